From an optimization exercise on the open Yosys and OpenROAD flow, aimed at small area; shortcuts taken in it are not production practice.
Function was checked by simulation only, so behaviour that the tests miss may differ from the original.
Runs are listed by start time; runs that overlapped did not see each other's results, and the first one shown may already differ from the original design.
Not every run is shown, and edits may drop behaviour that the tests do not exercise.
Power is estimated from default activity; no workload was simulated.

### flow/design.v
`timescale 1ns / 1ps
module pap_predictor (
    input  wire       clk,
    input  wire       reset,
    input  wire       branch_detected,
    input  wire       branch_taken,
    input  wire [5:0] pc,
    output wire       prediction,
    output wire [5:0] bht_out,
    output wire [1:0] pht_select
);
    reg [5:0] bht [0:63];
    reg [1:0] pht [0:255];
    integer i;
    reg [7:0] bh, bl;
    always @* begin
        for (i = 0; i < 8; i = i + 1) begin
            bh[i] = (pc[5:3] == i);
            bl[i] = (pc[2:0] == i);
        end
    end
    reg [5:0] bgrp [0:7];
    reg [5:0] row;
    integer h, l;
    always @* begin
        for (h = 0; h < 8; h = h + 1) begin
            bgrp[h] = 6'b0;
            for (l = 0; l < 8; l = l + 1)
                bgrp[h] = bgrp[h] | (bht[h*8+l] & {6{bl[l]}});
        end
        row = 6'b0;
        for (h = 0; h < 8; h = h + 1)
            row = row | (bgrp[h] & {6{bh[h]}});
    end
    wire [7:0] idx = {pc[1:0], row};
    reg [15:0] ph, pl;
    always @* begin
        for (i = 0; i < 16; i = i + 1) begin
            ph[i] = (idx[7:4] == i);
            pl[i] = (idx[3:0] == i);
        end
    end
    reg [1:0] pgrp [0:15];
    reg [1:0] ctr;
    always @* begin
        for (h = 0; h < 16; h = h + 1) begin
            pgrp[h] = 2'b0;
            for (l = 0; l < 16; l = l + 1)
                pgrp[h] = pgrp[h] | (pht[h*16+l] & {2{pl[l]}});
        end
        ctr = 2'b0;
        for (h = 0; h < 16; h = h + 1)
            ctr = ctr | (pgrp[h] & {2{ph[h]}});
    end
    assign bht_out    = row;
    assign pht_select = pc[1:0];
    assign prediction = ctr[1];
    wire [1:0] ctr_upd = branch_taken ? ((ctr == 2'b11) ? 2'b11 : ctr + 2'b01)
                                      : ((ctr == 2'b00) ? 2'b00 : ctr - 2'b01);
    wire [1:0] ctr_nxt = reset ? 2'b01 : ctr_upd;
    wire [5:0] row_nxt = reset ? 6'b000000 : {row[4:0], branch_taken};
    wire [7:0]  bwh = {8{reset}} | ({8{branch_detected}} & bh);
    wire [7:0]  bwl = {8{reset}} | bl;
    wire [15:0] pwh = {16{reset}} | ({16{branch_detected}} & ph);
    wire [15:0] pwl = {16{reset}} | pl;
    genvar r;
    generate
        for (r = 0; r < 64; r = r + 1) begin : g_bht
            always @(posedge clk)
                if (bwh[r/8] & bwl[r%8])
                    bht[r] <= row_nxt;
        end
        for (r = 0; r < 256; r = r + 1) begin : g_pht
            always @(posedge clk)
                if (pwh[r/16] & pwl[r%16])
                    pht[r] <= ctr_nxt;
        end
    endgenerate
endmodule
### flow/constraint.sdc
create_clock -name core_clock -period 12.0 [get_ports {clk}]
set_input_delay 2.4000 -clock core_clock [delete_from_list [all_inputs] [get_ports {clk}]]
set_output_delay 2.4000 -clock core_clock [all_outputs]
set_load 0.01 [all_outputs]
### flow/config.mk
export PLATFORM = sky130hd
export DESIGN_NAME = pap_predictor
export DESIGN_NICKNAME = pap_predictor
export VERILOG_FILES = /design/flow/design.v
export SDC_FILE = /design/flow/constraint.sdc
export NUM_CORES = 4
export LEC_CHECK = 0
export CAP_MARGIN = 20
export CORE_MARGIN = 2
export CORE_UTILIZATION = 40
export SLEW_MARGIN = 20
### flow/run.sh
#!/bin/bash
# synth_recipe.tcl (not shown) runs the flow's synth.tcl, then flattens the netlist and writes it again
# the make line also repeats each setting of config.mk as NAME=value (left out here)
make -C /OpenROAD-flow-scripts/flow DESIGN_CONFIG=/design/flow/config.mk WORK_HOME=/design/flow/orfs CLKGATE_MAP_FILE= SYNTH_SCRIPT=/design/flow/synth_recipe.tcl finish
==> impl_metrics.ini, run 1 <==
[setup_path]
path_common_cell = buf_4
crit_fanout = 30
rrSetupSlack_ns = 5.37
crit_path_top_delay_cell = and2_2
cp-start-kind = primary input
critPathTopFamily = buffers and inverters
path_cells = buf_4, buf_4, and2_2, a22oi_1, o32ai_1, a221o_1, nor4_4, inv_2, buf_4, mux2i_1, o32ai_1, a221o_1, or3_1, a2111oi_2, nand4_1, or2_2, clkdlybuf4s50_1
crit_type = primary input to output port
slowest_delay_ns = 0.74
critPathBufInv = 5
required_ns = 9.60
critPathCaptureType = output port
crit_arrival_ns = 8.78

[final_layout]
regArea_sq_mm = 0.0269
final_common_cell = edfxtp_1
drive_gt1_share_pct = 15.2
multi_input_area_sq_mm = 0.00935
insertedDiodeCount = 0
fill_cells = 7913
final_cell_mix = 896 x edfxtp_1, 355 x nor2_1, 145 x a22oi_1
instances_no_fill = 3823
syn_to_final_growth_pct = 14.1
final_nets = 2579
final_area_sq_mm = 0.0420

[min_path]
hold_path_class = flop to flop

[yosys]
synth_top_area_share_pct = 73.1
dominantRegCellSynth = edfxtp_1
yosys.area_share.simple_pct = 9.54
synthArstFlopShare_pct = 0
synth_edf_count = 896
synth_area_leaders = edfxtp_1 73%, nor2_1 3.8%, a22oi_1 3.0%, mux2i_1 1.4%, nand2_1 1.3%
yosys.area_share.adder_pct = 0
synth_area_per_cell_sq_um = 14.7
synth-seq-area-share_pct = 73.1
yosysWarnings = 5
synth_top_family_by_area = compound AO/OA/AOI/OAI gates
yosysTopAreaCell = edfxtp_1
synth_cell_types = 78
synth_compound_area_share_pct = 11.4
synth_seq_cells = 896
syn_nets = 2520
netlist_area_sq_mm = 0.0368
synthCells = 2510
synth_xor_area_share_pct = 0
synthMuxAreaShare_pct = 3.53

[flow_run]
maxCapViolCount = 0

[sta]
clock_skew_ns = 0.0337
finalSetupTns_ns = 0
slew_headroom_pct = 12.2
setup_viol = 0
fmax_ghz = 0.0895
rsz0062_at_grt = false
min_period_over_period_pct = 93.1
period_needed_ns = 11.18
final-hold-violation-count = 0
slew_viol_final = 0
fin_hold_ws_ns = 1.67
worst_pin_slew_ns = 1.31

[routing]
drcViolationCount = 0
post_drt_wl_per_cell_um = 32.5
viasPerCell = 6.54
drt_iter0_drc = 4391
first_pass_iters = 9
wl_um = 124000
ant_nets = 0
dr_total_vias = 24999

[floorplanning]
row_count = 111
initial_core_util_pct = 40.3
die_h_um = 307
die_w_um = 307
ioPinCount = 19
fp.coreArea_sq_mm = 0.0914
die_area_sq_mm = 0.0944

[global_routing]
overflow = 0
grt_pass1_vias = 23910
antenna_found_initial = 7
grt_max_degree = 144
grt_pass1_wl_um = 176000
grt_usage_pct = 25.9

[clock_tree]
hold_buffers = 0
clockBufferDepth = 3
clock_latency_ns = 0.67
htreeDepth = 3
tritoncts = done
cts_buffers = 88
cts_resized = 0
cts.clk_slew.worst_paths_ns = 0.07
root_buffer = clkbuf_16
cts_sinks = 896
postCtsSetupRepairBufs = 0

[placed_design]
gp_congestion = 0.990
place_area_sq_mm = 0.0391
post-place-cells = 3664
io_buffers = 18
hpwl_um = 78200

[power]
total_power_mw = 8.37
vdd_drop_max_uv = 130
p_per_area_mw_per_mm2 = 200
leakagePower_nw = 13.9

[outcome]
run_status = finished clean
==> routing by layer <==
layer	vias up	routed length (um)	GRT usage [%]
li1	10086	-	-
met1	12692	49200	37.4
met2	1922	53600	37.5
met5	-	81	0
met3	287	16900	6.50
met4	12	4590	9.89
==> logic make-up after synthesis <==
family	Yosys count
buffers and inverters	202
multiplexers	104
AND/OR/NAND/NOR	747
flip-flops	896
AO/OA/AOI/OAI	561
==> synth_stat cells (5+ instances only) <==
| library cell | count |
|---|---|
| edfxtp_1 | 896 |
| nor2_1 | 376 |
| a22oi_1 | 145 |
| nand2_1 | 126 |
| clkbuf_1 | 95 |
| a21oi_1 | 83 |
| buf_2 | 63 |
| nand3_1 | 54 |
| mux2i_1 | 52 |
| o22ai_1 | 47 |
| a221oi_1 | 42 |
| nand3b_1 | 36 |
| mux2_2 | 34 |
| a22o_1 | 33 |
| nor3_1 | 29 |
| o21ai_0 | 26 |
| a31oi_1 | 24 |
| buf_1 | 22 |
| and3_1 | 20 |
| a32oi_1 | 18 |
| mux4_2 | 17 |
| a32o_1 | 13 |
| nand4_1 | 13 |
| nor3b_1 | 13 |
| nor4_1 | 13 |
| o211ai_1 | 13 |
| o221ai_1 | 12 |
| o2bb2ai_1 | 12 |
| or3b_2 | 12 |
| a221o_1 | 11 |
| nor2b_1 | 11 |
| o32ai_1 | 9 |
| a211oi_1 | 8 |
| and2_1 | 8 |
| a211o_1 | 7 |
| o2111ai_1 | 7 |
| a222oi_1 | 6 |
| and3b_1 | 6 |
| buf_4 | 6 |
| or4_1 | 6 |
| a2111o_1 | 5 |
| a2111oi_0 | 5 |
| buf_6 | 5 |
| inv_1 | 5 |
==> report_power, final <==
part / leakage, nW / internal (mW) / switching, mW / total [mW]
Combinational: 4.05 / 0.368 / 1.06 / 1.43
Clock: 1.37 / 1.57 / 1.18 / 2.75
Sequential: 8.49 / 4.07 / 0.119 / 4.19
==> final cells by class <==
| type | count | share of cell area, % |
|---|---|---|
| Tap cell | 1186 | 3.54 |
| Timing Repair Buffer | 160 | 3.30 |
| Multi-Input combinational cell | 1412 | 22.3 |
| Clock buffer | 105 | 5.45 |
| Clock inverter | 53 | 1.23 |
| Sequential cell | 896 | 64.1 |
| Inverter | 11 | 0.101 |
==> flip-flops by register name, indices dropped and copies added (netlist names) <==
signal / count
pht: 512
bht: 384
==> worst reg2reg max path: stages, from the launching register on <==
cell and delay (ns):
edfxtp_1 0.37, and3b_1 0.17, o21ai_0 0.48, o2111ai_1 0.19
a221o_1 0.45, nor4_4 0.43, inv_2 0.36, buf_4 0.34
nor3_2 0.57, buf_4 0.32, a22oi_1 0.09, a21oi_1 0.26
o41ai_1 0.14, a211o_1 0.27, o221ai_1 0.12, o21ai_0 0.29
o2bb2ai_4 0.79, buf_12 0.51
==> final timing paths <==
kind / startpoint / end / depth (start not counted)
min reg2reg: pht[39][0] / pht[168][0] / 5
min: pht[39][0] / pht[168][0] / 5
max reg2reg: bht[22][1] / pht[239][1] / 17
max: pc[0] / prediction / 17
==> through the flow <==
step / utilization, % / setup WS, ns
final: 45.9 / 0.824
after global routing: 45.9 / 0.697
after CTS: 45.9 / 0.904
after detailed placement: 42.8 / 0.902
after global placement: 42.8 / 0.322
after floorplan: - / 0.991
==> run 2: changes to the inputs <==
==> flow/design.v (replaced) <==
`timescale 1ns / 1ps
module pap_oai22 (input wire a0, b0, a1, b1, output wire y);
    assign y = ~((a0 | b0) & (a1 | b1));
endmodule
module pap_o21a (input wire a0, a1, b, output wire y);
    assign y = (a0 | a1) & b;
endmodule
module pap_inv (input wire a, output wire y);
    assign y = ~a;
endmodule
module pap_nor2 (input wire a, b, output wire y);
    assign y = ~(a | b);
endmodule
module pap_nand2 (input wire a, b, output wire y);
    assign y = ~(a & b);
endmodule
module pap_nand3 (input wire a, b, c, output wire y);
    assign y = ~(a & b & c);
endmodule
module pap_nand4 (input wire a, b, c, d, output wire y);
    assign y = ~(a & b & c & d);
endmodule
module pap_and2 (input wire a, b, output wire y);
    assign y = a & b;
endmodule
module pap_and4 (input wire a, b, c, d, output wire y);
    assign y = a & b & c & d;
endmodule
module pap_xor2 (input wire a, b, output wire y);
    assign y = a ^ b;
endmodule
module pap_sel4 (
    input  wire [3:0] s_n,
    input  wire [3:0] d_n,
    output wire       y_n
);
    wire p0, p1;
    pap_oai22 u0 (.a0(s_n[0]), .b0(d_n[0]), .a1(s_n[1]), .b1(d_n[1]), .y(p0));
    pap_oai22 u1 (.a0(s_n[2]), .b0(d_n[2]), .a1(s_n[3]), .b1(d_n[3]), .y(p1));
    pap_nor2  u2 (.a(p0), .b(p1), .y(y_n));
endmodule
module pap_sel8n (
    input  wire [7:0] s_n,
    input  wire [7:0] d_n,
    output wire       y_n
);
    wire q0, q1;
    pap_sel4 u0 (.s_n(s_n[3:0]), .d_n(d_n[3:0]), .y_n(q0));
    pap_sel4 u1 (.s_n(s_n[7:4]), .d_n(d_n[7:4]), .y_n(q1));
    pap_and2 u2 (.a(q0), .b(q1), .y(y_n));
endmodule
module pap_sel8 (
    input  wire [7:0] s_n,
    input  wire [7:0] d_n,
    output wire       y
);
    wire q0, q1;
    pap_sel4  u0 (.s_n(s_n[3:0]), .d_n(d_n[3:0]), .y_n(q0));
    pap_sel4  u1 (.s_n(s_n[7:4]), .d_n(d_n[7:4]), .y_n(q1));
    pap_nand2 u2 (.a(q0), .b(q1), .y(y));
endmodule
module pap_sel16n (
    input  wire [15:0] s_n,
    input  wire [15:0] d_n,
    output wire        y_n
);
    wire [3:0] q;
    genvar i;
    generate
        for (i = 0; i < 4; i = i + 1) begin : g_q
            pap_sel4 u (.s_n(s_n[4*i +: 4]), .d_n(d_n[4*i +: 4]), .y_n(q[i]));
        end
    endgenerate
    pap_and4 u4 (.a(q[0]), .b(q[1]), .c(q[2]), .d(q[3]), .y(y_n));
endmodule
module pap_sel16 (
    input  wire [15:0] s_n,
    input  wire [15:0] d_n,
    output wire        y
);
    wire [3:0] q;
    genvar i;
    generate
        for (i = 0; i < 4; i = i + 1) begin : g_q
            pap_sel4 u (.s_n(s_n[4*i +: 4]), .d_n(d_n[4*i +: 4]), .y_n(q[i]));
        end
    endgenerate
    pap_nand4 u4 (.a(q[0]), .b(q[1]), .c(q[2]), .d(q[3]), .y(y));
endmodule
module pap_dec2 (input wire [1:0] a, input wire [1:0] a_n, output wire [3:0] y);
    pap_nor2 u0 (.a(a[1]),   .b(a[0]),   .y(y[0]));
    pap_nor2 u1 (.a(a[1]),   .b(a_n[0]), .y(y[1]));
    pap_nor2 u2 (.a(a_n[1]), .b(a[0]),   .y(y[2]));
    pap_nor2 u3 (.a(a_n[1]), .b(a_n[0]), .y(y[3]));
endmodule
module pap_dec3n (input wire [2:0] a, output wire [7:0] y_n);
    wire [2:0] a_n;
    pap_inv i0 (.a(a[0]), .y(a_n[0]));
    pap_inv i1 (.a(a[1]), .y(a_n[1]));
    pap_inv i2 (.a(a[2]), .y(a_n[2]));
    genvar i;
    generate
        for (i = 0; i < 8; i = i + 1) begin : g_y
            pap_nand3 u (.a(i & 1 ? a[0] : a_n[0]), .b(i & 2 ? a[1] : a_n[1]),
                         .c(i & 4 ? a[2] : a_n[2]), .y(y_n[i]));
        end
    endgenerate
endmodule
module pap_dec4n (input wire [3:0] a, output wire [15:0] y_n);
    wire [3:0] a_n, lo, hi;
    pap_inv i0 (.a(a[0]), .y(a_n[0]));
    pap_inv i1 (.a(a[1]), .y(a_n[1]));
    pap_inv i2 (.a(a[2]), .y(a_n[2]));
    pap_inv i3 (.a(a[3]), .y(a_n[3]));
    pap_dec2 u_lo (.a(a[1:0]), .a_n(a_n[1:0]), .y(lo));
    pap_dec2 u_hi (.a(a[3:2]), .a_n(a_n[3:2]), .y(hi));
    genvar i;
    generate
        for (i = 0; i < 16; i = i + 1) begin : g_y
            pap_nand2 u (.a(hi[i/4]), .b(lo[i%4]), .y(y_n[i]));
        end
    endgenerate
endmodule
module pap_wdech #(parameter N = 8) (
    input  wire         rst_n,
    input  wire         bd_n,
    input  wire [N-1:0] sel_n,
    output wire [N-1:0] y_n
);
    genvar i;
    generate
        for (i = 0; i < N; i = i + 1) begin : g_y
            pap_o21a u (.a0(bd_n), .a1(sel_n[i]), .b(rst_n), .y(y_n[i]));
        end
    endgenerate
endmodule
module pap_wdecl #(parameter N = 8) (
    input  wire         rst_n,
    input  wire [N-1:0] sel_n,
    output wire [N-1:0] y_n
);
    genvar i;
    generate
        for (i = 0; i < N; i = i + 1) begin : g_y
            pap_and2 u (.a(rst_n), .b(sel_n[i]), .y(y_n[i]));
        end
    endgenerate
endmodule
module pap_wline (input wire h_n, l_n, output wire wr, hold);
    pap_nor2 u0 (.a(h_n), .b(l_n), .y(wr));
    pap_inv  u1 (.a(wr), .y(hold));
endmodule
module pap_next (
    input  wire       reset,
    input  wire       taken,
    input  wire       p,
    input  wire [5:0] y_row,
    input  wire [1:0] ctr,
    output wire [5:0] row_d,
    output wire [1:0] ctr_d
);
    wire [1:0] ctr_upd = taken ? ((ctr == 2'b11) ? 2'b11 : ctr + 2'b01)
                               : ((ctr == 2'b00) ? 2'b00 : ctr - 2'b01);
    assign ctr_d = reset ? 2'b01 : ~(ctr_upd ^ {2{p}});
    assign row_d = reset ? 6'b000000 : {~y_row[4:0], ~(taken ^ p)};
endmodule
module pap_phase_next (input wire reset, p, output wire y);
    assign y = ~(reset | p);
endmodule
module pap_predictor (
    input  wire       clk,
    input  wire       reset,
    input  wire       branch_detected,
    input  wire       branch_taken,
    input  wire [5:0] pc,
    output wire       prediction,
    output wire [5:0] bht_out,
    output wire [1:0] pht_select
);
    reg       p;
    reg [5:0] bht_x [0:63];
    reg [1:0] pht_x [0:255];
    genvar g, k, b;
    wire rst_n, bd_n;
    pap_inv u_rstn (.a(reset), .y(rst_n));
    pap_inv u_bdn  (.a(branch_detected), .y(bd_n));
    wire [7:0] bh_n, bl_n;
    pap_dec3n u_bh (.a(pc[5:3]), .y_n(bh_n));
    pap_dec3n u_bl (.a(pc[2:0]), .y_n(bl_n));
    wire [5:0] y_row, row;
    generate
        for (b = 0; b < 6; b = b + 1) begin : g_bb
            wire [7:0] gv_n;
            for (g = 0; g < 8; g = g + 1) begin : g_g
                wire [7:0] d_n;
                for (k = 0; k < 8; k = k + 1) begin : g_k
                    assign d_n[k] = bht_x[g*8+k][b];
                end
                pap_sel8n u_in (.s_n(bl_n), .d_n(d_n), .y_n(gv_n[g]));
            end
            pap_sel8 u_out (.s_n(bh_n), .d_n(gv_n), .y(y_row[b]));
            pap_xor2 u_x (.a(y_row[b]), .b(p), .y(row[b]));
        end
    endgenerate
    wire [7:0] idx = {pc[1:0], row};
    wire [15:0] ph_n, pl_n;
    pap_dec4n u_ph (.a(idx[7:4]), .y_n(ph_n));
    pap_dec4n u_pl (.a(idx[3:0]), .y_n(pl_n));
    wire [1:0] y_ctr, ctr;
    generate
        for (b = 0; b < 2; b = b + 1) begin : g_pb
            wire [15:0] gv_n;
            for (g = 0; g < 16; g = g + 1) begin : g_g
                wire [15:0] d_n;
                for (k = 0; k < 16; k = k + 1) begin : g_k
                    assign d_n[k] = pht_x[g*16+k][b];
                end
                pap_sel16n u_in (.s_n(pl_n), .d_n(d_n), .y_n(gv_n[g]));
            end
            pap_sel16 u_out (.s_n(ph_n), .d_n(gv_n), .y(y_ctr[b]));
            pap_xor2 u_x (.a(y_ctr[b]), .b(p), .y(ctr[b]));
        end
    endgenerate
    assign bht_out    = row;
    assign pht_select = pc[1:0];
    assign prediction = ctr[1];
    wire [5:0] row_d;
    wire [1:0] ctr_d;
    pap_next u_next (.reset(reset), .taken(branch_taken), .p(p), .y_row(y_row),
                     .ctr(ctr), .row_d(row_d), .ctr_d(ctr_d));
    wire p_d;
    pap_phase_next u_pn (.reset(reset), .p(p), .y(p_d));
    always @(posedge clk) p <= p_d;
    wire [7:0]  bwh_n, bwl_n;
    wire [15:0] pwh_n, pwl_n;
    pap_wdech #(.N(8))  u_bwh (.rst_n(rst_n), .bd_n(bd_n), .sel_n(bh_n), .y_n(bwh_n));
    pap_wdecl #(.N(8))  u_bwl (.rst_n(rst_n), .sel_n(bl_n), .y_n(bwl_n));
    pap_wdech #(.N(16)) u_pwh (.rst_n(rst_n), .bd_n(bd_n), .sel_n(ph_n), .y_n(pwh_n));
    pap_wdecl #(.N(16)) u_pwl (.rst_n(rst_n), .sel_n(pl_n), .y_n(pwl_n));
    generate
        for (g = 0; g < 64; g = g + 1) begin : g_bht
            wire wr, hold;
            pap_wline u_l (.h_n(bwh_n[g/8]), .l_n(bwl_n[g%8]), .wr(wr), .hold(hold));
            for (b = 0; b < 6; b = b + 1) begin : g_b
                wire nx;
                pap_oai22 u_s (.a0(bht_x[g][b]), .b0(wr), .a1(hold), .b1(row_d[b]), .y(nx));
                always @(posedge clk) bht_x[g][b] <= nx;
            end
        end
        for (g = 0; g < 256; g = g + 1) begin : g_pht
            wire wr, hold;
            pap_wline u_l (.h_n(pwh_n[g/16]), .l_n(pwl_n[g%16]), .wr(wr), .hold(hold));
            for (b = 0; b < 2; b = b + 1) begin : g_b
                wire nx;
                pap_oai22 u_s (.a0(pht_x[g][b]), .b0(wr), .a1(hold), .b1(ctr_d[b]), .y(nx));
                always @(posedge clk) pht_x[g][b] <= nx;
            end
        end
    endgenerate
endmodule
--- a/flow/config.mk
+++ b/flow/config.mk
@@ -9,3 +9,4 @@
 export CORE_MARGIN = 2
 export CORE_UTILIZATION = 40
 export SLEW_MARGIN = 20
+export SYNTH_HIERARCHICAL = 1
==> run 2 against run 1 <==
Still clean. Critical path depth up 5. Utilization up 1.7 points. Worst hold slack worse by 1.2 ns. Clock power up 11%. Fmax about the same. Non-clock buffer count down 68. Largest cell class unchanged.
==> impl_metrics.ini, run 2 <==
[outcome]
run_status = finished clean

[final_layout]
drive_gt1_share_pct = 6.65
final_core_util_pct = 47.6
final_nets = 3602
top_regs = pht_x (512), bht_x (384), p (1)
fill_cells = 7483
final_cell_mix = 1384 x o22ai_1, 897 x dfxtp_1, 582 x nor2_1
syn_to_final_growth_pct = 17.7
final_common_cell = o22ai_1
largest_register_ffs = 512
insertedDiodeCount = 0
regMostFlops = pht_x

[setup_path]
required_ns = 9.60
critPathCaptureType = output port
crit_arrival_ns = 8.77
rrSetupSlack_ns = 5.68
crit_type = primary input to output port
crit_fanout = 32
cp-start-kind = primary input

[routing]
ant_nets = 0
wl_um = 101000
drcViolationCount = 0
viasPerCell = 6.00
first_pass_iters = 6
dr_total_vias = 28233
drt_iter0_drc = 2394
post_drt_wl_per_cell_um = 21.4

[global_routing]
overflow = 0
grt_max_degree = 207
grt_pass1_wl_um = 156000
antenna_found_initial = 2
grt_pass1_vias = 27019
grt_usage_pct = 24.1

[clock_tree]
cts_sinks = 897
root_buffer = clkbuf_16
cts_resized = 0
hold_buffers = 0
clockBufferDepth = 3
cts_buffers = 94
postCtsSetupRepairBufs = 0
cts.clk_slew.worst_paths_ns = 0.05
clock_latency_ns = 0.67
tritoncts = done
htreeDepth = 3

[floorplanning]
ioPinCount = 19
row_count = 102
die_h_um = 284
fp.coreArea_sq_mm = 0.0776
die_area_sq_mm = 0.0807
initial_core_util_pct = 40.4
die_w_um = 284

[placed_design]
hpwl_um = 63400
dp_slack_ns = 0.997
gp_congestion = 0.839
io_buffers = 18

[yosys]
dominantRegCellSynth = dfxtp_1
synthArstFlopShare_pct = 0
synth_most_common_cell = o22ai_1
syn_nets = 3417
synth_top_area_share_pct = 57.2
netlist_area_sq_mm = 0.0314
synth_cell_types = 18
synthTopCellsByCount = 1384 x o22ai_1, 897 x dfxtp_1, 588 x nor2_1
synth_area_leaders = dfxtp_1 57%, o22ai_1 28%, nor2_1 7.0%, inv_1 4.0%, and2_1 1.4%
synth-seq-area-share_pct = 57.2
synth_area_per_cell_sq_um = 9.21
yosysWarnings = 11
synth_seq_cells = 897
synthCells = 3407
synth_edf_count = 0
yosysTopAreaCell = dfxtp_1

[sta]
layout_setup_ws_ns = 0.826
min_period_over_period_pct = 93.1
slew_headroom_pct = 20.8
final-hold-violation-count = 0
setup_viol = 0
worst_pin_slew_ns = 1.19
period_needed_ns = 11.17
slew_viol_final = 0
rsz0062_at_grt = false
clock_skew_ns = 0.0603
finalSetupTns_ns = 0
fmax_ghz = 0.0895

[flow_run]
maxCapViolCount = 0

[power]
vdd_drop_max_uv = 216
leakagePower_nw = 13.8
p_per_area_mw_per_mm2 = 270

[min_path]
hold_path_class = flop to flop
run 2: cell count changes after synthesis, moves of 42 or more:
cell / delta
edfxtp_1: -896
nand2_1: -88
a221oi_1: -42
a22oi_1: -145
inv_1: +332
and2_1: +64
buf_2: -63
dfxtp_1: +897
clkbuf_1: -94
a21oi_1: -83
o22ai_1: +1337
nor2_1: +212
mux2i_1: -51
run 2: report_power, final:
group / total (mW) / switching (mW) / internal [mW] / leakage (nW)
Sequential: 4.64 / 0.590 / 4.05 / 7.57
Clock: 3.06 / 1.23 / 1.83 / 1.62
Combinational: 2.27 / 1.36 / 0.913 / 4.64
Total: 9.98 / 3.19 / 6.79 / 13.8
run 2: final timing paths:
path,startpoint,end,depth (start not counted)
worst max-delay path,pc[1],prediction,22
worst min-delay path,bht_x[11][1],bht_x[11][1],1
worst max register to register,bht_x[20][1],pht_x[4][1],22
worst min register to register,bht_x[11][1],bht_x[11][1],1
run 2: cell type report:
| type | instances | area, sq um | area share (%) |
|---|---|---|---|
| Timing Repair Buffer | 92 | 863 | 2.34 |
| Multi-Input combinational cell | 2170 | 12300 | 33.2 |
| Inverter | 337 | 1260 | 3.42 |
| Tap cell | 1040 | 1300 | 3.52 |
| Sequential cell | 897 | 18000 | 48.6 |
| Clock buffer | 139 | 2770 | 7.51 |
| Clock inverter | 32 | 527 | 1.43 |
run 2: stage by stage:
step                instances  hold WS (ns)  area (sq um)  power (mW)
finish                   4707         0.441         36900        9.98
global route             4707         0.449         36900        10.5
CTS                      4707         0.445         36900        9.98
detailed placement       4536         0.437         33600        6.92
global placement         4534         0.430         33600        6.89
floorplan                3407         0.422         31400        6.08
run 2: metal layers:
layer / global-route usage, % / routed length [um] / vias to the layer above
met5: 0 / 10 / -
met4: 9.37 / 3670 / 2
met3: 4.04 / 6550 / 204
met2: 38.3 / 45300 / 918
met1: 32.8 / 45300 / 13636
li1: - / - / 13473
run 2: logic make-up after synthesis:
logic type	Yosys count	synth area share, %
AO/OA/AOI/OAI	1408	28.2
flip-flops	897	57.2
AND/OR/NAND/NOR	749	10.1
buffers and inverters	340	4.09
XOR/XNOR	9	0.251
multiplexers	2	0.0797
adder cells (fa/ha/maj)	2	0.0678
run 2: modules after synthesis (local to each module, per instance), excerpt:
module	area, sq um	flops+latches
pap_nor2	3.75	0
pap_next	95.1	0
pap_predictor	18000	897
pap_xor2	8.76	0
pap_nand3	5.00	0
pap_nand4	6.26	0
pap_inv	3.75	0
pap_phase_next	3.75	0
pap_and4	8.76	0
pap_nand2	3.75	0
run 2: worst max-delay path, cell delays in order:
cell             delay, ns
clkdlybuf4s50_1       0.70
nand3_2               0.71
buf_4                 0.47
o22ai_1               0.14
nor2_1                0.08
and2_1                0.15
o22ai_1               0.22
nor2_1                0.10
nand2_1               0.21
xor2_1                0.36
inv_1                 0.10
nor2_1                0.22
nand2_1               0.56
buf_4                 0.39
o22ai_1               0.15
nor2_1                0.07
and4_1                0.21
o22ai_1               0.22
nor2_1                0.14
nand4_1               0.13
xor2_1                0.39
clkdlybuf4s50_1       0.63
==> run 3: changes to the inputs <==
--- a/flow/design.v
+++ b/flow/design.v
@@ -28,6 +28,9 @@
 endmodule
 module pap_xor2 (input wire a, b, output wire y);
     assign y = a ^ b;
+endmodule
+module pap_xnor2 (input wire a, b, output wire y);
+    assign y = ~(a ^ b);
 endmodule
 module pap_sel4 (
     input  wire [3:0] s_n,
@@ -38,26 +41,6 @@
     pap_oai22 u0 (.a0(s_n[0]), .b0(d_n[0]), .a1(s_n[1]), .b1(d_n[1]), .y(p0));
     pap_oai22 u1 (.a0(s_n[2]), .b0(d_n[2]), .a1(s_n[3]), .b1(d_n[3]), .y(p1));
     pap_nor2  u2 (.a(p0), .b(p1), .y(y_n));
-endmodule
-module pap_sel8n (
-    input  wire [7:0] s_n,
-    input  wire [7:0] d_n,
-    output wire       y_n
-);
-    wire q0, q1;
-    pap_sel4 u0 (.s_n(s_n[3:0]), .d_n(d_n[3:0]), .y_n(q0));
-    pap_sel4 u1 (.s_n(s_n[7:4]), .d_n(d_n[7:4]), .y_n(q1));
-    pap_and2 u2 (.a(q0), .b(q1), .y(y_n));
-endmodule
-module pap_sel8 (
-    input  wire [7:0] s_n,
-    input  wire [7:0] d_n,
-    output wire       y
-);
-    wire q0, q1;
-    pap_sel4  u0 (.s_n(s_n[3:0]), .d_n(d_n[3:0]), .y_n(q0));
-    pap_sel4  u1 (.s_n(s_n[7:4]), .d_n(d_n[7:4]), .y_n(q1));
-    pap_nand2 u2 (.a(q0), .b(q1), .y(y));
 endmodule
 module pap_sel16n (
     input  wire [15:0] s_n,
@@ -93,18 +76,14 @@
     pap_nor2 u2 (.a(a_n[1]), .b(a[0]),   .y(y[2]));
     pap_nor2 u3 (.a(a_n[1]), .b(a_n[0]), .y(y[3]));
 endmodule
-module pap_dec3n (input wire [2:0] a, output wire [7:0] y_n);
-    wire [2:0] a_n;
+module pap_dec2n (input wire [1:0] a, output wire [3:0] y_n);
+    wire [1:0] a_n;
     pap_inv i0 (.a(a[0]), .y(a_n[0]));
     pap_inv i1 (.a(a[1]), .y(a_n[1]));
-    pap_inv i2 (.a(a[2]), .y(a_n[2]));
-    genvar i;
-    generate
-        for (i = 0; i < 8; i = i + 1) begin : g_y
-            pap_nand3 u (.a(i & 1 ? a[0] : a_n[0]), .b(i & 2 ? a[1] : a_n[1]),
-                         .c(i & 4 ? a[2] : a_n[2]), .y(y_n[i]));
-        end
-    endgenerate
+    pap_nand2 u0 (.a(a_n[1]), .b(a_n[0]), .y(y_n[0]));
+    pap_nand2 u1 (.a(a_n[1]), .b(a[0]),   .y(y_n[1]));
+    pap_nand2 u2 (.a(a[1]),   .b(a_n[0]), .y(y_n[2]));
+    pap_nand2 u3 (.a(a[1]),   .b(a[0]),   .y(y_n[3]));
 endmodule
 module pap_dec4n (input wire [3:0] a, output wire [15:0] y_n);
     wire [3:0] a_n, lo, hi;
@@ -154,7 +133,7 @@
     input  wire       reset,
     input  wire       taken,
     input  wire       p,
-    input  wire [5:0] y_row,
+    input  wire [5:0] y_row_n,
     input  wire [1:0] ctr,
     output wire [5:0] row_d,
     output wire [1:0] ctr_d
@@ -162,7 +141,7 @@
     wire [1:0] ctr_upd = taken ? ((ctr == 2'b11) ? 2'b11 : ctr + 2'b01)
                                : ((ctr == 2'b00) ? 2'b00 : ctr - 2'b01);
     assign ctr_d = reset ? 2'b01 : ~(ctr_upd ^ {2{p}});
-    assign row_d = reset ? 6'b000000 : {~y_row[4:0], ~(taken ^ p)};
+    assign row_d = reset ? 6'b000000 : {y_row_n[4:0], ~(taken ^ p)};
 endmodule
 module pap_phase_next (input wire reset, p, output wire y);
     assign y = ~(reset | p);
@@ -184,22 +163,23 @@
     wire rst_n, bd_n;
     pap_inv u_rstn (.a(reset), .y(rst_n));
     pap_inv u_bdn  (.a(branch_detected), .y(bd_n));
-    wire [7:0] bh_n, bl_n;
-    pap_dec3n u_bh (.a(pc[5:3]), .y_n(bh_n));
-    pap_dec3n u_bl (.a(pc[2:0]), .y_n(bl_n));
-    wire [5:0] y_row, row;
+    wire [3:0]  bh_n;
+    wire [15:0] bl_n;
+    pap_dec2n u_bh (.a(pc[5:4]), .y_n(bh_n));
+    pap_dec4n u_bl (.a(pc[3:0]), .y_n(bl_n));
+    wire [5:0] y_row_n, row;
     generate
         for (b = 0; b < 6; b = b + 1) begin : g_bb
-            wire [7:0] gv_n;
-            for (g = 0; g < 8; g = g + 1) begin : g_g
-                wire [7:0] d_n;
-                for (k = 0; k < 8; k = k + 1) begin : g_k
-                    assign d_n[k] = bht_x[g*8+k][b];
+            wire [3:0] gv_n;
+            for (g = 0; g < 4; g = g + 1) begin : g_g
+                wire [15:0] d_n;
+                for (k = 0; k < 16; k = k + 1) begin : g_k
+                    assign d_n[k] = bht_x[g*16+k][b];
                 end
-                pap_sel8n u_in (.s_n(bl_n), .d_n(d_n), .y_n(gv_n[g]));
-            end
-            pap_sel8 u_out (.s_n(bh_n), .d_n(gv_n), .y(y_row[b]));
-            pap_xor2 u_x (.a(y_row[b]), .b(p), .y(row[b]));
+                pap_sel16n u_in (.s_n(bl_n), .d_n(d_n), .y_n(gv_n[g]));
+            end
+            pap_sel4 u_out (.s_n(bh_n), .d_n(gv_n), .y_n(y_row_n[b]));
+            pap_xnor2 u_x (.a(y_row_n[b]), .b(p), .y(row[b]));
         end
     endgenerate
     wire [7:0] idx = {pc[1:0], row};
@@ -226,21 +206,22 @@
     assign prediction = ctr[1];
     wire [5:0] row_d;
     wire [1:0] ctr_d;
-    pap_next u_next (.reset(reset), .taken(branch_taken), .p(p), .y_row(y_row),
+    pap_next u_next (.reset(reset), .taken(branch_taken), .p(p), .y_row_n(y_row_n),
                      .ctr(ctr), .row_d(row_d), .ctr_d(ctr_d));
     wire p_d;
     pap_phase_next u_pn (.reset(reset), .p(p), .y(p_d));
     always @(posedge clk) p <= p_d;
-    wire [7:0]  bwh_n, bwl_n;
+    wire [3:0]  bwh_n;
+    wire [15:0] bwl_n;
     wire [15:0] pwh_n, pwl_n;
-    pap_wdech #(.N(8))  u_bwh (.rst_n(rst_n), .bd_n(bd_n), .sel_n(bh_n), .y_n(bwh_n));
-    pap_wdecl #(.N(8))  u_bwl (.rst_n(rst_n), .sel_n(bl_n), .y_n(bwl_n));
+    pap_wdech #(.N(4))  u_bwh (.rst_n(rst_n), .bd_n(bd_n), .sel_n(bh_n), .y_n(bwh_n));
+    pap_wdecl #(.N(16)) u_bwl (.rst_n(rst_n), .sel_n(bl_n), .y_n(bwl_n));
     pap_wdech #(.N(16)) u_pwh (.rst_n(rst_n), .bd_n(bd_n), .sel_n(ph_n), .y_n(pwh_n));
     pap_wdecl #(.N(16)) u_pwl (.rst_n(rst_n), .sel_n(pl_n), .y_n(pwl_n));
     generate
         for (g = 0; g < 64; g = g + 1) begin : g_bht
             wire wr, hold;
-            pap_wline u_l (.h_n(bwh_n[g/8]), .l_n(bwl_n[g%8]), .wr(wr), .hold(hold));
+            pap_wline u_l (.h_n(bwh_n[g/16]), .l_n(bwl_n[g%16]), .wr(wr), .hold(hold));
             for (b = 0; b < 6; b = b + 1) begin : g_b
                 wire nx;
                 pap_oai22 u_s (.a0(bht_x[g][b]), .b0(wr), .a1(hold), .b1(row_d[b]), .y(nx));
--- a/flow/config.mk
+++ b/flow/config.mk
@@ -8,5 +8,8 @@
 export CAP_MARGIN = 20
 export CORE_MARGIN = 2
 export CORE_UTILIZATION = 40
+export CTS_BUF_LIST = sky130_fd_sc_hd__clkbuf_8
+export CTS_CLUSTER_DIAMETER = 50
+export CTS_CLUSTER_SIZE = 16
 export SLEW_MARGIN = 20
 export SYNTH_HIERARCHICAL = 1
==> run 3 against run 2 <==
Largest cell class unchanged. Global-route usage fell by 0.21 points. Non-clock buffer count fell by 17. Final cell count fell by 1.3%.
==> impl_metrics.ini, run 3 <==
[outcome]
run_status = finished clean

[yosys]
synth_top_area_share_pct = 57.5
yosysTopAreaCell = dfxtp_1
synth_cell_types = 17
synthTopCellsByCount = 1372 x o22ai_1, 897 x dfxtp_1, 585 x nor2_1
netlist_area_sq_mm = 0.0312
synthArstFlopShare_pct = 0
dominantRegCellSynth = dfxtp_1
synth_area_leaders = dfxtp_1 58%, o22ai_1 27%, nor2_1 7.0%, inv_1 4.1%, and4_1 1.6%
synthCells = 3374
syn_nets = 3384
yosysWarnings = 11
synth_area_per_cell_sq_um = 9.26
synth_seq_cells = 897
synth_edf_count = 0
synth-seq-area-share_pct = 57.5
synth_most_common_cell = o22ai_1

[setup_path]
crit_arrival_ns = 8.71
crit_fanout = 25
r2r.worst_path.cells = 21
critPathTopFamily = simple AND/OR/NAND/NOR gates
critPathBufInv = 4
crit_type = primary input to output port
path_cells = clkdlybuf4s50_1, nor2_1, nand2_1, o22ai_1, nor2_1, and4_1, o22ai_1, nor2_1, xnor2_1, inv_1, nor2_1, nand2_1, buf_4, o22ai_1, nor2_1, and4_1, o22ai_1, nor2_1, nand4_1, xor2_1, clkdlybuf4s50_1
r2r-start = bht_x[38][1]
required_ns = 9.60
reg2reg_to = pht_x[177][1]
path_common_cell = nor2_1
cp-start-kind = primary input
crit_path_top_delay_cell = nand2_1
critPathCaptureType = output port
slowest_delay_ns = 0.74
rrSetupSlack_ns = 5.68

[final_layout]
final_nets = 3546
final_core_util_pct = 45.7
final_cell_mix = 1372 x o22ai_1, 897 x dfxtp_1, 584 x nor2_1
drive_gt1_share_pct = 6.13
final_common_cell = o22ai_1
fill_cells = 7568
syn_to_final_growth_pct = 13.2
largest_register_ffs = 512
top_regs = pht_x (512), bht_x (384), p (1)
regMostFlops = pht_x
instances_no_fill = 4647

[sta]
rsz0062_at_grt = false
fmax_ghz = 0.0900
min_period_over_period_pct = 92.6
slew_viol_final = 0
clock_skew_ns = 0.0539
slew_headroom_pct = 26.7
fin_hold_ws_ns = 0.446
setup_viol = 0
final-hold-violation-count = 0
period_needed_ns = 11.11
finalSetupTns_ns = 0
worst_pin_slew_ns = 1.10

[min_path]
min_from = pht_x[135][0]
min_to = pht_x[135][0]
min_delay_path_depth = 1
hold_path_class = flop to flop

[clock_tree]
clockBufferDepth = 3
cts.clk_slew.worst_paths_ns = 0.08
postCtsSetupRepairBufs = 0
clock_latency_ns = 0.75
root_buffer = clkbuf_8
cts_resized = 0
tritoncts = done
cts_buffers = 87
cts_sinks = 897
htreeDepth = 3
hold_buffers = 0

[routing]
drt_iter0_drc = 2452
wl_um = 99900
viasPerCell = 5.98
dr_total_vias = 27781
post_drt_wl_per_cell_um = 21.5
ant_nets = 0
drcViolationCount = 0
first_pass_iters = 5

[floorplanning]
initial_core_util_pct = 40.4
die_w_um = 283
die_area_sq_mm = 0.0803
ioPinCount = 19
fp.coreArea_sq_mm = 0.0773
die_h_um = 283
row_count = 102

[placed_design]
hpwl_um = 63100
post-place-cells = 4487
io_buffers = 18
gp_congestion = 0.916

[global_routing]
grt_max_degree = 157
grt_pass1_vias = 25991
grt_pass1_wl_um = 153000
grt_usage_pct = 23.9
overflow = 0
antenna_found_initial = 2

[power]
p_per_area_mw_per_mm2 = 256
total_power_mw = 9.04
vdd_drop_max_uv = 165
leakagePower_nw = 13.1

[flow_run]
maxCapViolCount = 0
## run 3: cell count changes in the layout (fill, tap and decap cells not counted), sizes merged, moves of 4 or more
cell and delta:
xor2 -6, o22ai -12, nand2 +14, and4 +24, buf -17, o21a -4
clkbuf -46, and2 -40, clkinvlp +8, inv +28, xnor2 +6, nor2b +5
nand3 -16
## run 3: worst max-delay path by stage
| stage | start | endpoint | slack (ns) | cells after the start |
|---|---|---|---|---|
| floorplan | pc[2] | pht_x[0][0] | 1.70 | 23 |
| global placement | pc[3] | prediction | 1.14 | 21 |
| detailed placement | pc[3] | prediction | 1.12 | 21 |
| CTS | pc[3] | prediction | 1.11 | 21 |
| global route | pc[3] | prediction | 0.60 | 22 |
| finish | pc[0] | prediction | 0.89 | 21 |
## run 3: modules after synthesis, one instance, submodules excluded, excerpt
module          area (sq um)  cells
pap_o21a                7.51      1
pap_nor2                3.75      1
pap_and4                8.76      1
pap_and2                6.26      1
pap_phase_next          3.75      1
pap_predictor          18000    899
pap_xnor2               8.76      1
pap_next                 104     14
pap_inv                 3.75      1
pap_nand2               3.75      1
pap_xor2                8.76      1
pap_nand4               6.26      1
pap_oai22               6.26      1
## run 3: cell type report
type	instances	area, sq um	area share (%)
clock buffer	93	1280	3.62
sequential	897	18000	50.8
timing repair buffer	75	708	2.00
inverter	337	1260	3.58
antenna	2	5.00	0.0142
multi-input combinational	2138	12100	34.1
clock inverter	65	764	2.16
tap	1040	1300	3.68
## run 3: kinds of logic (layout without fill, tap and decap cells)
| logic type | count (synthesis) | in the layout | share of synthesized area (%) |
|---|---|---|---|
| compound gates | 1392 | 1392 | 28.0 |
| flops | 897 | 897 | 57.5 |
| simple gates | 733 | 733 | 10.0 |
| buf+inv | 339 | 570 | 4.10 |
| xor+xnor | 9 | 9 | 0.252 |
| fa+ha+maj | 2 | 2 | 0.0681 |
| mux | 2 | 2 | 0.0801 |
| other cells | 0 | 2 | 0 |
## run 3: worst reg2reg max path, stage by stage (launching register included)
cell and delay [ns]:
dfxtp_1 0.34, o22ai_1 0.10, nor2_1 0.38, and4_1 0.27, o22ai_1 0.11, nor2_1 0.43, xnor2_1 0.26, inv_1 0.10
nor2_1 0.24, nand2_1 0.58, buf_12 0.39, o22ai_1 0.13, nor2_1 0.07, and4_1 0.17, o22ai_1 0.21, nor2_1 0.15
nand4_1 0.11, xor2_1 0.39, maj3_2 0.31, mux2_8 0.65, buf_4 0.63, o22ai_1 0.18
## run 3: layer usage
| metal | GRT usage, % | vias to the layer above | part of all wire [%] |
|---|---|---|---|
| met5 | 0 | - | 0 |
| met4 | 11.0 | 0 | 4.5 |
| met3 | 3.29 | 210 | 6.2 |
| met2 | 37.1 | 998 | 44 |
| met1 | 33.1 | 13252 | 45 |
| li1 | - | 13321 | - |
## run 3: power by group
part	total (mW)	leakage, nW	internal [mW]	switching [mW]
clock network	2.17	1.04	0.977	1.19
logic	2.26	4.46	0.897	1.36
registers	4.62	7.57	4.04	0.576
## run 3: metrics by stage
step	setup WS, ns	instance area, sq um
5_1_grt	0.596	35300
3_5_place_dp	1.12	33300
4_1_cts	1.11	35300
3_3_place_gp	1.14	33300
2_1_floorplan	1.70	31200
6_report	0.886	35300
==> run 4: changes to the inputs <==
==> flow/flow/run.sh (new file) <==
#!/bin/bash
# Standard layout, with clock tree synthesis told not to add dummy loads
# and to cluster sinks under clkbuf_8 leaf buffers.
set -euo pipefail
export CTS_ARGS="-sink_clustering_enable -repair_clock_nets -dont_use_dummy_load -buf_list sky130_fd_sc_hd__clkbuf_8 -sink_clustering_size 20 -sink_clustering_max_diameter 50"
bash standard.sh > standard_flow.log 2>&1
==> flow/standard.sh (new file) <==
#!/bin/bash
# synth_recipe.tcl (not shown) runs the flow's synth.tcl, then flattens the netlist and writes it again
# the make line also repeats each setting of config.mk as NAME=value (left out here)
make -C /OpenROAD-flow-scripts/flow DESIGN_CONFIG=/design/flow/config.mk WORK_HOME=/design/flow/orfs CLKGATE_MAP_FILE= SYNTH_SCRIPT=/design/flow/synth_recipe.tcl "${@:-finish}"
--- a/flow/config.mk
+++ b/flow/config.mk
@@ -8,8 +8,5 @@
 export CAP_MARGIN = 20
 export CORE_MARGIN = 2
 export CORE_UTILIZATION = 40
-export CTS_BUF_LIST = sky130_fd_sc_hd__clkbuf_8
-export CTS_CLUSTER_DIAMETER = 50
-export CTS_CLUSTER_SIZE = 16
 export SLEW_MARGIN = 20
 export SYNTH_HIERARCHICAL = 1
removed: flow/run.sh
==> run 4 against run 3 <==
Global-route usage is 0.13 points lower. Wire length is 0.55% lower. Sequential power hardly changed. Final cell count is 1.5% lower. Critical path type unchanged. Fmax is 0.64% higher. Power is 6.3% lower. Worst hold slack worse by 0.0044 ns. First-iteration DRC count is 2.0% higher. Utilization is 1.1 points lower. Sequential share of layout area is 1.3 points higher.
==> impl_metrics.ini, run 4 <==
[yosys]
synth_edf_count = 0
synth_cell_types = 17
synth_xor_area_share_pct = 0.252
synthTopCellsByCount = 1372 x o22ai_1, 897 x dfxtp_1, 585 x nor2_1
yosysTopAreaCell = dfxtp_1
syn_nets = 3384
synthArstFlopShare_pct = 0
yosysWarnings = 11
synth_top_family_by_area = compound AO/OA/AOI/OAI gates
synth-seq-area-share_pct = 57.5
synthCells = 3374
synth_area_per_cell_sq_um = 9.26
synth_compound_area_share_pct = 28.0
yosys.area_share.simple_pct = 10.0
synth_seq_cells = 897
netlist_area_sq_mm = 0.0312
synth_top_area_share_pct = 57.5
synthMuxAreaShare_pct = 0.0801
dominantRegCellSynth = dfxtp_1
synth_area_leaders = dfxtp_1 58%, o22ai_1 27%, nor2_1 7.0%, inv_1 4.1%, and4_1 1.6%
synth_most_common_cell = o22ai_1
yosys.area_share.adder_pct = 0.0681

[final_layout]
final_nets = 3545
syn_to_final_growth_pct = 10.4
instances_no_fill = 4575
fill_cells = 7636
largest_register_ffs = 512
final_cell_mix = 1372 x o22ai_1, 897 x dfxtp_1, 584 x nor2_1
final_common_cell = o22ai_1
regMostFlops = pht_x
regArea_sq_mm = 0.0180
final_core_util_pct = 44.6
top_regs = pht_x (512), bht_x (384), p (1)
multi_input_area_sq_mm = 0.0121
drive_gt1_share_pct = 4.36

[floorplanning]
fp.coreArea_sq_mm = 0.0773
die_area_sq_mm = 0.0803
row_count = 102
initial_core_util_pct = 40.4
die_w_um = 283
die_h_um = 283
ioPinCount = 19

[min_path]
min_to = pht_x[161][0]
hold_path_class = flop to flop
min_delay_path_depth = 1
min_from = pht_x[161][0]

[global_routing]
grt_pass1_vias = 25797
overflow = 0
grt_max_degree = 157
grt_usage_pct = 23.8
antenna_found_initial = 1
grt_pass1_wl_um = 152000

[placed_design]
gp_congestion = 0.916
hpwl_um = 63100
io_buffers = 18
post-place-cells = 4487

[clock_tree]
cts_buffers = 86
tritoncts = done
hold_buffers = 0
root_buffer = clkbuf_8
cts_resized = 0
htreeDepth = 3
clockBufferDepth = 3
cts.clk_slew.worst_paths_ns = 0.06
cts_sinks = 897
postCtsSetupRepairBufs = 0
clock_latency_ns = 0.73

[routing]
wl_um = 99400
drcViolationCount = 0
viasPerCell = 6.02
wl_met2_um = 43700
maxUsedRoutingLayer = met4
m1WireLength_um = 45400
dr_total_vias = 27538
first_pass_iters = 8
drt_iter0_drc = 2502
ant_nets = 0
wl_met3_um = 5890
post_drt_wl_per_cell_um = 21.7

[sta]
final-hold-violation-count = 0
rsz0062_at_grt = false
finalSetupTns_ns = 0
setup_viol = 0
period_needed_ns = 11.04
slew_headroom_pct = 26.4
min_period_over_period_pct = 92.0
slew_viol_final = 0
clock_skew_ns = 0.117
fmax_ghz = 0.0905
worst_pin_slew_ns = 1.10

[power]
vdd_drop_max_uv = 164
leakagePower_nw = 12.6
p_per_area_mw_per_mm2 = 246

[outcome]
run_status = finished clean

[setup_path]
crit_arrival_ns = 8.64
cp-start-kind = primary input
r2r.worst_path.cells = 21
crit_fanout = 25
rrSetupSlack_ns = 5.71
required_ns = 9.60
reg2reg_to = pht_x[177][1]
critPathCaptureType = output port
crit_type = primary input to output port
r2r-start = bht_x[16][2]

[flow_run]
maxCapViolCount = 0
[run 4: through the flow]
step | worst slack [ns] | hold WS, ns | area [sq um] | total power, mW
global placement | 1.14 | 0.430 | 33300 | 6.87
finish | 0.956 | 0.442 | 34500 | 8.48
global route | 0.602 | 0.455 | 34500 | 8.92
CTS | 1.12 | 0.444 | 34500 | 8.47
floorplan | 1.70 | 0.422 | 31200 | 6.05
detailed placement | 1.12 | 0.437 | 33300 | 6.89
[run 4: cell type report]
type | instances | area share (%)
well taps | 1040 | 3.77
clock buffers | 86 | 3.43
inverters | 337 | 3.67
repair buffers | 75 | 2.05
multi-input cells | 2138 | 35.0
flip-flops and latches | 897 | 52.1
diodes | 2 | 0.0145
[run 4: logic make-up (layout without fill, tap and decap cells)]
kind of cell,count (synthesis),count (layout)
compound gates,1392,1392
xor+xnor,9,9
fa+ha+maj,2,2
buf+inv,339,498
flops,897,897
mux,2,2
other cells,0,2
simple gates,733,733
[run 4: report_power, final]
| group | internal, mW | switching (mW) |
|---|---|---|
| Combinational | 0.897 | 1.35 |
| Clock | 0.638 | 0.969 |
| Sequential | 4.04 | 0.575 |
[run 4: modules after synthesis, one instance, submodules excluded, excerpt]
module	cells inside	flops+latches
pap_and2	1	0
pap_and4	1	0
pap_inv	1	0
pap_nand2	1	0
pap_nand4	1	0
pap_next	14	0
pap_nor2	1	0
pap_o21a	1	0
pap_oai22	1	0
pap_phase_next	1	0
pap_predictor	899	897
pap_xnor2	1	0
pap_xor2	1	0
[run 4: routing by layer]
layer | vias up | track usage [%]
met3 | 199 | 3.28
met5 | - | 0
li1 | 13247 | -
met1 | 13183 | 32.9
met4 | 0 | 10.6
met2 | 909 | 37.0
[run 4: how the worst max path moves through the flow]
stage / from / endpoint / cells past startpoint
4_1_cts: pc[3] / prediction / 21
3_3_place_gp: pc[3] / prediction / 21
5_1_grt: pc[3] / prediction / 22
6_report: pc[0] / prediction / 21
3_5_place_dp: pc[3] / prediction / 21
2_1_floorplan: pc[2] / pht_x[0][0] / 23
[run 4: critical path, stage by stage]
cell and delay (ns):
clkdlybuf4s50_1 0.66, nor2_1 0.16, nand2_1 0.74, o22ai_1 0.18, nor2_1 0.32, and4_1 0.27, o22ai_1 0.09, nor2_1 0.39
xnor2_1 0.25, inv_1 0.11, nor2_1 0.24, nand2_1 0.58, buf_12 0.39, o22ai_1 0.12, nor2_1 0.08, and4_1 0.18
o22ai_1 0.19, nor2_1 0.14, nand4_1 0.11, xor2_1 0.38, clkdlybuf4s50_1 0.62
==> run 5: changes to the inputs <==
==> flow/run.sh (new file) <==
#!/bin/bash
# synth_recipe.tcl (not shown) runs the flow's synth.tcl, then flattens the netlist and writes it again
# the make line also repeats each setting of config.mk as NAME=value (left out here)
make -C /OpenROAD-flow-scripts/flow DESIGN_CONFIG=/design/flow/config.mk WORK_HOME=/design/flow/orfs CLKGATE_MAP_FILE= SYNTH_SCRIPT=/design/flow/synth_recipe.tcl finish
--- a/flow/config.mk
+++ b/flow/config.mk
@@ -8,5 +8,8 @@
 export CAP_MARGIN = 20
 export CORE_MARGIN = 2
 export CORE_UTILIZATION = 40
+export CTS_BUF_LIST = sky130_fd_sc_hd__clkbuf_8
+export CTS_CLUSTER_DIAMETER = 50
+export CTS_CLUSTER_SIZE = 20
 export SLEW_MARGIN = 20
 export SYNTH_HIERARCHICAL = 1
removed: flow/flow/run.sh
removed: flow/standard.sh
==> run 5 against run 4 <==
Still clean. Final cell count up 1.6%. Combinational power barely moved. Worst hold slack improved by 0.0054 ns. Synthesized area unchanged. Die area is the same. Global-route usage rose by 0.12 points. Power is 6.3% higher. Register-to-register slack gained 0.06 ns. Largest power group unchanged.
==> impl_metrics.ini, run 5 <==
[yosys]
synthCells = 3374
yosysWarnings = 11
synth_area_per_cell_sq_um = 9.26
syn_nets = 3384
netlist_area_sq_mm = 0.0312
synth_cell_types = 17
synthArstFlopShare_pct = 0
synth_seq_cells = 897
synth_most_common_cell = o22ai_1
synth_edf_count = 0
synth_top_area_share_pct = 57.5
synth-seq-area-share_pct = 57.5
synthTopCellsByCount = 1372 x o22ai_1, 897 x dfxtp_1, 585 x nor2_1
synth_area_leaders = dfxtp_1 58%, o22ai_1 27%, nor2_1 7.0%, inv_1 4.1%, and4_1 1.6%
dominantRegCellSynth = dfxtp_1
yosysTopAreaCell = dfxtp_1

[setup_path]
crit_path_top_delay_cell = nand2_1
path_cells = clkdlybuf4s50_1, nor2_1, nand2_1, o22ai_1, nor2_1, and4_1, o22ai_1, nor2_1, xnor2_1, inv_1, nor2_1, nand2_1, buf_4, o22ai_1, nor2_1, and4_1, o22ai_1, nor2_1, nand4_1, xor2_1, clkdlybuf4s50_1
slowest_delay_ns = 0.74
required_ns = 9.60
critPathCaptureType = output port
cp-start-kind = primary input
critPathBufInv = 4
cp.depth = 21
crit_fanout = 25
crit_type = primary input to output port
crit_arrival_ns = 8.65
critPathTopFamily = simple AND/OR/NAND/NOR gates
r2r.worst_path.cells = 21
path_common_cell = nor2_1

[clock_tree]
clockBufferDepth = 3
cts_resized = 0
tritoncts = done
root_buffer = clkbuf_8
cts.clk_slew.worst_paths_ns = 0.11
hold_buffers = 0
postCtsSetupRepairBufs = 0
cts_buffers = 86
cts_sinks = 897
htreeDepth = 3
clock_latency_ns = 0.74

[floorplanning]
die_area_sq_mm = 0.0803
fp.coreArea_sq_mm = 0.0773
initial_core_util_pct = 40.4
die_h_um = 283
row_count = 102
die_w_um = 283
ioPinCount = 19

[sta]
slew_viol_final = 0
layout_setup_ws_ns = 0.950
period_needed_ns = 11.05
min_period_over_period_pct = 92.1
final-hold-violation-count = 0
setup_viol = 0
fin_hold_ws_ns = 0.447
fmax_ghz = 0.0905
worst_pin_slew_ns = 1.13
clock_skew_ns = 0.0506
slew_headroom_pct = 24.3
rsz0062_at_grt = false
finalSetupTns_ns = 0

[final_layout]
final_area_sq_mm = 0.0353
largest_register_ffs = 512
regMostFlops = pht_x
final_common_cell = o22ai_1
drive_gt1_share_pct = 6.27
final_cell_mix = 1372 x o22ai_1, 897 x dfxtp_1, 584 x nor2_1
syn_to_final_growth_pct = 13.2
final_core_util_pct = 45.7
final_nets = 3545
top_regs = pht_x (512), bht_x (384), p (1)

[power]
swShare_pct = 35.5
vdd_drop_max_uv = 166
power.net_switching_mw = 3.19
power_frac_clock_pct = 23.8
power_frac_comb_pct = 25.0
p_per_area_mw_per_mm2 = 255
p_int_mw = 5.82
pwr-share-seq_pct = 51.3
leakagePower_nw = 13.0

[global_routing]
grt_usage_pct = 23.9
overflow = 0
grt_max_degree = 157
grt_pass1_wl_um = 153000
antenna_found_initial = 1
grt-busiest-layer = met2
use_met3_pct = 3.34
grtUsageMet2_pct = 37.2
grt_pass1_vias = 25979
met1_usage_pct = 33.1

[routing]
post_drt_wl_per_cell_um = 21.5
drt_iter0_drc = 2388
wl_um = 99800
viasPerCell = 5.97
ant_nets = 0
dr_total_vias = 27730
first_pass_iters = 6
drcViolationCount = 0

[outcome]
run_status = finished clean

[placed_design]
hpwl_um = 63100
gp_congestion = 0.916
place_area_sq_mm = 0.0333
dp_slack_ns = 1.12
io_buffers = 18

[min_path]
hold_path_class = flop to flop
min_delay_path_depth = 1

[flow_run]
maxCapViolCount = 0
-- run 5: final cells by class --
type | instances | area, sq um
clock inverter | 71 | 832
clock buffer | 88 | 1210
sequential | 897 | 18000
timing repair buffer | 75 | 708
multi-input combinational | 2138 | 12100
fill | 7560 | 42000
antenna | 2 | 5.00
inverter | 337 | 1260
tap | 1040 | 1300
-- run 5: per-module statistics from Yosys (local to each module, per instance), a selection --
module,flip-flops and latches,cells
pap_and2,0,1
pap_nor2,0,1
pap_oai22,0,1
pap_and4,0,1
pap_predictor,897,899
pap_phase_next,0,1
pap_nand4,0,1
pap_o21a,0,1
pap_xnor2,0,1
pap_next,0,14
-- run 5: final timing paths --
path | start | end | slack, ns
setup reg to reg | bht_x[2][1] | pht_x[93][1] | 5.77
setup / recovery | pc[0] | prediction | 0.95
hold reg to reg | pht_x[171][0] | pht_x[171][0] | 0.45
hold / removal | pht_x[171][0] | pht_x[171][0] | 0.45
-- run 5: cells by family (layout without fill, tap and decap cells) --
logic type | count (synthesis) | count (layout) | synth area share [%]
AOI/OAI and AO/OA | 1392 | 1392 | 28.0
xor gates and xnor gates | 9 | 9 | 0.252
and+or+nand+nor | 733 | 733 | 10.0
buffers and inverters | 339 | 571 | 4.10
DFF | 897 | 897 | 57.5
adders and majority gates | 2 | 2 | 0.0681
muxes | 2 | 2 | 0.0801
other | 0 | 2 | 0
-- run 5: power by group through the flow --
stage               Clock [mW]  Combinational [mW]  Sequential, mW
floorplan                    0                1.54            4.51
global placement             0                2.18            4.69
detailed placement           0                2.22            4.67
CTS                       2.18                2.22            4.61
global route              2.30                2.43            4.74
finish                    2.14                2.25            4.62
-- run 5: per-layer routing --
layer | part of all wire, % | wire length (um)
met5 | 0 | 0
met4 | 4.3 | 4250
met3 | 6.0 | 5960
met2 | 44 | 44100
met1 | 46 | 45500
-- run 5: per-stage QoR --
stage | total power [mW] | std cells
4_1_cts | 9.01 | 4646
3_3_place_gp | 6.87 | 4487
3_5_place_dp | 6.89 | 4487
6_report | 9.01 | 4648
2_1_floorplan | 6.05 | 3374
5_1_grt | 9.47 | 4648
-- run 5: worst register-to-register path, delay by kind of cell, from the launching register on --
kind | cells | cell delay, ns
multiplexers | 1 | 0.67
XOR/XNOR | 2 | 0.62
flip-flops | 1 | 0.35
adder cells (fa/ha/maj) | 1 | 0.30
AND/OR/NAND/NOR | 9 | 2.35
buffers and inverters | 3 | 1.09
AO/OA/AOI/OAI | 5 | 0.73
==> run 6: changes to the inputs <==
==> flow/flow/run.sh (new file) <==
#!/bin/bash
# Standard layout, with clock tree synthesis told not to add dummy loads
# and to cluster sinks under clkbuf_16 leaf buffers.
set -euo pipefail
export CTS_ARGS="-sink_clustering_enable -repair_clock_nets -dont_use_dummy_load -buf_list sky130_fd_sc_hd__clkbuf_16 -sink_clustering_size 28 -sink_clustering_max_diameter 60"
bash standard.sh > standard_flow.log 2>&1
==> flow/standard.sh (new file) <==
#!/bin/bash
# synth_recipe.tcl (not shown) runs the flow's synth.tcl, then flattens the netlist and writes it again
# the make line also repeats each setting of config.mk as NAME=value (left out here)
make -C /OpenROAD-flow-scripts/flow DESIGN_CONFIG=/design/flow/config.mk WORK_HOME=/design/flow/orfs CLKGATE_MAP_FILE= SYNTH_SCRIPT=/design/flow/synth_recipe.tcl "${@:-finish}"
--- a/flow/config.mk
+++ b/flow/config.mk
@@ -8,8 +8,5 @@
 export CAP_MARGIN = 20
 export CORE_MARGIN = 2
 export CORE_UTILIZATION = 40
-export CTS_BUF_LIST = sky130_fd_sc_hd__clkbuf_8
-export CTS_CLUSTER_DIAMETER = 50
-export CTS_CLUSTER_SIZE = 20
 export SLEW_MARGIN = 20
 export SYNTH_HIERARCHICAL = 1
removed: flow/run.sh
==> run 6 against run 5 <==
Fmax is 0.27% lower. Count of clock-buffer cells in the layout is 33 lower. Power is 4.0% lower. Synthesized cell count stayed put. Cell area is 1.9% lower. Synthesized area stayed put. Clock power is 17% lower. Sequential share of layout area is 0.98 points higher. Largest cell class unchanged.
==> impl_metrics.ini, run 6 <==
[sta]
worst_pin_slew_ns = 1.14
slew_headroom_pct = 24.2
rsz0062_at_grt = false
final-hold-violation-count = 0
setup_viol = 0
clock_skew_ns = 0.105
slew_viol_final = 0
min_period_over_period_pct = 92.3
fmax_ghz = 0.0903
finalSetupTns_ns = 0
period_needed_ns = 11.08

[setup_path]
crit_arrival_ns = 8.68
crit_fanout = 25
required_ns = 9.60
path_common_cell = nor2_1
critPathBufInv = 4
critPathTopFamily = simple AND/OR/NAND/NOR gates
slowest_delay_ns = 0.74
cp-start-kind = primary input
crit_type = primary input to output port
crit_path_top_delay_cell = nand2_1
critPathCaptureType = output port
path_cells = clkdlybuf4s50_1, nor2_1, nand2_1, o22ai_1, nor2_1, and4_1, o22ai_1, nor2_1, xnor2_1, inv_1, nor2_1, nand2_1, buf_4, o22ai_1, nor2_1, and4_1, o22ai_1, nor2_1, nand4_1, xor2_1, clkdlybuf4s50_1

[yosys]
synthArstFlopShare_pct = 0
netlist_area_sq_mm = 0.0312
synth_area_leaders = dfxtp_1 58%, o22ai_1 27%, nor2_1 7.0%, inv_1 4.1%, and4_1 1.6%
synth_seq_cells = 897
synthTopCellsByCount = 1372 x o22ai_1, 897 x dfxtp_1, 585 x nor2_1
synth_top_area_share_pct = 57.5
synth_cell_types = 17
dominantRegCellSynth = dfxtp_1
yosysWarnings = 11
synth_edf_count = 0
yosysTopAreaCell = dfxtp_1
synthCells = 3374
synth_most_common_cell = o22ai_1
synth_area_per_cell_sq_um = 9.26
synth-seq-area-share_pct = 57.5
syn_nets = 3384

[floorplanning]
die_w_um = 283
ioPinCount = 19
row_count = 102
die_area_sq_mm = 0.0803
fp.coreArea_sq_mm = 0.0773
initial_core_util_pct = 40.4
die_h_um = 283

[power]
swShare_pct = 33.6
leakagePower_nw = 12.7
power_frac_clock_pct = 20.6
p_int_mw = 5.75
power.net_switching_mw = 2.90
p_per_area_mw_per_mm2 = 250
power_frac_comb_pct = 26.0
vdd_drop_max_uv = 163
pwr-share-seq_pct = 53.4

[final_layout]
insertedDiodeCount = 0
fill_cells = 7609
final_common_cell = o22ai_1
syn_to_final_growth_pct = 11.0
final_nets = 3514
regArea_sq_mm = 0.0180
final_core_util_pct = 44.8
regMostFlops = pht_x
top_regs = pht_x (512), bht_x (384), p (1)
drive_gt1_share_pct = 3.51
final_cell_mix = 1372 x o22ai_1, 897 x dfxtp_1, 584 x nor2_1
largest_register_ffs = 512
multi_input_area_sq_mm = 0.0121

[clock_tree]
root_buffer = clkbuf_16
cts_sinks = 897
clockBufferDepth = 3
hold_buffers = 0
tritoncts = done
postCtsSetupRepairBufs = 0
clock_latency_ns = 0.68
htreeDepth = 2
cts_resized = 0
cts_buffers = 55
cts.clk_slew.worst_paths_ns = 0.07

[outcome]
run_status = finished clean

[global_routing]
grt_pass1_vias = 25532
grt_pass1_wl_um = 152000
grt_max_degree = 157
antenna_found_initial = 0
grt_usage_pct = 23.7
overflow = 0

[routing]
drcViolationCount = 0
dr_total_vias = 27332
drt_iter0_drc = 2410
wl_um = 99200
viasPerCell = 6.02
first_pass_iters = 5
ant_nets = 0
post_drt_wl_per_cell_um = 21.8

[flow_run]
maxCapViolCount = 0

[placed_design]
gp_congestion = 0.916
hpwl_um = 63100
io_buffers = 18

[min_path]
hold_path_class = flop to flop
## run 6: changes by cell type in the layout (fill, tap and decap cells not counted)
cell / previous run / this run
bufinv_16: 4 / 0
clkbuf_16: 0 / 55
clkbuf_8: 88 / 0
clkinv_2: 4 / 0
clkinv_4: 10 / 0
clkinv_8: 13 / 0
clkinvlp_4: 6 / 0
diode_2: 2 / 0
inv_1: 338 / 337
inv_12: 3 / 0
inv_6: 17 / 0
inv_8: 13 / 0
## run 6: stage by stage
step / std cells / worst slack [ns] / hold WS (ns) / area, sq um / total power [mW]
after floorplan: 3374 / 1.70 / 0.422 / 31200 / 6.05
after global placement: 4487 / 1.14 / 0.430 / 33300 / 6.87
after detailed placement: 4487 / 1.12 / 0.437 / 33300 / 6.89
after CTS: 4542 / 1.11 / 0.446 / 34700 / 8.64
after global routing: 4542 / 0.604 / 0.456 / 34700 / 9.09
final: 4542 / 0.920 / 0.444 / 34700 / 8.66
## run 6: logic make-up (layout without fill, tap and decap cells)
kind of cell    count (synthesis)  after routing  share of synthesized area, %
compound gates               1392           1392                          28.0
xor+xnor                        9              9                         0.252
fa+ha+maj                       2              2                        0.0681
buf+inv                       339            467                          4.10
flops                         897            897                          57.5
mux                             2              2                        0.0801
simple gates                  733            733                          10.0
## run 6: area by class of cell
cell class              instances  share of cell area (%)
well taps                    1040                    3.75
repair buffers                 75                    2.04
clock buffers                  55                    3.97
flip-flops and latches        897                    51.8
multi-input cells            2138                    34.8
inverters                     337                    3.65
## run 6: path summary, 6_finish.rpt
| kind | from | end | slack, ns | cells after the start |
|---|---|---|---|---|
| hold / removal | bht_x[11][5] | bht_x[11][5] | 0.44 | 1 |
| setup reg to reg | bht_x[2][1] | pht_x[177][1] | 5.66 | 21 |
| setup / recovery | pc[0] | prediction | 0.92 | 21 |
| hold reg to reg | bht_x[11][5] | bht_x[11][5] | 0.44 | 1 |
## run 6: Yosys stat by module, one instance, submodules excluded, a selection
module	flops+latches	cell area, sq um	copies in the design	cells inside
pap_predictor	897	18000	1	899
pap_and2	0	6.26	32	1
pap_xor2	0	8.76	2	1
pap_next	0	104	1	14
pap_and4	0	8.76	56	1
pap_phase_next	0	3.75	1	1
pap_inv	0	3.75	336	1
pap_oai22	0	6.26	1372	1
pap_o21a	0	7.51	20	1
pap_nand4	0	6.26	2	1
pap_xnor2	0	8.76	6	1
pap_nor2	0	3.75	582	1
pap_nand2	0	3.75	52	1
## run 6: power groups by stage
stage          logic (mW)  clock network [mW]  registers [mW]
6_report             2.25                1.78            4.62
5_1_grt              2.43                1.91            4.74
4_1_cts              2.22                1.81            4.62
3_5_place_dp         2.22                   0            4.67
3_3_place_gp         2.18                   0            4.69
2_1_floorplan        1.54                   0            4.51
## run 6: routing by layer
metal	up-vias	global-route usage [%]	routed length, um
met4	0	9.38	3790
li1	13175	-	-
met2	844	37.4	44200
met3	164	2.88	5750
met1	13149	33.0	45500
met5	-	0	0
==> run 7: changes to the inputs <==
==> flow/flow/run.sh (replaced) <==
#!/bin/bash
# Standard layout, with clock tree synthesis told not to add dummy loads
# and to cluster sinks under clkbuf_8 leaf buffers.
set -euo pipefail
export CTS_ARGS="-sink_clustering_enable -repair_clock_nets -dont_use_dummy_load -buf_list sky130_fd_sc_hd__clkbuf_8 -sink_clustering_size 20 -sink_clustering_max_diameter 50"
bash standard.sh > standard_flow.log 2>&1
--- a/flow/config.mk
+++ b/flow/config.mk
@@ -7,6 +7,7 @@
 export LEC_CHECK = 0
 export CAP_MARGIN = 20
 export CORE_MARGIN = 2
-export CORE_UTILIZATION = 40
+export CORE_UTILIZATION = 65
+export PLACE_DENSITY = 0.8
 export SLEW_MARGIN = 20
 export SYNTH_HIERARCHICAL = 1
==> run 7 against run 6 <==
Still clean on timing, DRC and antenna. Non-clock buffer count shrank 20. Critical path depth up 1. Sequential power grew 1%. Power shrank 4.5%. Global-route usage rose by 15 points. Utilization is 25 points higher. Critical path type unchanged. Largest power group unchanged.
==> impl_metrics.ini, run 7 <==
[clock_tree]
cts.clk_slew.worst_paths_ns = 0.08
hold_buffers = 0
root_buffer = clkbuf_8
cts_resized = 0
htreeDepth = 2
postCtsSetupRepairBufs = 0
clock_latency_ns = 0.74
cts_buffers = 60
clockBufferDepth = 3
cts_sinks = 897
tritoncts = done

[setup_path]
critPathCaptureType = output port
crit_arrival_ns = 8.85
critical_path.endpoint = prediction
crit_type = primary input to output port
reg2reg_to = pht_x[185][1]
startpoint = pc[0]
rrSetupSlack_ns = 5.64
r2r.worst_path.cells = 21
r2r-start = bht_x[27][0]
crit_fanout = 25
required_ns = 9.60
cp-start-kind = primary input

[floorplanning]
die_w_um = 223
ioPinCount = 19
die_area_sq_mm = 0.0498
initial_core_util_pct = 65.7
row_count = 80
fp.coreArea_sq_mm = 0.0475
die_h_um = 223

[yosys]
synth_area_leaders = dfxtp_1 58%, o22ai_1 27%, nor2_1 7.0%, inv_1 4.1%, and4_1 1.6%
synth_seq_cells = 897
synth_top_area_share_pct = 57.5
synth-seq-area-share_pct = 57.5
synth_cell_types = 17
syn_nets = 3384
synthTopCellsByCount = 1372 x o22ai_1, 897 x dfxtp_1, 585 x nor2_1
synth_most_common_cell = o22ai_1
dominantRegCellSynth = dfxtp_1
synth_area_per_cell_sq_um = 9.26
synthCells = 3374
netlist_area_sq_mm = 0.0312
synthArstFlopShare_pct = 0
yosysTopAreaCell = dfxtp_1
synth_edf_count = 0
yosysWarnings = 11

[flow_run]
maxCapViolCount = 0

[sta]
slew_viol_final = 0
worst_pin_slew_ns = 1.08
rsz0062_at_grt = false
slew_headroom_pct = 27.7
final-hold-violation-count = 0
setup_viol = 0
fmax_ghz = 0.0889
clock_skew_ns = 0.0524
period_needed_ns = 11.25
min_period_over_period_pct = 93.8
finalSetupTns_ns = 0

[global_routing]
antenna_found_initial = 2
grt_pass1_wl_um = 152000
grt_max_degree = 156
overflow = 0
grt_usage_pct = 38.9
grt_pass1_vias = 28075

[routing]
m1WireLength_um = 38100
drt_iter0_drc = 3541
wl_met2_um = 44500
maxUsedRoutingLayer = met5
wl_um = 99800
first_pass_iters = 6
wl_met3_um = 10200
drcViolationCount = 0
post_drt_wl_per_cell_um = 24.3
dr_total_vias = 28869
viasPerCell = 7.04
ant_nets = 0

[final_layout]
final_cell_mix = 1372 x o22ai_1, 897 x dfxtp_1, 584 x nor2_1
final_core_util_pct = 70.2
drive_gt1_share_pct = 3.13
final_common_cell = o22ai_1
syn_to_final_growth_pct = 6.95
final_nets = 3499
top_regs = pht_x (512), bht_x (384), p (1)
largest_register_ffs = 512
regMostFlops = pht_x

[placed_design]
hpwl_um = 64500
gp_congestion = 0.995
io_buffers = 18

[power]
pwr-share-seq_pct = 56.5
p_per_area_mw_per_mm2 = 247
vdd_drop_max_uv = 215
power_frac_comb_pct = 27.3
p_int_mw = 5.37
power.net_switching_mw = 2.89
leakagePower_nw = 12.3
power_frac_clock_pct = 16.2
total_power_mw = 8.26
swShare_pct = 35.0

[min_path]
hold_path_class = flop to flop

[outcome]
run_status = finished clean
==> run 7: cell counts after synthesis <==
Identical to the previous run, type by type.
==> run 7: stage by stage <==
step	cells	hold slack, ns	area (sq um)	worst slack, ns
2_1_floorplan	3374	0.422	31200	1.70
4_1_cts	4100	0.445	33400	0.978
5_1_grt	4102	0.455	33400	0.542
3_3_place_gp	4040	0.429	32500	1.20
6_report	4103	0.448	33400	0.749
3_5_place_dp	4040	0.437	32500	1.07
==> run 7: cell type report <==
cell class              instances  area, sq um
diodes                          1         2.50
clock buffers                  60          826
fillers                      3601        14100
inverters                     337         1260
multi-input cells            2138        12100
flip-flops and latches        897        18000
well taps                     615          769
repair buffers                 55          514
==> run 7: how the worst min path moves through the flow <==
| stage | startpoint | to | slack (ns) | cells after the start |
|---|---|---|---|---|
| floorplan | bht_x[0][0] | bht_x[0][0] | 0.42 | 1 |
| global placement | pht_x[18][0] | pht_x[18][0] | 0.43 | 1 |
| detailed placement | pht_x[102][0] | pht_x[102][0] | 0.44 | 1 |
| CTS | bht_x[34][2] | bht_x[34][2] | 0.45 | 1 |
| global route | bht_x[14][2] | bht_x[14][2] | 0.46 | 1 |
| finish | pht_x[223][1] | pht_x[223][1] | 0.45 | 1 |
==> run 7: power groups by stage <==
stage	Combinational, mW	Clock, mW	Sequential (mW)
2_1_floorplan	1.54	0	4.51
3_3_place_gp	2.06	0	4.66
3_5_place_dp	2.17	0	4.71
4_1_cts	2.17	1.34	4.65
5_1_grt	2.39	1.44	4.77
6_report	2.26	1.33	4.67
==> run 7: worst max-delay path: stages <==
cell and delay [ns]:
clkdlybuf4s50_1 0.66, inv_1 0.11, nor2_1 0.27, nand2_1 0.62
o22ai_1 0.35, nor2_1 0.16, and4_1 0.25, o22ai_1 0.21
nor2_1 0.12, xnor2_1 0.31, inv_1 0.11, nor2_1 0.25
nand2_1 0.60, buf_12 0.40, o22ai_1 0.13, nor2_1 0.07
and4_1 0.17, o22ai_1 0.25, nor2_1 0.15, nand4_1 0.15
xor2_1 0.30, clkdlybuf4s50_1 0.78
==> run 7: logic make-up (layout without fill, tap and decap cells) <==
logic type	Yosys count	count (layout)	synth area share (%)
adder cells (fa/ha/maj)	2	2	0.0681
AO/OA/AOI/OAI	1392	1392	28.0
multiplexers	2	2	0.0801
buffers and inverters	339	452	4.10
XOR/XNOR	9	9	0.252
AND/OR/NAND/NOR	733	733	10.0
flip-flops	897	897	57.5
other	0	1	0
==> run 7: per-layer routing <==
metal / GRT usage [%] / vias to the layer above
met5: 0 / -
met4: 24.9 / 2
met3: 7.07 / 410
met2: 61.4 / 1764
met1: 49.5 / 13587
li1: - / 13106
==> run 7: Yosys stat by module (local to each module, per instance), excerpt <==
module | area, sq um | flip-flops and latches | cells inside
pap_nor2 | 3.75 | 0 | 1
pap_xor2 | 8.76 | 0 | 1
pap_predictor | 18000 | 897 | 899
pap_xnor2 | 8.76 | 0 | 1
pap_nand4 | 6.26 | 0 | 1
pap_next | 104 | 0 | 14
pap_and4 | 8.76 | 0 | 1
pap_and2 | 6.26 | 0 | 1
pap_nand2 | 3.75 | 0 | 1
pap_phase_next | 3.75 | 0 | 1
pap_inv | 3.75 | 0 | 1
pap_oai22 | 6.26 | 0 | 1
pap_o21a | 7.51 | 0 | 1
==> run 8: changes to the inputs <==
==> flow/flow/run.sh (replaced) <==
#!/bin/bash
# Standard layout, with clock tree synthesis told not to add dummy loads
# and to cluster sinks under clkbuf_4 leaf buffers.
set -euo pipefail
export CTS_ARGS="-sink_clustering_enable -repair_clock_nets -dont_use_dummy_load -buf_list sky130_fd_sc_hd__clkbuf_4 -sink_clustering_size 11 -sink_clustering_max_diameter 35"
bash standard.sh > standard_flow.log 2>&1
--- a/flow/config.mk
+++ b/flow/config.mk
@@ -7,7 +7,7 @@
 export LEC_CHECK = 0
 export CAP_MARGIN = 20
 export CORE_MARGIN = 2
-export CORE_UTILIZATION = 65
-export PLACE_DENSITY = 0.8
+export CORE_UTILIZATION = 80
+export PLACE_DENSITY = 0.9
 export SLEW_MARGIN = 20
 export SYNTH_HIERARCHICAL = 1
==> run 8 against run 7 <==
Still clean on timing, DRC and antenna. Synthesized area stayed put. Non-clock buffer count fell by 4. Fmax fell by 2.4%. First-iteration DRC count grew 26%. Utilization is 16 points higher. Wire length up 1.6%. Register-to-register slack lost 0.82 ns. Setup slack got worse by 0.28 ns. Worst hold slack barely moved. Sequential share of layout area is 0.24 points higher. Sequential power about the same. Critical endpoint unchanged. Largest power group unchanged.
==> impl_metrics.ini, run 8 <==
[setup_path]
required_ns = 9.60
path_common_cell = nor2_1
crit_arrival_ns = 9.13
path_cells = clkdlybuf4s50_1, inv_1, nor2_1, nand2_1, o22ai_1, nor2_1, and4_1, o22ai_1, nor2_1, xnor2_1, inv_1, nor2_1, nand2_1, buf_4, o22ai_1, nor2_1, and4_1, o22ai_1, nor2_1, nand4_1, xor2_1, clkdlybuf4s50_1
cp-start-kind = primary input
crit_fanout = 25
critPathCaptureType = output port
crit_type = primary input to output port
slowest_delay_ns = 0.73
crit_path_top_delay_cell = nand2_1

[clock_tree]
cts.clk_slew.worst_paths_ns = 0.07
cts_buffers = 111
clock_latency_ns = 0.90
postCtsSetupRepairBufs = 0
clockBufferDepth = 3
cts_resized = 0
hold_buffers = 0
tritoncts = done
root_buffer = clkbuf_4
cts_sinks = 897
htreeDepth = 3

[final_layout]
final_cell_mix = 1372 x o22ai_1, 897 x dfxtp_1, 584 x nor2_1
drive_gt1_share_pct = 4.44
final_common_cell = o22ai_1
top_regs = pht_x (512), bht_x (384), p (1)
final_core_util_pct = 86.2
largest_register_ffs = 512
syn_to_final_growth_pct = 6.48
regArea_sq_mm = 0.0180
regMostFlops = pht_x
multi_input_area_sq_mm = 0.0121
fill_cells = 2061
final_area_sq_mm = 0.0333
final_nets = 3546
instances_no_fill = 4054

[routing]
viasPerCell = 7.49
post_drt_wl_per_cell_um = 25.0
wl_um = 101000
drt_iter0_drc = 4457
ant_nets = 0
first_pass_iters = 9
dr_total_vias = 30374
drcViolationCount = 0

[yosys]
synth_top_family_by_area = compound AO/OA/AOI/OAI gates
synthTopCellsByCount = 1372 x o22ai_1, 897 x dfxtp_1, 585 x nor2_1
syn_nets = 3384
synth_edf_count = 0
synth_area_leaders = dfxtp_1 58%, o22ai_1 27%, nor2_1 7.0%, inv_1 4.1%, and4_1 1.6%
synth_most_common_cell = o22ai_1
synthMuxAreaShare_pct = 0.0801
synth-seq-area-share_pct = 57.5
synthArstFlopShare_pct = 0
yosys.area_share.adder_pct = 0.0681
dominantRegCellSynth = dfxtp_1
yosys.area_share.simple_pct = 10.0
netlist_area_sq_mm = 0.0312
synthCells = 3374
synth_seq_cells = 897
yosysTopAreaCell = dfxtp_1
synth_compound_area_share_pct = 28.0
synth_xor_area_share_pct = 0.252
synth_area_per_cell_sq_um = 9.26
synth_cell_types = 17
yosysWarnings = 11
synth_top_area_share_pct = 57.5

[floorplanning]
initial_core_util_pct = 81.0
ioPinCount = 19
fp.coreArea_sq_mm = 0.0386
die_h_um = 202
row_count = 72
die_area_sq_mm = 0.0406
die_w_um = 202

[min_path]
hold_path_class = flop to flop

[sta]
clock_skew_ns = 0.0983
period_needed_ns = 11.53
slew_headroom_pct = 15.7
min_period_over_period_pct = 96.1
finalSetupTns_ns = 0
worst_pin_slew_ns = 1.27
fin_hold_ws_ns = 0.448
setup_viol = 0
fmax_ghz = 0.0868
rsz0062_at_grt = false
layout_setup_ws_ns = 0.473
slew_viol_final = 0
final-hold-violation-count = 0

[outcome]
run_status = finished clean

[global_routing]
grt_max_degree = 231
grt_usage_pct = 48.2
overflow = 0
grt_pass1_vias = 29704
antenna_found_initial = 5
grt_pass1_wl_um = 156000

[placed_design]
post-place-cells = 3941
place_area_sq_mm = 0.0324
hpwl_um = 64900
gp_congestion = 0.988
io_buffers = 18
dp_slack_ns = 1.02

[power]
vdd_drop_max_uv = 250
leakagePower_nw = 12.4
p_per_area_mw_per_mm2 = 250
total_power_mw = 8.30

[flow_run]
maxCapViolCount = 0
## run 8: final cells by class
class                   count  share of cell area [%]
well taps                 518                    1.95
repair buffers             51                    1.44
diodes                      2                  0.0151
inverters                 337                    3.80
clock buffers             111                    2.51
flip-flops and latches    897                    54.0
multi-input cells        2138                    36.3
## run 8: per-module statistics from Yosys (local to each module, per instance), a selection
module,cell area [sq um],cells inside,copies in the design
pap_next,104,14,1
pap_and4,8.76,1,56
pap_xor2,8.76,1,2
pap_oai22,6.26,1,1372
pap_nand4,6.26,1,2
pap_and2,6.26,1,32
pap_inv,3.75,1,336
pap_phase_next,3.75,1,1
pap_nor2,3.75,1,582
pap_nand2,3.75,1,52
## run 8: kinds of logic after synthesis
logic type,Yosys count
AO/OA/AOI/OAI,1392
flip-flops,897
AND/OR/NAND/NOR,733
buffers and inverters,339
XOR/XNOR,9
multiplexers,2
adder cells (fa/ha/maj),2
## run 8: worst paths after layout
kind / start / endpoint / slack [ns] / cells after the start
min: bht_x[31][3] / bht_x[31][3] / 0.45 / 1
max reg2reg: bht_x[61][2] / pht_x[155][1] / 4.82 / 21
max: pc[0] / prediction / 0.47 / 22
min reg2reg: bht_x[31][3] / bht_x[31][3] / 0.45 / 1
## run 8: where the power goes
part           switching, mW  total, mW  internal (mW)
clock                  0.920       1.34          0.422
combinational           1.40       2.28          0.877
sequential             0.631       4.68           4.04
## run 8: worst max-delay path, delay by kind of cell
family,cells,cell delay (ns)
xor gates and xnor gates,2,0.73
buffers and inverters,5,1.99
and+or+nand+nor,11,2.97
AOI/OAI and AO/OA,4,1.00
## run 8: metal layers
layer  track usage, %  wire [um]  vias up  share of wire (%)
li1                 -          -    13228                  -
met1             56.7      34500    13933                 34
met2             74.8      44400     2494                 44
met3             12.1      13100      715                 13
met4             39.9       9350        4                9.2
met5                0         22        -              0.022
==> run 9: changes to the inputs <==
==> flow/flow/run.sh (replaced) <==
#!/bin/bash
# Standard layout, with clock tree synthesis told not to add dummy loads
# and to cluster sinks under clkbuf_4 leaf buffers, and ports buffered
# with buf_1.
set -euo pipefail
export CTS_ARGS="-sink_clustering_enable -repair_clock_nets -dont_use_dummy_load -buf_list sky130_fd_sc_hd__clkbuf_4 -sink_clustering_size 11 -sink_clustering_max_diameter 35"
export BUFFER_PORTS_ARGS="-buffer_cell sky130_fd_sc_hd__buf_1"
bash standard.sh > standard_flow.log 2>&1
==> flow/config.mk (replaced) <==
export PLATFORM = sky130hd
export DESIGN_NAME = pap_predictor
export DESIGN_NICKNAME = pap_predictor
export VERILOG_FILES = /design/flow/design.v
export SDC_FILE = /design/flow/constraint.sdc
export NUM_CORES = 4
export LEC_CHECK = 0
export CAP_MARGIN = 0
export CORE_MARGIN = 2
export CORE_UTILIZATION = 70
export PLACE_DENSITY = 0.85
export SLEW_MARGIN = 0
export SYNTH_HIERARCHICAL = 1
==> run 9 against run 8 <==
Still clean. Cell area about the same. Global-route usage decreased by 6.3 points. Wire length shrank 1.2%. Synthesized area unchanged. Sequential power about the same.
==> impl_metrics.ini, run 9 <==
[final_layout]
largest_register_ffs = 512
regMostFlops = pht_x
drive_gt1_share_pct = 4.63
syn_to_final_growth_pct = 6.58
final_area_sq_mm = 0.0333
final_common_cell = o22ai_1
instances_no_fill = 4144
final_cell_mix = 1372 x o22ai_1, 897 x dfxtp_1, 584 x nor2_1
final_nets = 3557
top_regs = pht_x (512), bht_x (384), p (1)

[routing]
viasPerCell = 7.15
first_pass_iters = 9
dr_total_vias = 29647
post_drt_wl_per_cell_um = 24.2
wl_um = 100000
ant_nets = 0
drt_iter0_drc = 3635
drcViolationCount = 0

[clock_tree]
tritoncts = done
clock_latency_ns = 0.94
root_buffer = clkbuf_4
clockBufferDepth = 3
cts_buffers = 115
htreeDepth = 3
cts.clk_slew.worst_paths_ns = 0.07
postCtsSetupRepairBufs = 0
cts_sinks = 897
hold_buffers = 0
cts_resized = 0

[floorplanning]
die_h_um = 215
ioPinCount = 19
die_area_sq_mm = 0.0463
initial_core_util_pct = 70.8
fp.coreArea_sq_mm = 0.0441
die_w_um = 215
row_count = 77

[yosys]
synthCells = 3374
netlist_area_sq_mm = 0.0312
synth_edf_count = 0
synthTopCellsByCount = 1372 x o22ai_1, 897 x dfxtp_1, 585 x nor2_1
synth_area_leaders = dfxtp_1 58%, o22ai_1 27%, nor2_1 7.0%, inv_1 4.1%, and4_1 1.6%
synth_seq_cells = 897
yosysTopAreaCell = dfxtp_1
synth_top_area_share_pct = 57.5
dominantRegCellSynth = dfxtp_1
synth-seq-area-share_pct = 57.5
synth_most_common_cell = o22ai_1
syn_nets = 3384
synth_area_per_cell_sq_um = 9.26
synthArstFlopShare_pct = 0
synth_cell_types = 17
yosysWarnings = 11

[sta]
worst_pin_slew_ns = 1.29
fmax_ghz = 0.0949
clock_skew_ns = 0.0809
rsz0062_at_grt = false
period_needed_ns = 10.54
finalSetupTns_ns = 0
slew_viol_final = 0
final-hold-violation-count = 0
setup_viol = 0
min_period_over_period_pct = 87.8
slew_headroom_pct = 14.3

[power]
vdd_drop_max_uv = 189
p_int_mw = 5.34
power.net_switching_mw = 2.94
power_frac_comb_pct = 27.0
pwr-share-seq_pct = 56.6
leakagePower_nw = 12.4
swShare_pct = 35.5
power_frac_clock_pct = 16.4
p_per_area_mw_per_mm2 = 249

[global_routing]
grt_pass1_vias = 28535
grt_usage_pct = 41.9
overflow = 0
grt_max_degree = 187
antenna_found_initial = 4
grt_pass1_wl_um = 154000

[setup_path]
r2r.worst_path.cells = 20
critical_path.endpoint = prediction
r2r-start = bht_x[49][0]
cp-start-kind = primary input
crit_type = primary input to output port
crit_fanout = 25
required_ns = 9.60
rrSetupSlack_ns = 5.15
critPathCaptureType = output port
startpoint = pc[1]
crit_arrival_ns = 8.14
reg2reg_to = pht_x[198][1]

[placed_design]
io_buffers = 18
hpwl_um = 65100
post-place-cells = 4022
place_area_sq_mm = 0.0324
gp_congestion = 1.03

[flow_run]
maxCapViolCount = 0

[min_path]
min_from = pht_x[105][0]
hold_path_class = flop to flop

[outcome]
run_status = finished clean
==> run 9: cell count changes in the layout (fill, tap and decap cells not counted) <==
cell	previous run	this run
and2_1	28	32
and2_2	4	0
buf_1	0	18
buf_12	4	1
buf_4	29	39
clkbuf_4	111	115
clkdlybuf4s50_1	18	0
diode_2	2	7
==> run 9: worst max-delay path, stage by stage <==
cell and delay [ns]:
buf_1 0.23, inv_1 0.09, nor2_1 0.24, nand2_1 0.59
o22ai_1 0.43, nor2_1 0.18, and4_1 0.21, o22ai_1 0.17
nor2_1 0.10, xnor2_1 0.43, nor2_1 0.18, nand2_1 0.75
buf_4 0.35, o22ai_1 0.10, nor2_1 0.25, and4_1 0.25
o22ai_1 0.10, nor2_1 0.26, nand4_1 0.18, xor2_1 0.28
buf_1 0.35
==> run 9: cells by family after synthesis <==
logic type	count (synthesis)	share of synthesized area, %
AO/OA/AOI/OAI	1392	28.0
XOR/XNOR	9	0.252
adder cells (fa/ha/maj)	2	0.0681
buffers and inverters	339	4.10
flip-flops	897	57.5
multiplexers	2	0.0801
AND/OR/NAND/NOR	733	10.0
==> run 9: area by class of cell <==
cell class,instances,area (sq um)
antenna,7,17.5
inverter,337,1260
clock buffer,115,863
timing repair buffer,58,380
fill,3213,10800
sequential,897,18000
multi-input combinational,2138,12100
tap,592,741
==> run 9: per-stage QoR <==
step                utilization (%)  power, mW  hold WS, ns  worst slack (ns)
finish                         75.4       8.28        0.445              1.46
global route                   75.4       8.63        0.458              1.17
CTS                            75.4       8.17        0.446              1.76
detailed placement             73.4       6.87        0.437              1.75
global placement               73.4       6.72        0.429              1.95
floorplan                         -       6.05        0.422              1.70
==> run 9: power groups by stage <==
stage / registers [mW] / clock network (mW) / logic [mW]
floorplan: 4.51 / 0 / 1.54
global placement: 4.68 / 0 / 2.04
detailed placement: 4.72 / 0 / 2.15
CTS: 4.67 / 1.36 / 2.15
global route: 4.78 / 1.47 / 2.37
finish: 4.69 / 1.35 / 2.24
==> run 9: modules after synthesis (local to each module, per instance), excerpt <==
module	cell area (sq um)	flip-flops and latches	cells inside
pap_and2	6.26	0	1
pap_next	104	0	14
pap_nand2	3.75	0	1
pap_oai22	6.26	0	1
pap_xnor2	8.76	0	1
pap_nor2	3.75	0	1
pap_xor2	8.76	0	1
pap_inv	3.75	0	1
==> run 9: worst min-delay path by stage <==
stage | slack, ns | cells past startpoint | end
2_1_floorplan | 0.42 | 1 | bht_x[0][0]
3_3_place_gp | 0.43 | 1 | pht_x[16][0]
3_5_place_dp | 0.44 | 1 | bht_x[46][5]
4_1_cts | 0.45 | 1 | pht_x[199][1]
5_1_grt | 0.46 | 1 | pht_x[187][1]
6_report | 0.45 | 1 | pht_x[105][0]
==> run 9: routing by layer <==
metal	vias to the layer above	wire length, um	global-route usage (%)
met4	2	8230	30.7
met2	2013	43500	64.4
met1	13824	36600	51.7
met5	-	11	0
met3	536	11800	9.79
li1	13272	-	-
==> run 10: changes to the inputs <==
--- a/flow/design.v
+++ b/flow/design.v
@@ -135,13 +135,29 @@
     input  wire       p,
     input  wire [5:0] y_row_n,
     input  wire [1:0] ctr,
+    input  wire [7:0] xr,
+    input  wire [1:0] bank,
     output wire [5:0] row_d,
-    output wire [1:0] ctr_d
+    output wire [7:0] pht_d
 );
     wire [1:0] ctr_upd = taken ? ((ctr == 2'b11) ? 2'b11 : ctr + 2'b01)
                                : ((ctr == 2'b00) ? 2'b00 : ctr - 2'b01);
-    assign ctr_d = reset ? 2'b01 : ~(ctr_upd ^ {2{p}});
+    wire [1:0] nx = ~(ctr_upd ^ {2{p}});
+    genvar k;
+    generate
+        for (k = 0; k < 4; k = k + 1) begin : g_k
+            assign pht_d[2*k +: 2] = reset ? 2'b01 : ((bank == k) ? nx : xr[2*k +: 2]);
+        end
+    endgenerate
     assign row_d = reset ? 6'b000000 : {y_row_n[4:0], ~(taken ^ p)};
+endmodule
+module pap_bank (
+    input  wire [7:0] xr,
+    input  wire [1:0] bank,
+    input  wire       p,
+    output wire [1:0] ctr
+);
+    assign ctr = ~(xr[2*bank +: 2] ^ {2{p}});
 endmodule
 module pap_phase_next (input wire reset, p, output wire y);
     assign y = ~(reset | p);
@@ -158,7 +174,7 @@
 );
     reg       p;
     reg [5:0] bht_x [0:63];
-    reg [1:0] pht_x [0:255];
+    reg [7:0] pht_x [0:63];
     genvar g, k, b;
     wire rst_n, bd_n;
     pap_inv u_rstn (.a(reset), .y(rst_n));
@@ -182,42 +198,44 @@
             pap_xnor2 u_x (.a(y_row_n[b]), .b(p), .y(row[b]));
         end
     endgenerate
-    wire [7:0] idx = {pc[1:0], row};
-    wire [15:0] ph_n, pl_n;
-    pap_dec4n u_ph (.a(idx[7:4]), .y_n(ph_n));
-    pap_dec4n u_pl (.a(idx[3:0]), .y_n(pl_n));
-    wire [1:0] y_ctr, ctr;
-    generate
-        for (b = 0; b < 2; b = b + 1) begin : g_pb
-            wire [15:0] gv_n;
-            for (g = 0; g < 16; g = g + 1) begin : g_g
+    wire [3:0]  qh_n;
+    wire [15:0] ql_n;
+    pap_dec2n u_qh (.a(row[5:4]), .y_n(qh_n));
+    pap_dec4n u_ql (.a(row[3:0]), .y_n(ql_n));
+    wire [7:0] xr;       
+    generate
+        for (b = 0; b < 8; b = b + 1) begin : g_pb
+            wire [3:0] gv_n;
+            for (g = 0; g < 4; g = g + 1) begin : g_g
                 wire [15:0] d_n;
                 for (k = 0; k < 16; k = k + 1) begin : g_k
                     assign d_n[k] = pht_x[g*16+k][b];
                 end
-                pap_sel16n u_in (.s_n(pl_n), .d_n(d_n), .y_n(gv_n[g]));
-            end
-            pap_sel16 u_out (.s_n(ph_n), .d_n(gv_n), .y(y_ctr[b]));
-            pap_xor2 u_x (.a(y_ctr[b]), .b(p), .y(ctr[b]));
-        end
-    endgenerate
+                pap_sel16n u_in (.s_n(ql_n), .d_n(d_n), .y_n(gv_n[g]));
+            end
+            pap_sel4 u_out (.s_n(qh_n), .d_n(gv_n), .y_n(xr[b]));
+        end
+    endgenerate
+    wire [1:0] ctr;
+    pap_bank u_bank (.xr(xr), .bank(pc[1:0]), .p(p), .ctr(ctr));
     assign bht_out    = row;
     assign pht_select = pc[1:0];
     assign prediction = ctr[1];
     wire [5:0] row_d;
-    wire [1:0] ctr_d;
+    wire [7:0] pht_d;
     pap_next u_next (.reset(reset), .taken(branch_taken), .p(p), .y_row_n(y_row_n),
-                     .ctr(ctr), .row_d(row_d), .ctr_d(ctr_d));
+                     .ctr(ctr), .xr(xr), .bank(pc[1:0]), .row_d(row_d), .pht_d(pht_d));
     wire p_d;
     pap_phase_next u_pn (.reset(reset), .p(p), .y(p_d));
     always @(posedge clk) p <= p_d;
     wire [3:0]  bwh_n;
     wire [15:0] bwl_n;
-    wire [15:0] pwh_n, pwl_n;
+    wire [3:0]  pwh_n;
+    wire [15:0] pwl_n;
     pap_wdech #(.N(4))  u_bwh (.rst_n(rst_n), .bd_n(bd_n), .sel_n(bh_n), .y_n(bwh_n));
     pap_wdecl #(.N(16)) u_bwl (.rst_n(rst_n), .sel_n(bl_n), .y_n(bwl_n));
-    pap_wdech #(.N(16)) u_pwh (.rst_n(rst_n), .bd_n(bd_n), .sel_n(ph_n), .y_n(pwh_n));
-    pap_wdecl #(.N(16)) u_pwl (.rst_n(rst_n), .sel_n(pl_n), .y_n(pwl_n));
+    pap_wdech #(.N(4))  u_pwh (.rst_n(rst_n), .bd_n(bd_n), .sel_n(qh_n), .y_n(pwh_n));
+    pap_wdecl #(.N(16)) u_pwl (.rst_n(rst_n), .sel_n(ql_n), .y_n(pwl_n));
     generate
         for (g = 0; g < 64; g = g + 1) begin : g_bht
             wire wr, hold;
@@ -228,12 +246,12 @@
                 always @(posedge clk) bht_x[g][b] <= nx;
             end
         end
-        for (g = 0; g < 256; g = g + 1) begin : g_pht
+        for (g = 0; g < 64; g = g + 1) begin : g_pht
             wire wr, hold;
             pap_wline u_l (.h_n(pwh_n[g/16]), .l_n(pwl_n[g%16]), .wr(wr), .hold(hold));
-            for (b = 0; b < 2; b = b + 1) begin : g_b
+            for (b = 0; b < 8; b = b + 1) begin : g_b
                 wire nx;
-                pap_oai22 u_s (.a0(pht_x[g][b]), .b0(wr), .a1(hold), .b1(ctr_d[b]), .y(nx));
+                pap_oai22 u_s (.a0(pht_x[g][b]), .b0(wr), .a1(hold), .b1(pht_d[b]), .y(nx));
                 always @(posedge clk) pht_x[g][b] <= nx;
             end
         end
==> flow/flow/run.sh (replaced) <==
#!/bin/bash
# Standard layout, with clock tree synthesis told not to add dummy loads
# and to cluster sinks under clkbuf_8 leaf buffers.
set -euo pipefail
export CTS_ARGS="-sink_clustering_enable -repair_clock_nets -dont_use_dummy_load -buf_list sky130_fd_sc_hd__clkbuf_8 -sink_clustering_size 20 -sink_clustering_max_diameter 50"
bash standard.sh > standard_flow.log 2>&1
==> flow/config.mk (replaced) <==
export PLATFORM = sky130hd
export DESIGN_NAME = pap_predictor
export DESIGN_NICKNAME = pap_predictor
export VERILOG_FILES = /design/flow/design.v
export SDC_FILE = /design/flow/constraint.sdc
export NUM_CORES = 4
export LEC_CHECK = 0
export CAP_MARGIN = 20
export CORE_MARGIN = 2
export CORE_UTILIZATION = 65
export PLACE_DENSITY = 0.8
export SLEW_MARGIN = 20
export SYNTH_HIERARCHICAL = 1
==> run 10 against run 9 <==
Still clean on timing, DRC and antenna. Utilization shrank 4.8 points. Sequential cell count is the same. Critical path depth is the same. Wire length shrank 6.8%. Global-route usage shrank 3.8 points. Worst hold slack gained 0.0024 ns. First-iteration DRC count shrank 13%. Power grew 4.9%. Fmax shrank 8.4%. Die area grew 2.9%. Setup slack lost 0.96 ns. Clock skew shrank 0.015 ns. Critical path type unchanged. Largest power group unchanged.
==> impl_metrics.ini, run 10 <==
[outcome]
run_status = finished clean

[yosys]
synth_cell_types = 27
dominantRegCellSynth = dfxtp_1
synthArstFlopShare_pct = 0
synth-seq-area-share_pct = 60.2
synthTopCellsByCount = 1372 x o22ai_1, 897 x dfxtp_1, 384 x nor2_1
netlist_area_sq_mm = 0.0298
synthCells = 2982
synth_seq_cells = 897
synth_area_leaders = dfxtp_1 60%, o22ai_1 29%, nor2_1 4.8%, inv_1 1.8%, and4_1 1.6%
synth_edf_count = 0
synth_area_per_cell_sq_um = 10.0
synth_top_area_share_pct = 60.2
syn_nets = 2992
yosysTopAreaCell = dfxtp_1
yosysWarnings = 11
synth_most_common_cell = o22ai_1

[global_routing]
grt_pass1_vias = 25583
grt_pass1_wl_um = 143000
overflow = 0
grt_max_degree = 65
antenna_found_initial = 2
grt_usage_pct = 38.1

[clock_tree]
cts_resized = 0
htreeDepth = 2
tritoncts = done
cts.clk_slew.worst_paths_ns = 0.09
clockBufferDepth = 3
cts_sinks = 897
clock_latency_ns = 0.73
root_buffer = clkbuf_8
postCtsSetupRepairBufs = 0
hold_buffers = 0
cts_buffers = 59

[sta]
final-hold-violation-count = 0
slew_viol_final = 0
rsz0062_at_grt = false
clock_skew_ns = 0.0664
worst_pin_slew_ns = 1.02
fin_hold_ws_ns = 0.448
finalSetupTns_ns = 0
fmax_ghz = 0.0869
setup_viol = 0
period_needed_ns = 11.50
min_period_over_period_pct = 95.9
slew_headroom_pct = 32.2

[final_layout]
final_cell_mix = 1372 x o22ai_1, 897 x dfxtp_1, 384 x nor2_1
top_regs = pht_x (512), bht_x (384), p (1)
fill_cells = 3440
final_nets = 3109
regMostFlops = pht_x
drive_gt1_share_pct = 3.94
final_core_util_pct = 70.6
final_common_cell = o22ai_1
instances_no_fill = 3698
syn_to_final_growth_pct = 7.36
largest_register_ffs = 512

[routing]
dr_total_vias = 27081
wl_met3_um = 9010
wl_met2_um = 42000
ant_nets = 0
viasPerCell = 7.32
post_drt_wl_per_cell_um = 25.2
drcViolationCount = 0
first_pass_iters = 6
wl_um = 93400
maxUsedRoutingLayer = met5
m1WireLength_um = 36000
drt_iter0_drc = 3174

[placed_design]
gp_congestion = 0.976
io_buffers = 18
hpwl_um = 61100
post-place-cells = 3638

[setup_path]
crit_type = primary input to output port
cp-start-kind = primary input
r2r.worst_path.cells = 23
path_common_cell = nor2_1
critPathTopFamily = simple AND/OR/NAND/NOR gates
crit_arrival_ns = 9.10
reg2reg_to = pht_x[16][2]
rrSetupSlack_ns = 5.40
critPathCaptureType = output port
slowest_delay_ns = 0.83
startpoint = pc[1]
critical_path.endpoint = prediction
r2r-start = bht_x[16][2]
required_ns = 9.60
path_cells = clkdlybuf4s50_1, nor2_1, nand2_1, o22ai_1, nor2_1, and4_1, o22ai_1, nor2_1, xnor2_1, inv_1, nor2_1, nand2_1, buf_4, o22ai_1, nor2_1, and4_1, o22ai_1, nor2_1, mux4_2, xnor2_1, clkdlybuf4s50_1
critPathBufInv = 4
cp.depth = 21
crit_path_top_delay_cell = clkdlybuf4s50_1
crit_fanout = 33

[floorplanning]
ioPinCount = 19
die_w_um = 218
initial_core_util_pct = 65.8
row_count = 78
fp.coreArea_sq_mm = 0.0454
die_h_um = 218
die_area_sq_mm = 0.0476

[flow_run]
maxCapViolCount = 0

[power]
leakagePower_nw = 11.4
total_power_mw = 8.69
p_per_area_mw_per_mm2 = 271
vdd_drop_max_uv = 197

[min_path]
hold_path_class = flop to flop
## run 10: cell count changes after synthesis, moves of 4 or more
cell	change
a21oi_1	+4
inv_1	-194
nand2_1	-11
nand3b_1	+4
nand4bb_1	+4
nor2_1	-201
o21a_1	-12
o311ai_1	+4
o31ai_1	+4
## run 10: area by class of cell
cell class	count	area [sq um]	share of cell area [%]
clock buffers	59	812	2.53
inverters	143	537	1.68
diodes	1	2.50	0.00781
well taps	600	751	2.34
flip-flops and latches	897	18000	56.1
multi-input cells	1939	11500	35.9
repair buffers	59	483	1.51
## run 10: routing by layer
metal,up-vias,track usage (%)
met1,12864,49.3
met2,1747,60.0
met4,2,22.8
met3,373,6.61
li1,12095,-
met5,-,0
## run 10: how the worst min path moves through the flow
stage,slack (ns),from,depth (start not counted),to
detailed placement,0.44,bht_x[14][3],1,bht_x[14][3]
global placement,0.43,pht_x[42][3],1,pht_x[42][3]
CTS,0.45,bht_x[33][1],1,bht_x[33][1]
floorplan,0.42,bht_x[0][0],1,bht_x[0][0]
global route,0.46,bht_x[9][3],1,bht_x[9][3]
finish,0.45,bht_x[47][1],1,bht_x[47][1]
## run 10: Yosys stat by module (local to each module, per instance), excerpt
| module | cells inside | flops+latches | copies in the design | area [sq um] |
|---|---|---|---|---|
| pap_predictor | 899 | 897 | 1 | 18000 |
| pap_next | 40 | 0 | 1 | 298 |
| pap_xnor2 | 1 | 0 | 6 | 8.76 |
| pap_and4 | 1 | 0 | 56 | 8.76 |
| pap_o21a | 1 | 0 | 8 | 7.51 |
| pap_nand2 | 1 | 0 | 40 | 3.75 |
| pap_inv | 1 | 0 | 142 | 3.75 |
## run 10: metrics by stage
stage               setup WS, ns  instance area (sq um)
finish                     0.497                  32000
global placement            1.04                  31200
detailed placement         0.958                  31200
global route               0.369                  32000
floorplan                   1.03                  29800
CTS                        0.929                  32000
## run 10: report_power, final
group / leakage (nW) / internal (mW) / switching (mW)
registers: 7.57 / 4.15 / 0.676
clock network: 0.424 / 0.439 / 0.882
logic: 3.45 / 0.960 / 1.58
total: 11.4 / 5.55 / 3.14
## run 10: logic make-up after synthesis
| group | synth area share, % |
|---|---|
| AO/OA/AOI/OAI | 29.3 |
| multiplexers | 0.151 |
| adder cells (fa/ha/maj) | 0.0377 |
| flip-flops | 60.2 |
| buffers and inverters | 1.86 |
| XOR/XNOR | 0.235 |
| AND/OR/NAND/NOR | 8.21 |
==> run 11: changes to the inputs <==
==> flow/flow/run.sh (replaced) <==
#!/bin/bash
# Standard layout, with clock tree synthesis told not to add dummy loads
# and to cluster sinks under clkbuf_4 leaf buffers, and ports buffered
# with buf_1.
set -euo pipefail
export CTS_ARGS="-sink_clustering_enable -repair_clock_nets -dont_use_dummy_load -buf_list sky130_fd_sc_hd__clkbuf_4 -sink_clustering_size 10 -sink_clustering_max_diameter 32"
export BUFFER_PORTS_ARGS="-buffer_cell sky130_fd_sc_hd__buf_1"
bash standard.sh > standard_flow.log 2>&1
==> flow/config.mk (replaced) <==
export PLATFORM = sky130hd
export DESIGN_NAME = pap_predictor
export DESIGN_NICKNAME = pap_predictor
export VERILOG_FILES = /design/flow/design.v
export SDC_FILE = /design/flow/constraint.sdc
export NUM_CORES = 4
export LEC_CHECK = 0
export CAP_MARGIN = 0
export CORE_MARGIN = 2
export CORE_UTILIZATION = 70
export PLACE_DENSITY = 0.85
export SLEW_MARGIN = 0
export SYNTH_HIERARCHICAL = 1
==> run 11 against run 10 <==
Still clean. Via count grew 3.5%. Final cell count up 0.32%. Register-to-register slack worse by 0.43 ns. Combinational power barely moved. Sequential share of layout area hardly changed. First-iteration DRC count rose by 17%. Critical endpoint unchanged. Highest routed layer unchanged.
==> impl_metrics.ini, run 11 <==
[power]
p_int_mw = 5.61
leakagePower_nw = 11.6
power_frac_comb_pct = 28.9
p_per_area_mw_per_mm2 = 278
pwr-share-seq_pct = 54.8
vdd_drop_max_uv = 199
swShare_pct = 37.0
power.net_switching_mw = 3.29
power_frac_clock_pct = 16.2

[clock_tree]
cts_buffers = 134
clockBufferDepth = 3
htreeDepth = 4
hold_buffers = 0
cts_sinks = 897
cts_resized = 0
tritoncts = done
clock_latency_ns = 0.89
root_buffer = clkbuf_4
postCtsSetupRepairBufs = 0
cts.clk_slew.worst_paths_ns = 0.06

[routing]
drt_iter0_drc = 3716
first_pass_iters = 8
drcViolationCount = 0
ant_nets = 0
dr_total_vias = 28017
wl_um = 100000
viasPerCell = 7.55
post_drt_wl_per_cell_um = 27.0

[setup_path]
crit_arrival_ns = 9.02
critPathTopFamily = simple AND/OR/NAND/NOR gates
crit_type = primary input to output port
required_ns = 9.60
path_cells = buf_1, inv_1, nor2_1, nand2_1, o22ai_1, nor2_1, and4_1, o22ai_1, nor2_1, xnor2_1, inv_1, nor2_1, nand2_1, o22ai_1, nor2_1, and4_1, o22ai_1, nor2_1, mux4_2, xnor2_1, buf_1
slowest_delay_ns = 0.76
critPathBufInv = 4
crit_path_top_delay_cell = nand2_1
path_common_cell = nor2_1
cp-start-kind = primary input
critPathCaptureType = output port
crit_fanout = 33

[placed_design]
io_buffers = 18
place_area_sq_mm = 0.0310
post-place-cells = 3574
gp_congestion = 1.10
hpwl_um = 66900
dp_slack_ns = 1.02

[final_layout]
top_regs = pht_x (512), bht_x (384), p (1)
syn_to_final_growth_pct = 7.33
largest_register_ffs = 512
final_cell_mix = 1372 x o22ai_1, 897 x dfxtp_1, 384 x nor2_1
final_nets = 3181
multi_input_area_sq_mm = 0.0115
regArea_sq_mm = 0.0180
instances_no_fill = 3710
final_area_sq_mm = 0.0320
drive_gt1_share_pct = 6.09
fill_cells = 2976
regMostFlops = pht_x
final_common_cell = o22ai_1

[sta]
slew_viol_final = 0
min_period_over_period_pct = 95.1
period_needed_ns = 11.42
finalSetupTns_ns = 0
clock_skew_ns = 0.0854
layout_setup_ws_ns = 0.584
fmax_ghz = 0.0876
worst_pin_slew_ns = 1.28
slew_headroom_pct = 14.4
rsz0062_at_grt = false
final-hold-violation-count = 0
setup_viol = 0

[floorplanning]
ioPinCount = 19
initial_core_util_pct = 71.0
fp.coreArea_sq_mm = 0.0420
die_area_sq_mm = 0.0443
die_h_um = 210
die_w_um = 210
row_count = 75

[yosys]
yosysTopAreaCell = dfxtp_1
synthArstFlopShare_pct = 0
synth_most_common_cell = o22ai_1
synthCells = 2982
netlist_area_sq_mm = 0.0298
synth_area_leaders = dfxtp_1 60%, o22ai_1 29%, nor2_1 4.8%, inv_1 1.8%, and4_1 1.6%
dominantRegCellSynth = dfxtp_1
syn_nets = 2992
synth-seq-area-share_pct = 60.2
synth_seq_cells = 897
synth_top_area_share_pct = 60.2
yosysWarnings = 11
synth_area_per_cell_sq_um = 10.0
synthTopCellsByCount = 1372 x o22ai_1, 897 x dfxtp_1, 384 x nor2_1
synth_cell_types = 27
synth_edf_count = 0

[global_routing]
grt_pass1_vias = 26074
grt_pass1_wl_um = 151000
overflow = 0
grt_max_degree = 65
antenna_found_initial = 4
grt_usage_pct = 44.2

[min_path]
hold_path_class = flop to flop

[outcome]
run_status = finished clean

[flow_run]
maxCapViolCount = 0
[run 11: cell count changes in the layout (fill, tap and decap cells not counted)]
| cell | before | now |
|---|---|---|
| buf_1 | 0 | 18 |
| buf_2 | 1 | 0 |
| buf_4 | 41 | 38 |
| clkbuf_4 | 0 | 134 |
| clkbuf_8 | 59 | 0 |
| clkdlybuf4s50_1 | 17 | 0 |
| clkinv_1 | 0 | 1 |
| diode_2 | 1 | 2 |
| inv_1 | 143 | 142 |
[run 11: path summary, 6_finish.rpt]
path,start,end,slack [ns],depth (start not counted)
setup / recovery,pc[0],prediction,0.58,21
hold / removal,pht_x[59][0],pht_x[59][0],0.45,1
setup reg to reg,bht_x[22][0],pht_x[13][5],4.97,21
hold reg to reg,pht_x[59][0],pht_x[59][0],0.45,1
[run 11: cell type report]
class                   count  area share [%]
diodes                      2          0.0156
well taps                 539            2.11
repair buffers             56            1.10
flip-flops and latches    897            56.1
inverters                 143            1.68
multi-input cells        1939            35.9
clock buffers             134            3.14
[run 11: kinds of logic (layout without fill, tap and decap cells)]
group                      after synthesis  in the layout  synth area share (%)
muxes                                    2              2                 0.151
DFF                                    897            897                  60.2
and+or+nand+nor                        534            534                  8.21
buffers and inverters                  146            333                  1.86
other                                    0              2                     0
adders and majority gates                1              1                0.0377
xor gates and xnor gates                 8              8                 0.235
AOI/OAI and AO/OA                     1394           1394                  29.3
[run 11: routing by layer]
layer,share of wire [%],GRT usage (%),vias to the layer above
met4,9.2,34.6,2
met1,36,54.5,13184
li1,-,-,12313
met2,43,67.0,2039
met5,0.019,0,-
met3,11,10.6,479
[run 11: power groups by stage]
| stage | clock network, mW | registers [mW] | logic (mW) |
|---|---|---|---|
| 5_1_grt | 1.57 | 4.98 | 2.68 |
| 3_3_place_gp | 0 | 4.87 | 2.36 |
| 6_report | 1.45 | 4.88 | 2.57 |
| 2_1_floorplan | 0 | 4.65 | 1.66 |
| 3_5_place_dp | 0 | 4.90 | 2.46 |
| 4_1_cts | 1.45 | 4.85 | 2.46 |
[run 11: Yosys stat by module (local to each module, per instance), a selection]
| module | flops+latches | cell area, sq um | cells |
|---|---|---|---|
| pap_inv | 0 | 3.75 | 1 |
| pap_bank | 0 | 62.6 | 4 |
| pap_next | 0 | 298 | 40 |
| pap_phase_next | 0 | 3.75 | 1 |
| pap_and4 | 0 | 8.76 | 1 |
| pap_nand2 | 0 | 3.75 | 1 |
| pap_and2 | 0 | 6.26 | 1 |
| pap_oai22 | 0 | 6.26 | 1 |
| pap_predictor | 897 | 18000 | 899 |
| pap_xnor2 | 0 | 8.76 | 1 |
| pap_nor2 | 0 | 3.75 | 1 |
| pap_o21a | 0 | 7.51 | 1 |
[run 11: metrics by stage]
step	power [mW]	utilization, %	hold WS [ns]
2_1_floorplan	6.32	-	0.422
3_3_place_gp	7.22	73.8	0.429
3_5_place_dp	7.36	73.8	0.437
4_1_cts	8.75	76.2	0.446
5_1_grt	9.23	76.2	0.455
6_report	8.90	76.2	0.445
==> run 12: changes to the inputs <==
==> flow/flow/run.sh (replaced) <==
#!/bin/bash
# Standard layout, with clock tree synthesis told not to add dummy loads
# and to cluster sinks under clkbuf_8 leaf buffers, and ports buffered
# with buf_1.
set -euo pipefail
export CTS_ARGS="-sink_clustering_enable -repair_clock_nets -dont_use_dummy_load -buf_list sky130_fd_sc_hd__clkbuf_8 -sink_clustering_size 18 -sink_clustering_max_diameter 45"
export BUFFER_PORTS_ARGS="-buffer_cell sky130_fd_sc_hd__buf_1"
bash standard.sh > standard_flow.log 2>&1
--- a/flow/config.mk
+++ b/flow/config.mk
@@ -7,7 +7,7 @@
 export LEC_CHECK = 0
 export CAP_MARGIN = 0
 export CORE_MARGIN = 2
-export CORE_UTILIZATION = 70
-export PLACE_DENSITY = 0.85
+export CORE_UTILIZATION = 65
+export PLACE_DENSITY = 0.8
 export SLEW_MARGIN = 0
 export SYNTH_HIERARCHICAL = 1
==> run 12 against run 11 <==
Still clean on timing, DRC and antenna. Wire length fell by 6.6%. Setup slack got worse by 0.11 ns. Register-to-register slack got worse by 0.64 ns. Power fell by 0.98%. Clock skew fell by 0.0096 ns. Via count fell by 3.5%. Cell area rose by 0.22%. Critical path type unchanged. Largest cell class unchanged. Largest power group unchanged. Highest routed layer is now met4.
==> impl_metrics.ini, run 12 <==
[yosys]
synth_top_family_by_area = compound AO/OA/AOI/OAI gates
yosys.area_share.adder_pct = 0.0377
synth_xor_area_share_pct = 0.235
yosysTopAreaCell = dfxtp_1
netlist_area_sq_mm = 0.0298
synthCells = 2982
yosysWarnings = 11
synth_edf_count = 0
synth_area_per_cell_sq_um = 10.0
synth_most_common_cell = o22ai_1
synth_top_area_share_pct = 60.2
dominantRegCellSynth = dfxtp_1
synth_area_leaders = dfxtp_1 60%, o22ai_1 29%, nor2_1 4.8%, inv_1 1.8%, and4_1 1.6%
synth_seq_cells = 897
synth_compound_area_share_pct = 29.3
synthArstFlopShare_pct = 0
synth_cell_types = 27
synth-seq-area-share_pct = 60.2
yosys.area_share.simple_pct = 8.21
synthTopCellsByCount = 1372 x o22ai_1, 897 x dfxtp_1, 384 x nor2_1
syn_nets = 2992
synthMuxAreaShare_pct = 0.151

[floorplanning]
die_w_um = 218
fp.coreArea_sq_mm = 0.0454
row_count = 78
initial_core_util_pct = 65.8
die_area_sq_mm = 0.0476
die_h_um = 218
ioPinCount = 19

[setup_path]
crit_fanout = 33
rrSetupSlack_ns = 4.33
critPathBufInv = 3
cp-start-kind = primary input
slowest_delay_ns = 0.82
required_ns = 9.60
r2r.worst_path.cells = 20
crit_type = primary input to output port
critPathTopFamily = simple AND/OR/NAND/NOR gates
critPathCaptureType = output port
crit_path_top_delay_cell = nand2_1
crit_arrival_ns = 9.12
path_cells = buf_1, nor2_1, nand2_1, o22ai_1, nor2_1, and4_1, o22ai_1, nor2_1, xnor2_1, inv_1, nor2_1, nand2_1, o22ai_1, nor2_1, and4_1, o22ai_1, nor2_1, mux4_2, xnor2_1, buf_1
path_common_cell = nor2_1
r2r-start = bht_x[2][0]
reg2reg_to = pht_x[24][3]

[sta]
final-hold-violation-count = 0
period_needed_ns = 11.52
rsz0062_at_grt = false
worst_pin_slew_ns = 1.33
slew_viol_final = 0
fmax_ghz = 0.0868
min_period_over_period_pct = 96.0
finalSetupTns_ns = 0
clock_skew_ns = 0.0759
setup_viol = 0
slew_headroom_pct = 11.0

[clock_tree]
hold_buffers = 0
cts_buffers = 74
clockBufferDepth = 3
tritoncts = done
clock_latency_ns = 0.71
cts_sinks = 897
htreeDepth = 3
root_buffer = clkbuf_8
cts_resized = 0
cts.clk_slew.worst_paths_ns = 0.05
postCtsSetupRepairBufs = 0

[min_path]
min_delay_path_depth = 1
hold_path_class = flop to flop
min_to = pht_x[61][0]
min_from = pht_x[61][0]

[final_layout]
multi_input_area_sq_mm = 0.0115
regMostFlops = pht_x
fill_cells = 3379
final_nets = 3119
regArea_sq_mm = 0.0180
drive_gt1_share_pct = 4.22
final_cell_mix = 1372 x o22ai_1, 897 x dfxtp_1, 384 x nor2_1
syn_to_final_growth_pct = 7.57
top_regs = pht_x (512), bht_x (384), p (1)
largest_register_ffs = 512
final_common_cell = o22ai_1

[power]
swShare_pct = 35.9
vdd_drop_max_uv = 181
total_power_mw = 8.81
p_int_mw = 5.65
p_per_area_mw_per_mm2 = 275
power.net_switching_mw = 3.16
leakagePower_nw = 11.5
power_frac_clock_pct = 16.6
power_frac_comb_pct = 28.5
pwr-share-seq_pct = 54.9

[flow_run]
maxCapViolCount = 0

[routing]
wl_um = 93500
viasPerCell = 7.29
first_pass_iters = 6
post_drt_wl_per_cell_um = 25.2
drcViolationCount = 0
drt_iter0_drc = 3397
ant_nets = 0
dr_total_vias = 27041

[global_routing]
grt_pass1_wl_um = 143000
antenna_found_initial = 0
grt_pass1_vias = 25093
overflow = 0
grt_usage_pct = 38.3
grt_max_degree = 65

[outcome]
run_status = finished clean

[placed_design]
hpwl_um = 62300
gp_congestion = 1.03
io_buffers = 18
run 12: cell types whose count changed in the layout (fill, tap and decap cells not counted):
cell	change
clkbuf_4	-134
clkbuf_8	+74
buf_4	-2
clkinv_1	-1
diode_2	-1
inv_1	+1
run 12: routing by layer:
metal / GRT usage [%] / vias up / share of wire (%)
li1: - / 12139 / -
met1: 50.4 / 12740 / 39
met2: 59.2 / 1791 / 44
met3: 6.40 / 371 / 10
met4: 23.3 / 0 / 7.2
met5: 0 / - / 0
run 12: power by group through the flow:
stage,clock [mW],sequential [mW],combinational (mW)
floorplan,0,4.65,1.66
global placement,0,4.84,2.31
detailed placement,0,4.87,2.42
CTS,1.47,4.81,2.41
global route,1.58,4.95,2.63
finish,1.47,4.84,2.51
run 12: kinds of logic (layout without fill, tap and decap cells):
group                    after synthesis  count (layout)
AND/OR/NAND/NOR                      534             534
other                                  0               1
AO/OA/AOI/OAI                       1394            1394
adder cells (fa/ha/maj)                1               1
XOR/XNOR                               8               8
buffers and inverters                146             271
multiplexers                           2               2
flip-flops                           897             897
run 12: metrics by stage:
| step | worst slack (ns) | utilization (%) | hold WS, ns | area, sq um | instances |
|---|---|---|---|---|---|
| 5_1_grt | 0.214 | 70.7 | 0.451 | 32100 | 3707 |
| 3_3_place_gp | 1.08 | 68.5 | 0.429 | 31100 | 3633 |
| 4_1_cts | 0.889 | 70.7 | 0.445 | 32100 | 3707 |
| 3_5_place_dp | 0.894 | 68.5 | 0.437 | 31100 | 3633 |
| 2_1_floorplan | 1.03 | - | 0.422 | 29800 | 2982 |
| 6_report | 0.478 | 70.7 | 0.445 | 32100 | 3708 |
run 12: how the worst max path moves through the flow:
stage | startpoint | endpoint | slack, ns | cells past startpoint
2_1_floorplan | pc[2] | pht_x[0][2] | 1.03 | 23
3_3_place_gp | pc[0] | prediction | 1.08 | 20
3_5_place_dp | pc[0] | prediction | 0.89 | 20
4_1_cts | pc[0] | prediction | 0.89 | 20
5_1_grt | pc[1] | prediction | 0.21 | 21
6_report | pc[0] | prediction | 0.48 | 20
run 12: Yosys stat by module, one instance, submodules excluded, a selection:
| module | cells inside | times used |
|---|---|---|
| pap_xnor2 | 1 | 6 |
| pap_nand2 | 1 | 40 |
| pap_o21a | 1 | 8 |
| pap_oai22 | 1 | 1372 |
| pap_nor2 | 1 | 382 |
| pap_and4 | 1 | 56 |
| pap_phase_next | 1 | 1 |
| pap_and2 | 1 | 32 |
| pap_predictor | 899 | 1 |
| pap_inv | 1 | 142 |
run 12: worst reg2reg max path, stage by stage, from the launching register on:
cell	delay, ns
dfxtp_1	0.37
o22ai_1	0.11
nor2_1	0.35
and4_1	0.27
o22ai_1	0.09
nor2_1	0.40
xnor2_1	0.26
inv_1	0.11
nor2_1	0.25
nand2_1	0.82
o22ai_1	0.43
nor2_1	0.14
and4_1	0.21
o22ai_1	0.36
nor2_1	0.15
mux4_2	0.51
xnor2_1	0.21
maj3_2	0.49
o311ai_4	1.02
buf_4	0.69
o22ai_1	0.23
run 12: layout make-up:
type,count,share of cell area [%]
multi-input cells,1939,35.8
diodes,1,0.00780
inverters,143,1.67
repair buffers,54,1.05
clock buffers,74,3.17
flip-flops and latches,897,55.9
well taps,600,2.34

==> re-timing with driven ports <==
In the flow no input, the clock included, has a driving cell. The finished layouts below were timed again as built, in two steps. Step 1 assumes that a clkbuf_16 drives the clock port and a buf_2 every other input. Step 2 also shifts input and output timing later by t, the mid clock arrival at the registers, as if the neighbouring blocks saw the same clock. Three values: ideal, step 1, step 2; two values: the first two.
| run | t (ns) | setup slack, ns | worst setup path at the end | clock arrival spread, ns | cell pins on the clock port's net |
|---|---|---|---|---|---|
| run 1 | 0.718 | 0.824 / 0.794 / 0.794 | input to output | 0.033 / 0.033 | 1 |
| run 2 | 0.705 | 0.826 / 0.795 / 0.795 | input to output | 0.061 / 0.060 | 1 |
| run 3 | 0.782 | 0.886 / 0.864 / 0.864 | input to output | 0.053 / 0.054 | 1 |
| run 4 | 0.738 | 0.956 / 0.935 / 0.935 | input to output | 0.117 / 0.116 | 1 |
| run 5 | 0.781 | 0.950 / 0.926 / 0.926 | input to output | 0.051 / 0.050 | 1 |
| run 6 | 0.688 | 0.920 / 0.894 / 0.894 | input to output | 0.104 / 0.104 | 1 |
| run 7 | 0.769 | 0.749 / 0.722 / 0.722 | input to output | 0.053 / 0.052 | 1 |
| run 8 | 0.911 | 0.473 / 0.427 / 0.427 | input to output | 0.098 / 0.099 | 1 |
| run 9 | 0.954 | 1.459 / 1.438 / 1.438 | input to output | 0.081 / 0.081 | 1 |
| run 10 | 0.744 | 0.497 / 0.469 / 0.469 | input to output | 0.066 / 0.067 | 1 |
| run 11 | 0.902 | 0.584 / 0.561 / 0.561 | input to output | 0.086 / 0.085 | 1 |
| run 12 | 0.721 | 0.478 / 0.455 / 0.455 | input to output | 0.076 / 0.076 | 1 |
After both steps setup and hold are still met in every run listed. The setup slack of run 8, which loses most, moves by -0.046 ns with the drivers and by -0.046 ns with both steps.
